Source: an optimization exercise on an open RTL-to-GDS flow (aim: small area and a short achievable clock period). Production flows keep margins and buffers that such runs may drop.
In this exercise RTL edits were held to simulation tests only and were not proved equivalent to the original.
Runs are listed by start time; runs that overlapped did not see each other's results, and the first one shown may already differ from the original design.
Some runs may be left out. An edit can pass the tests and still lose a function that they never use.
No activity file was given, so power comes from the tool's default toggle rates.

File: config.mk
export PLATFORM = sky130hd
export DESIGN_NAME = smips_core
export DESIGN_NICKNAME = smips_core
export VERILOG_FILES = /design/flow/design.v
export SDC_FILE = /design/flow/constraint.sdc
export NUM_CORES = 4
export LEC_CHECK = 0
export CAP_MARGIN = 20
export CORE_MARGIN = 2
export CORE_UTILIZATION = 40
export SLEW_MARGIN = 20
File: constraint.sdc
create_clock -name core_clock -period 11.0 [get_ports {clk}]
set_input_delay 2.2000 -clock core_clock [delete_from_list [all_inputs] [get_ports {clk}]]
set_output_delay 2.2000 -clock core_clock [all_outputs]
set_load 0.01 [all_outputs]
File: design.v
module alu(
    input  [3:0]  ctl,
    input  [31:0] data_1,
    input  [31:0] data_2,
    output reg [31:0] res,
    output zero
);
    always @ * begin
        case(ctl)
            4'b0010: res = data_1 + data_2;
            4'b0110: res = data_1 - data_2;
            4'b0000: res = data_1 & data_2;
            4'b0001:  res = data_1 | data_2;
            4'b1100: res = ~(data_1 | data_2);
            default: res = 32'b0;
        endcase
    end
    assign zero = res == 32'd0;
endmodule
module alu_control(
    input [1:0] alu_op,
    input [5:0] funct,
    output reg [3:0] alu_ctrl
);
    always @ * begin
        case(alu_op)
            2'b00: alu_ctrl = 4'b0010;  
            2'b01: alu_ctrl = 4'b0110;  
            2'b10: begin  
                case(funct)
                    6'b100000: alu_ctrl = 4'b0010;
                    6'b100010: alu_ctrl = 4'b0110;
                    6'b100100: alu_ctrl = 4'b0000;
                    6'b100101: alu_ctrl = 4'b0001;
                    6'b101010: alu_ctrl = 4'b0111;
                    default: alu_ctrl = 4'b0;
                endcase
            end
            default: alu_ctrl = 4'b0;
        endcase
    end
endmodule
module control_unit(
    input [5:0] operation,
    output reg [1:0] alu_op,
    output reg reg_dst,
    output reg branch,
    output reg mem_read,
    output reg mem_write,
    output reg mem_to_reg,
    output reg alu_src,
    output reg reg_write_enable
);
    always @ *
        case(operation)
            6'b000000: reg_dst = 1'b1;
            default:   reg_dst = 1'b0;
        endcase
    always @ *
        case(operation)
            6'b000100:    branch = 1'b1;
            default: branch = 1'b0;
        endcase
    always @ *
        case(operation)
            6'b100011:     mem_read = 1'b1;
            default: mem_read = 1'b0;
        endcase
    always @ *
        case(operation)
            6'b101011:     mem_write = 1'b1;
            default: mem_write = 1'b0;
        endcase
    always @ *
        case(operation)
            6'b100011:     mem_to_reg = 1'b1;
            default: mem_to_reg = 1'b0;
        endcase
    always @ *
        case(operation)
            6'b100011:     alu_src = 1'b1;
            6'b101011:     alu_src = 1'b1;
            default: alu_src = 1'b0;
        endcase
    always @ *
        case(operation)
            6'b000000: reg_write_enable = 1'b1;
            6'b100011:       reg_write_enable = 1'b1;
            default:   reg_write_enable = 1'b0;
        endcase
    always @ *
        case(operation)
            6'b000000: alu_op = 2'b10;
            6'b000100:      alu_op = 2'b01;
            default:   alu_op = 2'b00;
        endcase
endmodule
module sign_extend(
    input [15:0] in,
    output [31:0] out
);
    assign out = { {16{in[15]}}, in[15:0] };
endmodule
module program_sequencer(
    input clk,
    input reset,
    input pc_src,
    input [31:0] branch_target,
    output [31:0] i_addr
);
    reg [31:0] pc;
    wire [31:0] pc_incr;
    assign pc_incr = pc + 4;
    always @(posedge clk) begin
        if(reset == 1'b1)
            pc <= 32'd0;
        else
            case(pc_src)
                1'b0: pc <= pc_incr;
                1'b1: pc <= pc_incr + (branch_target << 2);
                default: pc <= pc_incr;
            endcase
    end
    assign i_addr = pc;
endmodule
module register_file(
    input clk,
    input reset,
    input write_enable,
    input [4:0] reg_1, reg_2, write_reg,
    input [31:0] write_data,
    output reg [31:0] data_1, data_2
);
    reg [31:0] reg_file [31:0];
    integer i;  
    always @(posedge clk) begin
        if(reset == 1'b1) begin
            for(i=0; i<32; i=i+1)
                reg_file[i] <= 32'd0;
            data_1 <= 32'd0;
            data_2 <= 32'd0;
        end else begin
            data_1 <= reg_file[reg_1];
            data_2 <= reg_file[reg_2];
            if(write_enable) begin
                reg_file[write_reg] <= write_data;
            end
        end
    end
endmodule
module smips_core(
    input clk,
    input reset,
    output [31:0] imem_addr,
    input  [31:0] imem_rdata,
    output [31:0] dmem_addr,
    output [31:0] dmem_wdata,
    output        dmem_we,
    input  [31:0] dmem_rdata
);
    wire [3:0] alu_ctrl;
    wire [1:0] alu_op;
    wire alu_src;
    wire reg_dst;
    wire pc_src;
    wire reg_write_enable, ram_write_enable;
    wire write_back_select;
    wire branch;
    wire zero;
    wire ram_read_enable;  
    wire [31:0] i_addr, instruction;
    wire [31:0] data_1, alu_res;
    wire [31:0] ram_data_out;
    wire [31:0] reg_data_2;
    wire [31:0] branch_target;
    wire [5:0]  alu_funct;
    assign instruction  = imem_rdata;
    assign ram_data_out = dmem_rdata;
    assign imem_addr    = i_addr;
    assign dmem_addr    = alu_res;
    assign dmem_wdata   = reg_data_2;
    assign dmem_we      = ram_write_enable;
    assign alu_funct = instruction[5:0];
    assign pc_src = branch & zero;
    reg [31:0] reg_write_data;
    always @ * begin
        case(write_back_select)
            1'b0: reg_write_data = alu_res;
            1'b1: reg_write_data = ram_data_out;
            default: reg_write_data = alu_res;
        endcase
    end
    reg [4:0] reg_write_reg;
    always @ * begin
        case(reg_dst)
            1'b0: reg_write_reg = instruction[20:16];
            1'b1: reg_write_reg = instruction[15:11];
            default: reg_write_reg = instruction[15:11];
        endcase
    end
    reg [31:0] alu_data_2;
    always @ * begin
        case(alu_src)
            1'b0: alu_data_2 = reg_data_2;
            1'b1: alu_data_2 = branch_target;  
            default: alu_data_2 = reg_data_2;
        endcase
    end
    sign_extend jump_extend(
        .in(instruction[15:0]),
        .out(branch_target)
    );
    alu_control alu_controller(
        .alu_op(alu_op),
        .funct(alu_funct),
        .alu_ctrl(alu_ctrl)
    );
    alu alu(
        .ctl(alu_ctrl),
        .data_1(data_1),
        .data_2(alu_data_2),
        .res(alu_res),
        .zero(zero)
    );
    register_file reg_file(
        .clk(clk),
        .reset(reset),
        .reg_1(instruction[25:21]),
        .reg_2(instruction[20:16]),
        .write_reg(reg_write_reg),
        .write_data(reg_write_data),
        .write_enable(reg_write_enable),
        .data_1(data_1),
        .data_2(reg_data_2)
    );
    program_sequencer prog_seq(
        .clk(clk),
        .reset(reset),
        .pc_src(pc_src),
        .branch_target(branch_target),
        .i_addr(i_addr)
    );
    control_unit ctrl_unit(
        .operation(instruction[31:26]),
        .alu_op(alu_op),
        .reg_dst(reg_dst),
        .branch(branch),
        .mem_read(ram_read_enable),
        .mem_write(ram_write_enable),
        .mem_to_reg(write_back_select),
        .alu_src(alu_src),
        .reg_write_enable(reg_write_enable)
    );
endmodule
File: run.sh
#!/bin/bash
# synth_recipe.tcl (not shown) runs the flow's synth.tcl, then flattens the netlist and writes it again
# the make line also repeats each setting of config.mk as NAME=value (left out here)
make -C /OpenROAD-flow-scripts/flow DESIGN_CONFIG=/design/flow/config.mk WORK_HOME=/design/flow/orfs CLKGATE_MAP_FILE= SYNTH_SCRIPT=/design/flow/synth_recipe.tcl finish
==> impl_metrics.py, run 1 <==
metrics = {
    "placement": {
        "dpl.hpwl_um": 127300,
        "port_buffers": 160,
        "gp_congestion": 0.9537,
    },
    "cells_and_area": {
        "nets": 4567,
        "drive_gt1_share_pct": 24.86,
        "fillers": 13260,
        "syn2layout_area_growth_pct": 13.89,
        "antenna_cells": 0,
    },
    "clock_tree": {
        "cts_inserted_buffers": 116,
        "cts_max_level": 3,
        "cts.path.max_buffers": 3,
        "clkSinkCount": 1118,
        "cts_hold_buf": 0,
        "cts_tree": "done",
        "cts-resized-gates": 0,
        "post_cts_buffers": 0,
        "clockRootBuffer": "clkbuf_16",
        "path_clk_slew_ns": 0.06,
        "clk_latency_ns": 0.78,
    },
    "power_and_ir_drop": {
        "finalPower_w": 0.01140,
        "ir_worst_vdd_v": 0.0001505,
        "p_per_area_nw_per_um2": 165.8,
        "total_leakage_power_nw": 23.69,
    },
    "routing": {
        "wl_per_cell_um": 32.64,
        "ant_nets": 0,
        "topRoutingLayerUsed": "met5",
        "wl_met2_um": 97060,
        "vias": 41730,
        "routed_via_density": 6.368,
        "first_iter_violations": 6121,
        "wl_met1_um": 82470,
        "route.detailed.drc": 0,
        "drt_pass1_iterations": 8,
        "wl_met3_um": 24120,
        "wl_um": 213900,
    },
    "critical_path": {
        "start_kind": "input pin",
        "crit_type": "in -> out",
        "worstPathMaxFanout": 7,
        "arrival_ns": 8.26,
        "cp-end-kind": "primary output",
        "r2r_setup_slack_ns": 3.90,
        "cp.required_ns": 8.80,
    },
    "global_route": {
        "antenna_found_initial": 3,
        "grt_pass1_vias": 40100,
        "grt_overflow": 0,
        "grt_usage_pct": 27.58,
        "grt_pass1_wl_um": 299800,
        "grt_max_degree": 131,
    },
    "logic_synthesis": {
        "async_reset_ff_share_pct": 0,
        "synth_edf_count": 1024,
        "yosysMostFrequentCell": "nor2_1",
        "yosys.area.top_type": "edfxtp_1",
        "synth.yosys.warnings": 6,
        "syn-cell-area_sq_um": 60400,
        "ys_types": 77,
        "yosysTopAreaCellShare_pct": 50.91,
        "synth_common_cells": "nor2_1 (1220), edfxtp_1 (1024), mux4_2 (640)",
        "postSynthCellCount": 4397,
        "avgSynthCellArea_sq_um": 13.74,
        "ys.flop_type": "edfxtp_1",
        "ys_seq_area_share_pct": 54.03,
        "synthTopCellsByArea": "edfxtp_1 (51%), mux4_2 (24%), nor2_1 (7.6%)",
        "synth_seq_cells": 1118,
    },
    "die": {
        "die_x_um": 392.6,
        "die_h_um": 392.6,
        "coreArea_sq_um": 150000,
        "die_area_sq_um": 154100,
        "pin_count": 163,
        "start_util_pct": 40.28,
        "rows": 142,
    },
    "timing": {
        "drv_slew": 0,
        "min_period_over_period_pct": 95.08,
        "finClkSkew_ns": 0.05480,
        "tns_ns": 0,
        "rsz0062_at_grt": "false",
        "relSlewSlack_pct": 21.89,
        "fmax_mhz": 95.61,
        "setup_violations": 0,
        "hold_viol": 0,
        "tightestPinTransition_ns": 1.162,
        "finalCriticalPeriod_ns": 10.46,
    },
    "flow_run": {
        "drv_cap": 0,
    },
    "status": {
        "status": "finished clean",
    },
    "worst_hold_path": {
        "hold_class": "reg -> reg",
    },
}
==> layer usage <==
metal  vias up  global-route usage [%]
li1      16900                       -
met1     21710                   38.31
met2      2658                   42.13
met3       459                   5.702
met4         2                   11.91
met5         -                       0
==> area by class of cell <==
| class | instances | area, sq um | share of cell area (%) |
|---|---|---|---|
| Clock buffer | 153 | 3122 | 4.538 |
| Inverter | 36 | 140.1 | 0.2037 |
| Tap cell | 2016 | 2522 | 3.667 |
| Sequential cell | 1118 | 32630 | 47.44 |
| Timing Repair Buffer | 319 | 2999 | 4.360 |
| Multi-Input combinational cell | 2844 | 26670 | 38.78 |
| Clock inverter | 68 | 699.4 | 1.017 |
==> cells in the final DEF (no fill, tap or decap), types with 12 or more instances in the layout <==
cell	instances
a211oi_1	16
a21o_1	27
a21oi_1	99
and3_1	19
buf_4	149
clkbuf_1	29
clkbuf_16	117
clkdlybuf4s50_1	150
clkinv_1	18
clkinv_2	25
dfxtp_1	94
edfxtp_1	1024
ha_1	64
inv_1	34
mux2i_1	91
mux2i_4	25
mux4_2	640
nand2_1	82
nand2_2	33
nand2b_2	30
nand3_1	41
nor2_1	1218
nor2b_1	12
nor3_1	40
nor4_1	13
o21ai_0	65
xnor2_1	58
xor2_1	38
==> flip-flops by register name, summed over array words and instances (netlist names) <==
| signal | count |
|---|---|
| reg_file.reg_file | 1024 |
| reg_file.data_1 | 32 |
| reg_file.data_2 | 32 |
| prog_seq.pc | 30 |
==> worst max-delay path, cell delays in order <==
cell and delay [ns]:
clkdlybuf4s50_1 0.41, or3_1 0.44, or4_1 0.50, nor4_1 0.22
o21ai_0 0.19, or3_4 0.44, a21o_1 0.25, o41ai_2 0.45
nand2_1 0.09, o211ai_1 0.21, o21ai_0 0.18, ha_1 0.40
a21oi_2 0.30, and3_1 0.20, nand3_1 0.16, a31oi_1 0.31
o21ai_0 0.19, xnor2_1 0.18, o221ai_1 0.19, buf_4 0.18
clkdlybuf4s50_1 0.54
==> stage by stage <==
step / instances / hold slack (ns) / util [%] / area [sq um] / setup WS [ns]
after floorplan: 4398 / 0.6093 / - / 60400 / 0.7288
final: 6554 / 0.6565 / 45.87 / 68790 / 0.5412
after global placement: 6326 / 0.6342 / 43.18 / 64750 / 0.1899
after CTS: 6552 / 0.6657 / 45.81 / 68700 / 0.1549
after detailed placement: 6331 / 0.6448 / 43.27 / 64880 / 0.1745
after global routing: 6554 / 0.7101 / 45.87 / 68790 / 0.1307
==> logic make-up (layout without fill, tap and decap cells) <==
kind of cell	Yosys count	in the layout	synth area share, %
and+or+nand+nor	1564	1564	10.62
DFF	1118	1118	54.03
muxes	762	762	25.90
buffers and inverters	436	576	2.768
AOI/OAI and AO/OA	354	354	3.897
xor gates and xnor gates	96	96	1.392
adders and majority gates	66	66	1.392
other	1	2	0.006209
==> worst paths after layout <==
| path | start | endpoint | cells past startpoint |
|---|---|---|---|
| max | imem_rdata[2] | dmem_addr[31] | 21 |
| min | prog_seq.pc[31] | prog_seq.pc[31] | 3 |
| min reg2reg | prog_seq.pc[31] | prog_seq.pc[31] | 3 |
| max reg2reg | reg_file.data_2[3] | prog_seq.pc[31] | 24 |
==> power by group <==
group / switching, W / leakage, nW / internal, W
registers: 0.000109 / 11.3 / 0.00478
logic: 0.00162 / 10.5 / 0.000890
clock network: 0.00178 / 1.85 / 0.00222
==> run 2: changes to the inputs <==
==> design.v (replaced) <==
module smips_core(
    input clk,
    input reset,
    output [31:0] imem_addr,
    input  [31:0] imem_rdata,
    output [31:0] dmem_addr,
    output [31:0] dmem_wdata,
    output        dmem_we,
    input  [31:0] dmem_rdata
);
    wire [5:0]  op    = imem_rdata[31:26];
    wire [4:0]  rs    = imem_rdata[25:21];
    wire [4:0]  rt    = imem_rdata[20:16];
    wire [4:0]  rd    = imem_rdata[15:11];
    wire [5:0]  funct = imem_rdata[5:0];
    wire [31:0] imm   = {{16{imem_rdata[15]}}, imem_rdata[15:0]};
    reg  [31:0] A, B;
    reg  [29:0] pc;      
    wire is_r   = op == 6'b000000;
    wire is_lw  = op == 6'b100011;
    wire is_sw  = op == 6'b101011;
    wire is_beq = op == 6'b000100;
    wire f_add  = funct == 6'b100000;
    wire f_sub  = funct == 6'b100010;
    wire f_and  = funct == 6'b100100;
    wire f_or   = funct == 6'b100101;
    wire f_slt  = funct == 6'b101010;
    wire sel_addi = is_lw | is_sw;
    wire sel_sub  = is_beq | (is_r & f_sub);
    wire sel_or   = is_r & f_or;
    wire sel_and  = is_r & ~(f_add | f_sub | f_or | f_slt);
    wire sel_add  = (is_r & f_add) | ~(is_r | sel_addi | is_beq);
    wire [31:0] y_add  = A + B;
    wire [31:0] y_sub  = A - B;
    wire [31:0] y_addi = A + imm;
    wire [31:0] y = ({32{sel_add}}  & y_add)
                  | ({32{sel_sub}}  & y_sub)
                  | ({32{sel_and}}  & (A & B))
                  | ({32{sel_or}}   & (A | B))
                  | ({32{sel_addi}} & y_addi);
    assign imem_addr  = {pc, 2'b00};
    assign dmem_addr  = y;
    assign dmem_wdata = B;
    assign dmem_we    = is_sw;
    wire taken = is_beq & (A == B);
    wire [29:0] pc_next = pc + (taken ? imm[29:0] : 30'd0) + 30'd1;
    always @(posedge clk)
        if (reset) pc <= 30'd0;
        else       pc <= pc_next;
    wire        we = is_r | is_lw;
    wire [4:0]  wa = is_r ? rd : rt;
    wire [31:0] wd = reset ? 32'd0 : (is_lw ? dmem_rdata : y);
    reg  [31:0] rf [0:31];
    genvar g;
    generate
        for (g = 0; g < 32; g = g + 1) begin : regs
            wire wen = reset | (we & (wa == g));
            always @(posedge clk)
                if (wen) rf[g] <= wd;
        end
    endgenerate
    always @(posedge clk) begin
        if (reset) begin
            A <= 32'd0;
            B <= 32'd0;
        end else begin
            A <= rf[rs];
            B <= rf[rt];
        end
    end
endmodule
==> impl_metrics.py, run 2 <==
metrics = {
    "timing": {
        "hold_viol": 0,
        "setup_violations": 0,
        "fmax_mhz": 113.8,
        "tns_ns": 0,
        "finalCriticalPeriod_ns": 8.784,
        "worst_slack_ns": 2.216,
        "drv_slew": 0,
        "rsz0062_at_grt": "false",
        "tightestPinTransition_ns": 1.251,
        "relSlewSlack_pct": 16.40,
        "min_period_over_period_pct": 79.85,
        "finClkSkew_ns": 0.05851,
    },
    "placement": {
        "gp_congestion": 0.9737,
        "port_buffers": 160,
        "dp_slack_ns": 2.299,
        "dp.cells": 6109,
        "place_area_sq_um": 58240,
        "dpl.hpwl_um": 143200,
    },
    "critical_path": {
        "cp_slowest_cell": "clkdlybuf4s50_1",
        "arrival_ns": 6.58,
        "worstPathCellList": "clkdlybuf4s50_1 > or4_4 > a311oi_2 > a2111oi_0 > a21boi_0 > a22o_1 > a21oi_1 > o311ai_1 > a32oi_1 > o21ai_0 > clkdlybuf4s50_1",
        "cp.required_ns": 8.80,
        "start_kind": "input pin",
        "worstPathMaxFanout": 11,
        "crit_top_cell": "clkdlybuf4s50_1",
        "crit_type": "in -> out",
        "cp-end-kind": "primary output",
        "critPathMaxStageDelay_ns": 0.79,
    },
    "cells_and_area": {
        "drive_gt1_share_pct": 10.76,
        "postLayoutCoreUtil_pct": 46.35,
        "fillers": 11850,
        "syn2layout_area_growth_pct": 15.07,
        "stdcell_count": 6319,
        "nets": 4677,
        "largest_register_ffs": 1024,
        "layout_commonest_cell": "edfxtp_1",
        "mostFrequentLayoutCells": "edfxtp_1 (1024), a22oi_1 (374), a221oi_1 (310)",
        "reg_top3": "rf x1024, A x32, B x32",
        "multi_input_comb_area_sq_um": 20300,
        "regArea_sq_um": 32630,
        "regMostFlops": "rf",
        "finalInstanceArea_sq_um": 61780,
    },
    "die": {
        "rows": 134,
        "die_x_um": 370.4,
        "pin_count": 163,
        "die_h_um": 370.4,
        "start_util_pct": 40.28,
        "die_area_sq_um": 137200,
        "coreArea_sq_um": 133300,
    },
    "power_and_ir_drop": {
        "total_leakage_power_nw": 21.65,
        "p_per_area_nw_per_um2": 182.8,
        "ir_worst_vdd_v": 0.0001456,
        "seq_power_share_pct": 50.4,
        "p_clk_share_pct": 33.3,
        "internal-power_w": 0.007890,
        "p_sw_w": 0.003402,
        "switching_share_pct": 30.13,
        "power_frac_comb_pct": 16.3,
    },
    "routing": {
        "routed_via_density": 7.570,
        "ant_nets": 0,
        "wl_um": 265400,
        "wl_met3_um": 46410,
        "drt_pass1_iterations": 8,
        "topRoutingLayerUsed": "met5",
        "first_iter_violations": 10530,
        "wl_met1_um": 87800,
        "wl_per_cell_um": 41.99,
        "route.detailed.drc": 0,
        "vias": 47830,
        "wl_met2_um": 108200,
    },
    "logic_synthesis": {
        "synth_compound_area_share_pct": 22.00,
        "synthTopCellsByArea": "edfxtp_1 (57%), a22oi_1 (5.2%), a221oi_1 (5.1%)",
        "muxShareOfSynthArea_pct": 0.1491,
        "synth_xor_area_share_pct": 0.8808,
        "syn-cell-area_sq_um": 53690,
        "synth_simple_gate_area_share_pct": 9.493,
        "synth_top_family_by_area": "compound AO/OA/AOI/OAI gates",
        "postSynthCellCount": 4326,
        "yosys.area.top_type": "edfxtp_1",
        "synth_edf_count": 1024,
        "yosys.area_share.adder_pct": 3.761,
        "ys_seq_area_share_pct": 60.77,
        "synth.yosys.warnings": 2,
        "synth_common_cells": "edfxtp_1 (1024), a22oi_1 (374), a221oi_1 (310), nor2_1 (310), a22o_1 (298)",
        "yosysTopAreaCellShare_pct": 57.27,
        "ys_types": 95,
        "yosysMostFrequentCell": "edfxtp_1",
        "avgSynthCellArea_sq_um": 12.41,
        "synth_seq_cells": 1118,
        "ys.flop_type": "edfxtp_1",
        "async_reset_ff_share_pct": 0,
    },
    "status": {
        "status": "finished clean",
    },
    "global_route": {
        "grt_usage_pct": 37.39,
        "antenna_found_initial": 18,
        "grt_overflow": 0,
        "grt_pass1_wl_um": 355100,
        "grt_max_degree": 100,
        "grt_pass1_vias": 43900,
    },
    "flow_run": {
        "drv_cap": 0,
    },
    "clock_tree": {
        "cts-resized-gates": 0,
        "cts_hold_buf": 0,
        "clk_latency_ns": 0.78,
        "cts_tree": "done",
        "cts_max_level": 3,
        "clockRootBuffer": "clkbuf_16",
        "path_clk_slew_ns": 0.07,
        "cts_inserted_buffers": 109,
        "post_cts_buffers": 0,
        "cts.path.max_buffers": 3,
        "clkSinkCount": 1118,
    },
    "worst_hold_path": {
        "hold_class": "reg -> reg",
    },
}
[run 2: cell count changes in the layout (fill, tap and decap cells not counted), moves of 84 or more]
cell / before / now
nor2_1: 1218 / 243
mux4_2: 640 / 0
a22oi_1: 3 / 374
a221oi_1: 4 / 310
a22o_1: 0 / 298
nand4_1: 10 / 143
nor3_1: 40 / 145
ha_1: 64 / 155
a21oi_1: 99 / 183
[run 2: routing by layer]
metal	up-vias	global-route usage, %
li1	17880	-
met3	1522	16.39
met4	22	24.30
met1	23010	45.53
met2	5404	53.71
met5	-	0.1748
[run 2: kinds of logic after synthesis]
kind of cell,count (synthesis)
compound gates,1540
flops,1118
simple gates,1046
buf+inv,400
fa+ha+maj,159
xor+xnor,54
mux,8
other cells,1
[run 2: layout make-up]
class	count	area share, %
flip-flops and latches	1118	52.81
multi-input cells	2809	32.86
clock buffers	128	4.668
repair buffers	307	4.380
well taps	1768	3.580
clock inverters	74	1.019
inverters	107	0.6501
diodes	8	0.03240
[run 2: worst max-delay path, delay by kind of cell]
| kind | cells | cell delay [ns] |
|---|---|---|
| simple gates | 1 | 0.67 |
| compound gates | 8 | 2.34 |
| buf+inv | 2 | 1.38 |
[run 2: path summary, 6_finish.rpt]
check,startpoint,end,slack [ns],cells after the start
hold / removal,rf[0][4],B[4],0.55,2
setup / recovery,imem_rdata[29],dmem_addr[30],2.22,11
setup reg to reg,B[14],pc[24],4.95,17
hold reg to reg,rf[0][4],B[4],0.55,2
[run 2: stage by stage]
stage / power, W / hold WS [ns]
3_3_place_gp: 0.007480 / 0.5240
4_1_cts: 0.01115 / 0.5488
3_5_place_dp: 0.007485 / 0.5300
2_1_floorplan: 0.006549 / 0.5093
5_1_grt: 0.01152 / 0.5821
6_report: 0.01129 / 0.5469
[run 2: power groups by stage]
stage | combinational [W] | sequential (W) | clock, W
floorplan | 0.000915 | 0.00563 | 0
global placement | 0.00173 | 0.00575 | 0
detailed placement | 0.00174 | 0.00575 | 0
CTS | 0.00174 | 0.00566 | 0.00375
global route | 0.00189 | 0.00572 | 0.00391
finish | 0.00184 | 0.00569 | 0.00376
==> run 3: changes to the inputs <==
==> design.v (replaced) <==
module add_carry #(parameter N = 16) (
    input  [N-1:0] a,
    input  [N-1:0] b,
    output [N:0]   c
);
    wire [N:0] s = {1'b0, a} + {1'b0, b};
    assign c = s ^ {1'b0, a ^ b};
endmodule
module y_mux(input c, input z0, input z1, output y);
    assign y = c ? z1 : z0;
endmodule
module add_bk #(parameter N = 32) (
    input  [N-1:0] a,
    input  [N-1:0] b,
    input          ci,
    output [N-1:0] s
);
    localparam HALF = N / 2;
    reg [N:0] g, p;
    integer i, l;
    always @* begin
        g = {a & b, ci};
        p = {a ^ b, 1'b0};
        for (l = 1; l <= N; l = l * 2)
            for (i = 2*l-1; i <= N; i = i + 2*l) begin
                g[i] = g[i] | (p[i] & g[i-l]);
                p[i] = p[i] & p[i-l];
            end
        for (l = HALF; l >= 1; l = l / 2)
            for (i = 3*l-1; i <= N; i = i + 2*l) begin
                g[i] = g[i] | (p[i] & g[i-l]);
                p[i] = p[i] & p[i-l];
            end
    end
    assign s = a ^ b ^ g[N-1:0];
endmodule
module rf_aoi222(input s0, d0, s1, d1, s2, d2, output y);
    assign y = ~((s0 & d0) | (s1 & d1) | (s2 & d2));
endmodule
module rf_rdbit(input [31:0] sel, input [31:0] d, output q);
    wire [9:0] n;
    genvar g;
    generate
        for (g = 0; g < 10; g = g + 1) begin : t
            rf_aoi222 u(.s0(sel[3*g]), .d0(d[3*g]), .s1(sel[3*g+1]), .d1(d[3*g+1]),
                        .s2(sel[3*g+2]), .d2(d[3*g+2]), .y(n[g]));
        end
    endgenerate
    assign q = ~&n | (sel[30] & d[30]) | (sel[31] & d[31]);
endmodule
module smips_core(
    input clk,
    input reset,
    output [31:0] imem_addr,
    input  [31:0] imem_rdata,
    output [31:0] dmem_addr,
    output [31:0] dmem_wdata,
    output        dmem_we,
    input  [31:0] dmem_rdata
);
    wire [5:0]  op    = imem_rdata[31:26];
    wire [4:0]  rs    = imem_rdata[25:21];
    wire [4:0]  rt    = imem_rdata[20:16];
    wire [4:0]  rd    = imem_rdata[15:11];
    wire [5:0]  funct = imem_rdata[5:0];
    wire [15:0] imm   = imem_rdata[15:0];
    reg  [31:0] A, B;
    reg  [29:0] pc;      
    wire is_r   = op == 6'b000000;
    wire is_lw  = op == 6'b100011;
    wire is_sw  = op == 6'b101011;
    wire is_beq = op == 6'b000100;
    wire f_add  = funct == 6'b100000;
    wire f_sub  = funct == 6'b100010;
    wire f_or   = funct == 6'b100101;
    wire f_slt  = funct == 6'b101010;
    wire sel_addi = is_lw | is_sw;
    wire sel_sub  = is_beq | (is_r & f_sub);
    wire sel_or   = is_r & f_or;
    wire sel_and  = is_r & ~(f_add | f_sub | f_or | f_slt);
    wire sel_add  = (is_r & f_add) | ~(is_r | sel_addi | is_beq);
    wire [31:0] y_add, y_sub;
    add_bk #(32) u_add(.a(A), .b(B),  .ci(1'b0), .s(y_add));
    add_bk #(32) u_sub(.a(A), .b(~B), .ci(1'b1), .s(y_sub));
    wire [31:0] y_rr = ({32{sel_add}} & y_add)
                     | ({32{sel_sub}} & y_sub)
                     | ({32{sel_and}} & (A & B))
                     | ({32{sel_or}}  & (A | B));
    wire [16:0] c_lo;
    add_carry #(16) u_addi(.a(A[15:0]), .b(imm), .c(c_lo));
    wire [15:0] p_lo  = A[15:0] ^ imm;
    wire [15:0] a_hi  = A[31:16];
    wire [15:0] a_inc = a_hi + 16'd1;
    wire [15:0] a_dec = a_hi - 16'd1;
    wire [31:0] z0 = sel_addi ? {imm[15] ? a_dec : a_hi, p_lo}  : y_rr;
    wire [31:0] z1 = sel_addi ? {imm[15] ? a_hi : a_inc, ~p_lo} : y_rr;
    wire [31:0] cy = {{16{c_lo[16]}}, c_lo[15:0]};
    wire [31:0] y;
    assign y[0] = z0[0];
    genvar k;
    generate
        for (k = 1; k < 32; k = k + 1) begin : ym
            y_mux u(.c(cy[k]), .z0(z0[k]), .z1(z1[k]), .y(y[k]));
        end
    endgenerate
    assign imem_addr  = {pc, 2'b00};
    assign dmem_addr  = y;
    assign dmem_wdata = B;
    assign dmem_we    = is_sw;
    wire        taken  = is_beq & (y_sub == 32'd0);
    wire [29:0] pc_inc = pc + 30'd1;
    wire [29:0] pc_br  = pc_inc + {{14{imm[15]}}, imm};
    always @(posedge clk)
        if (reset)      pc <= 30'd0;
        else if (taken) pc <= pc_br;
        else            pc <= pc_inc;
    wire        we = is_r | is_lw;
    wire [4:0]  wa = is_r ? rd : rt;
    wire [31:0] wd = reset ? 32'd0 : (is_lw ? dmem_rdata : y);
    reg  [31:0] rf [0:31];
    genvar g, b;
    generate
        for (g = 0; g < 32; g = g + 1) begin : regs
            wire wen = reset | (we & (wa == g));
            always @(posedge clk)
                if (wen) rf[g] <= wd;
        end
    endgenerate
    wire [31:0] sel_a, sel_b, a_d, b_d;
    generate
        for (g = 0; g < 32; g = g + 1) begin : dec
            assign sel_a[g] = ~reset & (rs == g);
            assign sel_b[g] = ~reset & (rt == g);
        end
        for (b = 0; b < 32; b = b + 1) begin : rdp
            wire [31:0] col;
            for (g = 0; g < 32; g = g + 1) begin : c
                assign col[g] = rf[g][b];
            end
            rf_rdbit ua(.sel(sel_a), .d(col), .q(a_d[b]));
            rf_rdbit ub(.sel(sel_b), .d(col), .q(b_d[b]));
        end
    endgenerate
    always @(posedge clk) begin
        A <= a_d;
        B <= b_d;
    end
endmodule
--- a/config.mk
+++ b/config.mk
@@ -10,2 +10,4 @@
 export CORE_UTILIZATION = 40
 export SLEW_MARGIN = 20
+export SYNTH_HIERARCHICAL = 1
+export SYNTH_MINIMUM_KEEP_SIZE = 0
==> impl_metrics.py, run 3 <==
metrics = {
    "status": {
        "status": "finished clean",
    },
    "placement": {
        "dpl.hpwl_um": 120700,
        "gp_congestion": 0.9523,
        "port_buffers": 160,
        "place_area_sq_um": 56900,
    },
    "power_and_ir_drop": {
        "p_sw_w": 0.003529,
        "p_clk_share_pct": 31.4,
        "power_frac_comb_pct": 18.1,
        "seq_power_share_pct": 50.5,
        "total_leakage_power_nw": 21.08,
        "switching_share_pct": 29.20,
        "p_per_area_nw_per_um2": 199.5,
        "internal-power_w": 0.008555,
        "ir_worst_vdd_v": 0.0001545,
    },
    "logic_synthesis": {
        "postSynthCellCount": 3634,
        "syn-cell-area_sq_um": 51510,
        "avgSynthCellArea_sq_um": 14.17,
        "synth.yosys.warnings": 9,
    },
    "cells_and_area": {
        "syn2layout_area_growth_pct": 17.60,
        "nets": 4179,
        "reg_top3": "rf x1024, A x32, B x32",
        "mostFrequentLayoutCells": "edfxtp_1 (1024), a222oi_1 (643), nand2_1 (251)",
        "finalInstanceArea_sq_um": 60570,
        "drive_gt1_share_pct": 13.76,
        "postLayoutCoreUtil_pct": 47.44,
        "largest_register_ffs": 1024,
        "regMostFlops": "rf",
        "layout_commonest_cell": "edfxtp_1",
    },
    "critical_path": {
        "crit_top_cell": "clkdlybuf4s50_1",
        "cp.required_ns": 8.80,
        "cp_slowest_cell": "or3_1",
        "crit_type": "in -> out",
        "worstPathMaxFanout": 22,
        "cp-end-kind": "primary output",
        "arrival_ns": 6.06,
        "critPathMaxStageDelay_ns": 0.86,
        "start_kind": "input pin",
        "worstPathCellList": "clkdlybuf4s50_1 > or4_1 > or3_1 > nor2b_2 > buf_4 > a221o_1 > a211oi_1 > nor2_1 > mux2_4 > clkdlybuf4s50_1",
    },
    "global_route": {
        "grt_usage_pct": 28.48,
        "grt_overflow": 0,
        "grt_pass1_wl_um": 272000,
        "grt_max_degree": 49,
        "antenna_found_initial": 9,
        "grt_pass1_vias": 38620,
    },
    "timing": {
        "tns_ns": 0,
        "setup_violations": 0,
        "finalCriticalPeriod_ns": 8.258,
        "fin_hold_ws_ns": 0.5835,
        "fmax_mhz": 121.1,
        "min_period_over_period_pct": 75.07,
        "finClkSkew_ns": 0.05455,
        "hold_viol": 0,
        "relSlewSlack_pct": 13.38,
        "tightestPinTransition_ns": 1.299,
        "drv_slew": 0,
        "rsz0062_at_grt": "false",
    },
    "routing": {
        "drt_pass1_iterations": 14,
        "wl_per_cell_um": 34.02,
        "wl_um": 194800,
        "routed_via_density": 7.070,
        "first_iter_violations": 9317,
        "vias": 40480,
        "ant_nets": 0,
        "route.detailed.drc": 0,
    },
    "clock_tree": {
        "cts.path.max_buffers": 3,
        "cts_max_level": 3,
        "clk_latency_ns": 0.74,
        "cts_inserted_buffers": 111,
        "clockRootBuffer": "clkbuf_16",
        "cts_hold_buf": 0,
        "cts-resized-gates": 0,
        "post_cts_buffers": 0,
        "cts_tree": "done",
        "clkSinkCount": 1118,
        "path_clk_slew_ns": 0.08,
    },
    "flow_run": {
        "drv_cap": 0,
    },
    "die": {
        "die_area_sq_um": 131600,
        "die_x_um": 362.8,
        "rows": 131,
        "die_h_um": 362.8,
        "coreArea_sq_um": 127700,
        "start_util_pct": 40.34,
        "pin_count": 163,
    },
    "worst_hold_path": {
        "hold_class": "reg -> reg",
    },
}
run 3: through the flow:
stage / setup slack (ns) / std cells / power [W]
floorplan: 3.437 / 3636 / 0.007236
global placement: 2.943 / 5511 / 0.008224
detailed placement: 2.861 / 5514 / 0.008285
CTS: 2.845 / 5724 / 0.01203
global route: 2.637 / 5725 / 0.01247
finish: 2.742 / 5726 / 0.01208
run 3: per-layer routing:
layer	track usage [%]	wire (um)	up-vias	part of all wire, %
met2	43.80	85200	3355	44
met1	37.33	72190	19960	37
li1	-	-	16670	-
met4	11.68	7976	8	4.1
met3	8.829	29380	489	15
met5	0	61	-	0.031
run 3: worst max-delay path: cells and delay by family:
kind	cells	cell delay (ns)
AOI/OAI and AO/OA	2	0.83
buffers and inverters	3	1.34
muxes	1	0.31
and+or+nand+nor	4	1.34
run 3: power by group through the flow:
stage / Clock, W / Sequential (W) / Combinational (W)
CTS: 0.00383 / 0.00608 / 0.00213
detailed placement: 0 / 0.00616 / 0.00212
finish: 0.00380 / 0.00610 / 0.00218
floorplan: 0 / 0.00604 / 0.00120
global placement: 0 / 0.00612 / 0.00210
global route: 0.00399 / 0.00617 / 0.00231
run 3: area by class of cell:
cell class / instances / area, sq um
antenna: 1 / 2.502
clock buffer: 137 / 2907
clock inverter: 73 / 725.7
fill: 11100 / 67120
inverter: 128 / 480.5
multi-input combinational: 2310 / 19060
sequential: 1118 / 32630
tap: 1662 / 2079
timing repair buffer: 297 / 2680
run 3: path summary, 6_finish.rpt:
check                                    start  cells past startpoint             to  slack, ns
worst max register to register            A[0]                     18         pc[29]       5.27
worst max-delay path            imem_rdata[29]                     10  dmem_addr[14]       2.74
worst min register to register      rf[31][26]                      2          A[26]       0.58
worst min-delay path                rf[31][26]                      2          A[26]       0.58
==> run 4: changes to the inputs <==
--- a/config.mk
+++ b/config.mk
@@ -7,6 +7,10 @@
 export LEC_CHECK = 0
 export CAP_MARGIN = 20
+export CELL_PAD_IN_SITES_DETAIL_PLACEMENT = 1
 export CORE_MARGIN = 2
 export CORE_UTILIZATION = 40
+export CTS_BUF_LIST = sky130_fd_sc_hd__clkbuf_4 sky130_fd_sc_hd__clkbuf_8
+export PLACE_DENSITY = 0.5
+export SETUP_SLACK_MARGIN = 4.5
 export SLEW_MARGIN = 20
 export SYNTH_HIERARCHICAL = 1
==> impl_metrics.py, run 4 <==
metrics = {
    "die": {
        "coreArea_sq_um": 127700,
        "rows": 131,
        "start_util_pct": 40.34,
        "die_x_um": 362.8,
        "pin_count": 163,
        "die_area_sq_um": 131600,
        "die_h_um": 362.8,
    },
    "clock_tree": {
        "cts_max_level": 4,
        "clockRootBuffer": "clkbuf_8",
        "cts.path.max_buffers": 3,
        "clkSinkCount": 1118,
        "clk_latency_ns": 0.93,
        "cts_inserted_buffers": 185,
        "path_clk_slew_ns": 0.06,
        "cts_tree": "done",
    },
    "global_route": {
        "grt_usage_pct": 35.49,
        "grt_max_degree": 48,
        "grt_pass1_wl_um": 326500,
        "grt_pass1_vias": 42360,
        "grt_overflow": 0,
        "antenna_found_initial": 13,
    },
    "power_and_ir_drop": {
        "p_clk_share_pct": 29.4,
        "p_sw_w": 0.004027,
        "p_per_area_nw_per_um2": 200.2,
        "total_leakage_power_nw": 22.27,
        "seq_power_share_pct": 48.5,
        "power_frac_comb_pct": 22.1,
        "ir_worst_vdd_v": 0.0001424,
        "internal-power_w": 0.008629,
        "switching_share_pct": 31.82,
    },
    "cells_and_area": {
        "nets": 4357,
        "syn2layout_area_growth_pct": 22.76,
        "mostFrequentLayoutCells": "edfxtp_1 (1024), a222oi_1 (643), nand2_1 (237)",
        "layout_commonest_cell": "edfxtp_1",
        "regMostFlops": "rf",
        "largest_register_ffs": 1024,
        "reg_top3": "rf x1024, A x32, B x32",
        "stdcell_count": 5970,
        "fillers": 12630,
        "drive_gt1_share_pct": 24.36,
    },
    "timing": {
        "finalCriticalPeriod_ns": 6.831,
        "drv_slew": 0,
        "hold_viol": 0,
        "tightestPinTransition_ns": 1.007,
        "setup_violations": 0,
        "finClkSkew_ns": 0.05895,
        "tns_ns": 0,
        "fin_hold_ws_ns": 0.6013,
        "fmax_mhz": 146.4,
        "relSlewSlack_pct": 32.90,
        "rsz0062_at_grt": "true",
        "min_period_over_period_pct": 62.10,
    },
    "logic_synthesis": {
        "synth.yosys.warnings": 9,
        "syn-cell-area_sq_um": 51510,
        "postSynthCellCount": 3634,
        "avgSynthCellArea_sq_um": 14.17,
    },
    "routing": {
        "ant_nets": 0,
        "wl_per_cell_um": 40.13,
        "vias": 42430,
        "first_iter_violations": 8477,
        "drt_pass1_iterations": 10,
        "routed_via_density": 7.107,
        "route.detailed.drc": 0,
        "wl_um": 239600,
    },
    "placement": {
        "dpl.hpwl_um": 140000,
        "port_buffers": 160,
        "gp_congestion": 0.9846,
        "dp.cells": 5525,
    },
    "critical_path": {
        "start_kind": "input pin",
        "cp.required_ns": 8.80,
        "worstPathMaxFanout": 7,
        "cp-end-kind": "primary output",
        "arrival_ns": 4.63,
        "crit_type": "in -> out",
    },
    "worst_hold_path": {
        "hold_class": "reg -> reg",
    },
    "flow_run": {
        "drv_cap": 0,
    },
    "status": {
        "status": "finished clean",
    },
}
==> run 4: critical path: stages <==
cell	delay, ns
buf_6	0.09
or4_4	0.55
or2_4	0.27
a21oi_4	0.15
nor2_4	0.09
buf_16	0.17
a222oi_1	0.48
o21ai_1	0.17
mux2_4	0.33
buf_6	0.13
==> run 4: metrics by stage <==
step / power [W] / utilization, % / setup slack, ns / cell area (sq um)
after floorplan: 0.007234 / - / 4.274 / 51520
after global placement: 0.008467 / 44.65 / 3.046 / 57010
after detailed placement: 0.008536 / 44.67 / 3.022 / 57030
after CTS: 0.01249 / 49.10 / 4.283 / 62690
after global routing: 0.01304 / 49.51 / 4.161 / 63220
final: 0.01266 / 49.52 / 4.169 / 63230
==> run 4: final timing paths <==
path / slack [ns] / to / from / depth (start not counted)
worst max register to register: 5.59 / pc[29] / B[11] / 18
worst min register to register: 0.60 / B[5] / rf[31][5] / 2
worst min-delay path: 0.60 / B[5] / rf[31][5] / 2
worst max-delay path: 4.17 / dmem_addr[22] / imem_rdata[26] / 10
==> run 4: what timing repair did <==
action	CTS	global route
hold buffers	0	0
resized for setup	519	71
setup endpoints to repair	32	32
pin swaps	86	45
gates cloned	11	0
hold endpoints to repair	0	0
buffers inserted	56	27
==> run 4: area by class of cell <==
type                            count  area (sq um)  area share (%)
Antenna cell                        5         12.51         0.01979
Clock buffer                      255          3122           4.937
Clock inverter                     91         625.6          0.9894
Inverter                          128         498.0          0.7876
Multi-Input combinational cell   2311         20290           32.09
Sequential cell                  1118         32760           51.82
Tap cell                         1662          2079           3.289
Timing Repair Buffer              400          3841           6.075
==> run 4: power groups by stage <==
stage	Combinational [W]	Clock [W]	Sequential, W
floorplan	0.00120	0	0.00604
global placement	0.00232	0	0.00615
detailed placement	0.00235	0	0.00619
CTS	0.00259	0.00378	0.00612
global route	0.00289	0.00394	0.00621
finish	0.00279	0.00372	0.00614
==> run 4: routing by layer <==
metal  part of all wire (%)  vias to the layer above  routed length (um)  track usage, %
li1                       -                    17060                   -               -
met1                     36                    21640               87390           44.12
met2                     44                     3118              106400           54.45
met3                     12                      607               28100           9.094
met4                    7.4                        2               17640           24.02
met5                 0.0075                        -                  18               0
==> run 5: changes to the inputs <==
--- a/design.v
+++ b/design.v
@@ -9,4 +9,14 @@
 module y_mux(input c, input z0, input z1, output y);
     assign y = c ? z1 : z0;
+endmodule
+module z_bit(
+    input  s_add, s_sub, s_and, s_or, s_addi,
+    input  sum, diff, a, b, x0, x1,
+    output z0, z1
+);
+    wire n1 = ~((s_add & sum) | (s_sub & diff));
+    wire n2 = ~((s_and & a & b) | (s_or & (a | b)));
+    assign z0 = ~(n1 & n2 & ~(s_addi & x0));
+    assign z1 = ~(n1 & n2 & ~(s_addi & x1));
 endmodule
 module add_bk #(parameter N = 32) (
@@ -35,9 +45,32 @@
     assign s = a ^ b ^ g[N-1:0];
 endmodule
+module ctrl_dec(
+    input  [5:0] op,
+    input  [5:0] funct,
+    output s_add, s_sub, s_and, s_or, s_addi
+);
+    wire is_r   = op == 6'b000000;
+    wire is_lw  = op == 6'b100011;
+    wire is_sw  = op == 6'b101011;
+    wire is_beq = op == 6'b000100;
+    wire f_add  = funct == 6'b100000;
+    wire f_sub  = funct == 6'b100010;
+    wire f_or   = funct == 6'b100101;
+    wire f_slt  = funct == 6'b101010;
+    assign s_addi = is_lw | is_sw;
+    assign s_sub  = is_beq | (is_r & f_sub);
+    assign s_or   = is_r & f_or;
+    assign s_and  = is_r & ~(f_add | f_sub | f_or | f_slt);
+    assign s_add  = (is_r & f_add) | ~(is_r | s_addi | is_beq);
+endmodule
 module rf_aoi222(input s0, d0, s1, d1, s2, d2, output y);
     assign y = ~((s0 & d0) | (s1 & d1) | (s2 & d2));
 endmodule
+module rf_tail(input n8, n9, s0, d0, s1, d1, output y);
+    assign y = ~(n8 & n9 & ~((s0 & d0) | (s1 & d1)));
+endmodule
 module rf_rdbit(input [31:0] sel, input [31:0] d, output q);
     wire [9:0] n;
+    wire tl;
     genvar g;
     generate
@@ -47,5 +80,14 @@
         end
     endgenerate
-    assign q = ~&n | (sel[30] & d[30]) | (sel[31] & d[31]);
+    rf_tail u10(.n8(n[8]), .n9(n[9]), .s0(sel[30]), .d0(d[30]), .s1(sel[31]), .d1(d[31]), .y(tl));
+    assign q = ~&n[3:0] | ~&n[7:4] | tl;
+endmodule
+module rf_dec(input [4:0] a, input dis, output [31:0] y);
+    genvar g;
+    generate
+        for (g = 0; g < 32; g = g + 1) begin : d
+            assign y[g] = ~dis & (a == g);
+        end
+    endgenerate
 endmodule
 module smips_core(
@@ -71,20 +113,10 @@
     wire is_sw  = op == 6'b101011;
     wire is_beq = op == 6'b000100;
-    wire f_add  = funct == 6'b100000;
-    wire f_sub  = funct == 6'b100010;
-    wire f_or   = funct == 6'b100101;
-    wire f_slt  = funct == 6'b101010;
-    wire sel_addi = is_lw | is_sw;
-    wire sel_sub  = is_beq | (is_r & f_sub);
-    wire sel_or   = is_r & f_or;
-    wire sel_and  = is_r & ~(f_add | f_sub | f_or | f_slt);
-    wire sel_add  = (is_r & f_add) | ~(is_r | sel_addi | is_beq);
+    wire sel_add, sel_sub, sel_and, sel_or, sel_addi;
+    ctrl_dec u_dec(.op(op), .funct(funct), .s_add(sel_add), .s_sub(sel_sub),
+                   .s_and(sel_and), .s_or(sel_or), .s_addi(sel_addi));
     wire [31:0] y_add, y_sub;
     add_bk #(32) u_add(.a(A), .b(B),  .ci(1'b0), .s(y_add));
     add_bk #(32) u_sub(.a(A), .b(~B), .ci(1'b1), .s(y_sub));
-    wire [31:0] y_rr = ({32{sel_add}} & y_add)
-                     | ({32{sel_sub}} & y_sub)
-                     | ({32{sel_and}} & (A & B))
-                     | ({32{sel_or}}  & (A | B));
     wire [16:0] c_lo;
     add_carry #(16) u_addi(.a(A[15:0]), .b(imm), .c(c_lo));
@@ -93,13 +125,19 @@
     wire [15:0] a_inc = a_hi + 16'd1;
     wire [15:0] a_dec = a_hi - 16'd1;
-    wire [31:0] z0 = sel_addi ? {imm[15] ? a_dec : a_hi, p_lo}  : y_rr;
-    wire [31:0] z1 = sel_addi ? {imm[15] ? a_hi : a_inc, ~p_lo} : y_rr;
+    wire [31:0] x0 = {imm[15] ? a_dec : a_hi, p_lo};
+    wire [31:0] x1 = {imm[15] ? a_hi : a_inc, ~p_lo};
     wire [31:0] cy = {{16{c_lo[16]}}, c_lo[15:0]};
-    wire [31:0] y;
-    assign y[0] = z0[0];
+    wire [31:0] z0, z1, y;
     genvar k;
     generate
-        for (k = 1; k < 32; k = k + 1) begin : ym
-            y_mux u(.c(cy[k]), .z0(z0[k]), .z1(z1[k]), .y(y[k]));
+        for (k = 0; k < 32; k = k + 1) begin : ym
+            z_bit uz(.s_add(sel_add), .s_sub(sel_sub), .s_and(sel_and), .s_or(sel_or),
+                     .s_addi(sel_addi), .sum(y_add[k]), .diff(y_sub[k]), .a(A[k]), .b(B[k]),
+                     .x0(x0[k]), .x1(x1[k]), .z0(z0[k]), .z1(z1[k]));
+            if (k == 0) begin : b0
+                assign y[k] = z0[k];
+            end else begin : bk
+                y_mux u(.c(cy[k]), .z0(z0[k]), .z1(z1[k]), .y(y[k]));
+            end
         end
     endgenerate
@@ -108,11 +146,10 @@
     assign dmem_wdata = B;
     assign dmem_we    = is_sw;
-    wire        taken  = is_beq & (y_sub == 32'd0);
-    wire [29:0] pc_inc = pc + 30'd1;
-    wire [29:0] pc_br  = pc_inc + {{14{imm[15]}}, imm};
+    wire        taken   = is_beq & (A == B);
+    wire [29:0] pc_off  = taken ? {{14{imm[15]}}, imm} : 30'd0;
+    wire [30:0] pc_sum  = {pc, 1'b1} + {pc_off, 1'b1};
     always @(posedge clk)
-        if (reset)      pc <= 30'd0;
-        else if (taken) pc <= pc_br;
-        else            pc <= pc_inc;
+        if (reset) pc <= 30'd0;
+        else       pc <= pc_sum[30:1];
     wire        we = is_r | is_lw;
     wire [4:0]  wa = is_r ? rd : rt;
@@ -128,9 +165,7 @@
     endgenerate
     wire [31:0] sel_a, sel_b, a_d, b_d;
+    rf_dec u_deca(.a(rs), .dis(reset), .y(sel_a));
+    rf_dec u_decb(.a(rt), .dis(reset), .y(sel_b));
     generate
-        for (g = 0; g < 32; g = g + 1) begin : dec
-            assign sel_a[g] = ~reset & (rs == g);
-            assign sel_b[g] = ~reset & (rt == g);
-        end
         for (b = 0; b < 32; b = b + 1) begin : rdp
             wire [31:0] col;
==> flow/run.sh (new file) <==
#!/bin/bash
# Standard ORFS layout (standard.sh) with three changes:
#  - input/output ports buffered with buf_2 instead of the resizer's default pick
#  - clock tree: larger sink clusters, clkbuf_8/16 only, no dummy loads
# Each tool's output stays in orfs/logs; make's own output goes to standard.log.
set -euo pipefail
export BUFFER_PORTS_ARGS="-buffer_cell sky130_fd_sc_hd__buf_2"
export CTS_ARGS="-sink_clustering_enable -repair_clock_nets -dont_use_dummy_load -sink_clustering_size 20 -sink_clustering_max_diameter 80 -buf_list {sky130_fd_sc_hd__clkbuf_8 sky130_fd_sc_hd__clkbuf_16}"
bash standard.sh > standard.log 2>&1
==> standard.sh (new file) <==
#!/bin/bash
# synth_recipe.tcl (not shown) runs the flow's synth.tcl, then flattens the netlist and writes it again
# the make line also repeats each setting of config.mk as NAME=value (left out here)
make -C /OpenROAD-flow-scripts/flow DESIGN_CONFIG=/design/flow/config.mk WORK_HOME=/design/flow/orfs CLKGATE_MAP_FILE= SYNTH_SCRIPT=/design/flow/synth_recipe.tcl "${@:-finish}"
--- a/config.mk
+++ b/config.mk
@@ -10,5 +10,4 @@
 export CORE_MARGIN = 2
 export CORE_UTILIZATION = 40
-export CTS_BUF_LIST = sky130_fd_sc_hd__clkbuf_4 sky130_fd_sc_hd__clkbuf_8
 export PLACE_DENSITY = 0.5
 export SETUP_SLACK_MARGIN = 4.5
removed: run.sh
==> impl_metrics.py, run 5 <==
metrics = {
    "status": {
        "status": "finished clean",
    },
    "timing": {
        "rsz0062_at_grt": "true",
        "drv_slew": 0,
        "finClkSkew_ns": 0.09224,
        "finalCriticalPeriod_ns": 6.483,
        "relSlewSlack_pct": 27.31,
        "setup_violations": 0,
        "min_period_over_period_pct": 58.93,
        "fmax_mhz": 154.3,
        "hold_viol": 0,
        "tightestPinTransition_ns": 1.079,
        "tns_ns": 0,
    },
    "power_and_ir_drop": {
        "internal-power_w": 0.007639,
        "p_per_area_nw_per_um2": 188.9,
        "total_leakage_power_nw": 19.97,
        "ir_worst_vdd_v": 0.0001102,
        "seq_power_share_pct": 55.9,
        "p_sw_w": 0.003384,
        "p_clk_share_pct": 23.5,
        "power_frac_comb_pct": 20.6,
        "switching_share_pct": 30.70,
    },
    "worst_hold_path": {
        "min_path_cells": 2,
        "hold_end": "A[2]",
        "min-delay-start": "rf[10][2]",
        "hold_class": "reg -> reg",
    },
    "placement": {
        "dp.cells": 5432,
        "port_buffers": 160,
        "dpl.hpwl_um": 137100,
        "gp_congestion": 0.8927,
    },
    "global_route": {
        "grt_max_degree": 79,
        "grt.met2_usage_pct": 51.54,
        "grt_overflow": 0,
        "antenna_found_initial": 16,
        "grt_pass1_wl_um": 309400,
        "grtUsageMet1_pct": 44.42,
        "grt_usage_pct": 33.34,
        "grtUsageMet3_pct": 8.971,
        "grt_most_used_layer": "met2",
        "grt_pass1_vias": 40220,
    },
    "clock_tree": {
        "path_clk_slew_ns": 0.08,
        "clk_latency_ns": 0.68,
        "cts_inserted_buffers": 74,
        "cts_tree": "done",
        "clkSinkCount": 1118,
        "clockRootBuffer": "clkbuf_16",
        "cts_max_level": 3,
        "cts.path.max_buffers": 3,
    },
    "die": {
        "coreArea_sq_um": 127200,
        "die_h_um": 361.3,
        "pin_count": 163,
        "rows": 131,
        "die_area_sq_um": 130500,
        "die_x_um": 361.3,
        "start_util_pct": 40.14,
    },
    "critical_path": {
        "r2r_setup_slack_ns": 5.79,
        "cp.required_ns": 8.80,
        "cp-startpoint": "imem_rdata[9]",
        "worstPathMaxFanout": 8,
        "r2r_cells": 14,
        "arrival_ns": 4.28,
        "reg2reg_from": "A[3]",
        "start_kind": "input pin",
        "r2r_end": "pc[27]",
        "crit_type": "in -> out",
        "cp-end-kind": "primary output",
    },
    "routing": {
        "wl_per_cell_um": 40.40,
        "vias": 40780,
        "routed_via_density": 7.353,
        "ant_nets": 0,
        "first_iter_violations": 8296,
        "route.detailed.drc": 0,
        "wl_um": 224100,
        "drt_pass1_iterations": 14,
    },
    "cells_and_area": {
        "regMostFlops": "rf",
        "stdcell_count": 5546,
        "largest_register_ffs": 1024,
        "nets": 4086,
        "drive_gt1_share_pct": 18.54,
        "reg_top3": "rf x1024, A x32, B x32",
        "layout_commonest_cell": "edfxtp_1",
        "syn2layout_area_growth_pct": 14.26,
        "postLayoutCoreUtil_pct": 45.87,
        "mostFrequentLayoutCells": "edfxtp_1 (1024), a222oi_1 (672), nand2_1 (191)",
        "fillers": 12610,
    },
    "logic_synthesis": {
        "avgSynthCellArea_sq_um": 14.51,
        "synth.yosys.warnings": 9,
        "syn-cell-area_sq_um": 51060,
        "postSynthCellCount": 3518,
    },
    "flow_run": {
        "drv_cap": 0,
    },
}
[run 5: cell type report]
| type | instances | area [sq um] | share of cell area, % |
|---|---|---|---|
| Clock buffer | 74 | 1852 | 3.174 |
| Tap cell | 1662 | 2079 | 3.564 |
| Timing Repair Buffer | 330 | 2241 | 3.841 |
| Sequential cell | 1118 | 32750 | 56.14 |
| Inverter | 170 | 638.1 | 1.094 |
| Multi-Input combinational cell | 2187 | 18770 | 32.16 |
| Antenna cell | 5 | 12.51 | 0.02145 |
[run 5: power groups by stage]
stage	clock network [W]	logic [W]	registers, W
after CTS	0.00262	0.00215	0.00614
after global routing	0.00275	0.00241	0.00624
after detailed placement	0	0.00208	0.00622
final	0.00259	0.00227	0.00616
after floorplan	0	0.00118	0.00605
after global placement	0	0.00206	0.00618
[run 5: layer usage]
layer | part of all wire [%] | up-vias
li1 | - | 16210
met1 | 38 | 21100
met2 | 45 | 2898
met3 | 12 | 561
met4 | 4.6 | 16
met5 | 0.049 | -
[run 5: per-stage QoR]
step                      total power (W)  hold WS [ns]  area (sq um)  setup WS [ns]
after floorplan                  0.007231        0.4705         51100          3.741
after global placement           0.008240        0.4948         55500          4.052
after detailed placement         0.008308        0.5021         55500          3.961
after CTS                         0.01091        0.4873         57860          4.488
after global routing              0.01140        0.4952         58330          4.431
final                             0.01102        0.4845         58340          4.517
[run 5: how the worst max path moves through the flow]
| stage | slack (ns) | cells past startpoint | endpoint |
|---|---|---|---|
| 2_1_floorplan | 3.74 | 6 | dmem_addr[13] |
| 3_3_place_gp | 4.05 | 10 | dmem_addr[20] |
| 3_5_place_dp | 3.96 | 10 | dmem_addr[17] |
| 4_1_cts | 4.49 | 15 | dmem_addr[28] |
| 5_1_grt | 4.43 | 13 | dmem_addr[28] |
| 6_report | 4.52 | 10 | dmem_addr[18] |
[run 5: what timing repair did]
item / 4_1_cts / 5_1_grt
cloned: 3 / 0
buffers inserted: 13 / 19
resized for setup: 79 / 92
endpoints found under the setup margin: 32 / 32
pin swaps: 20 / 52
hold buffers: 0 / 0
[run 5: worst max-delay path, cell delays in order]
cell and delay [ns]:
buf_2 0.17, ha_1 0.34, a21oi_1 0.27, o21ai_2 0.14, a41oi_2 0.27, o21ai_4 0.09, buf_12 0.15, buf_12 0.15
mux2_4 0.33, buf_2 0.15
==> run 6: changes to the inputs <==
--- a/design.v
+++ b/design.v
@@ -7,16 +7,16 @@
     assign c = s ^ {1'b0, a ^ b};
 endmodule
-module y_mux(input c, input z0, input z1, output y);
-    assign y = c ? z1 : z0;
+module y_mux(input nc, input nz0, input nz1, output y);
+    assign y = ~(nc ? nz0 : nz1);
 endmodule
 module z_bit(
     input  s_add, s_sub, s_and, s_or, s_addi,
     input  sum, diff, a, b, x0, x1,
-    output z0, z1
+    output nz0, nz1
 );
     wire n1 = ~((s_add & sum) | (s_sub & diff));
     wire n2 = ~((s_and & a & b) | (s_or & (a | b)));
-    assign z0 = ~(n1 & n2 & ~(s_addi & x0));
-    assign z1 = ~(n1 & n2 & ~(s_addi & x1));
+    assign nz0 = n1 & n2 & ~(s_addi & x0);
+    assign nz1 = n1 & n2 & ~(s_addi & x1);
 endmodule
 module add_bk #(parameter N = 32) (
@@ -64,4 +64,87 @@
     assign s_add  = (is_r & f_add) | ~(is_r | s_addi | is_beq);
 endmodule
+module cg_nand2(input a, b, output y);
+    assign y = ~(a & b);
+endmodule
+module cg_nor2(input a, b, output y);
+    assign y = ~(a | b);
+endmodule
+module cg_inv(input a, output y);
+    assign y = ~a;
+endmodule
+module cg_a21oi(input a1, a2, b1, output y);
+    assign y = ~((a1 & a2) | b1);
+endmodule
+module cg_o21ai(input a1, a2, b1, output y);
+    assign y = ~((a1 | a2) & b1);
+endmodule
+module carry16(
+    input  [15:0] a,
+    input  [15:0] b,
+    output [15:0] nc,
+    output        nc16
+);
+    wire [15:0] g0, p0;       
+    wire [15:0] g1, p1;       
+    wire [15:0] g2, p2;       
+    wire [15:0] g3, p3;       
+    wire [15:0] g4;           
+    genvar i;
+    generate
+        for (i = 0; i < 16; i = i + 1) begin : l0
+            cg_nand2 ug(.a(a[i]), .b(b[i]), .y(g0[i]));
+            if (i >= 1) begin : p
+                cg_nor2 up(.a(a[i]), .b(b[i]), .y(p0[i]));
+            end else begin : np
+                assign p0[i] = 1'b1;
+            end
+        end
+        for (i = 0; i < 16; i = i + 1) begin : l1
+            if (i >= 1) begin : n
+                cg_o21ai ug(.a1(p0[i]), .a2(g0[i-1]), .b1(g0[i]), .y(g1[i]));
+            end else begin : t
+                cg_inv ug(.a(g0[i]), .y(g1[i]));
+            end
+            if (i >= 2) begin : p
+                cg_nor2 up(.a(p0[i]), .b(p0[i-1]), .y(p1[i]));
+            end else begin : np
+                assign p1[i] = 1'b0;
+            end
+        end
+        for (i = 0; i < 16; i = i + 1) begin : l2
+            if (i >= 2) begin : n
+                cg_a21oi ug(.a1(p1[i]), .a2(g1[i-2]), .b1(g1[i]), .y(g2[i]));
+            end else begin : t
+                cg_inv ug(.a(g1[i]), .y(g2[i]));
+            end
+            if (i >= 4) begin : p
+                cg_nand2 up(.a(p1[i]), .b(p1[i-2]), .y(p2[i]));
+            end else begin : np
+                assign p2[i] = 1'b1;
+            end
+        end
+        for (i = 0; i < 16; i = i + 1) begin : l3
+            if (i >= 4) begin : n
+                cg_o21ai ug(.a1(p2[i]), .a2(g2[i-4]), .b1(g2[i]), .y(g3[i]));
+            end else begin : t
+                cg_inv ug(.a(g2[i]), .y(g3[i]));
+            end
+            if (i >= 8) begin : p
+                cg_nor2 up(.a(p2[i]), .b(p2[i-4]), .y(p3[i]));
+            end else begin : np
+                assign p3[i] = 1'b0;
+            end
+        end
+        for (i = 0; i < 16; i = i + 1) begin : l4
+            if (i >= 8) begin : n
+                cg_a21oi ug(.a1(p3[i]), .a2(g3[i-8]), .b1(g3[i]), .y(g4[i]));
+            end else begin : t
+                cg_inv ug(.a(g3[i]), .y(g4[i]));
+            end
+        end
+    endgenerate
+    cg_a21oi ug16(.a1(p3[15]), .a2(g3[7]), .b1(g3[15]), .y(nc16));
+    assign nc = g4;
+endmodule
 module rf_aoi222(input s0, d0, s1, d1, s2, d2, output y);
     assign y = ~((s0 & d0) | (s1 & d1) | (s2 & d2));
@@ -113,12 +196,15 @@
     wire is_sw  = op == 6'b101011;
     wire is_beq = op == 6'b000100;
-    wire sel_add, sel_sub, sel_and, sel_or, sel_addi;
-    ctrl_dec u_dec(.op(op), .funct(funct), .s_add(sel_add), .s_sub(sel_sub),
-                   .s_and(sel_and), .s_or(sel_or), .s_addi(sel_addi));
+    wire [1:0] sel_add, sel_sub, sel_and, sel_or, sel_addi;
+    ctrl_dec u_dec0(.op(op), .funct(funct), .s_add(sel_add[0]), .s_sub(sel_sub[0]),
+                    .s_and(sel_and[0]), .s_or(sel_or[0]), .s_addi(sel_addi[0]));
+    ctrl_dec u_dec1(.op(op), .funct(funct), .s_add(sel_add[1]), .s_sub(sel_sub[1]),
+                    .s_and(sel_and[1]), .s_or(sel_or[1]), .s_addi(sel_addi[1]));
     wire [31:0] y_add, y_sub;
     add_bk #(32) u_add(.a(A), .b(B),  .ci(1'b0), .s(y_add));
     add_bk #(32) u_sub(.a(A), .b(~B), .ci(1'b1), .s(y_sub));
-    wire [16:0] c_lo;
-    add_carry #(16) u_addi(.a(A[15:0]), .b(imm), .c(c_lo));
+    wire [15:0] nc_lo;
+    wire        nc16b;
+    carry16 u_addi(.a(A[15:0]), .b(imm), .nc(nc_lo), .nc16(nc16b));
     wire [15:0] p_lo  = A[15:0] ^ imm;
     wire [15:0] a_hi  = A[31:16];
@@ -127,16 +213,16 @@
     wire [31:0] x0 = {imm[15] ? a_dec : a_hi, p_lo};
     wire [31:0] x1 = {imm[15] ? a_hi : a_inc, ~p_lo};
-    wire [31:0] cy = {{16{c_lo[16]}}, c_lo[15:0]};
-    wire [31:0] z0, z1, y;
+    wire [31:0] ncy = {{8{nc16b}}, {8{nc_lo[15]}}, nc_lo[14:0], 1'b1};
+    wire [31:0] nz0, nz1, y;
     genvar k;
     generate
         for (k = 0; k < 32; k = k + 1) begin : ym
-            z_bit uz(.s_add(sel_add), .s_sub(sel_sub), .s_and(sel_and), .s_or(sel_or),
-                     .s_addi(sel_addi), .sum(y_add[k]), .diff(y_sub[k]), .a(A[k]), .b(B[k]),
-                     .x0(x0[k]), .x1(x1[k]), .z0(z0[k]), .z1(z1[k]));
+            z_bit uz(.s_add(sel_add[k/16]), .s_sub(sel_sub[k/16]), .s_and(sel_and[k/16]),
+                     .s_or(sel_or[k/16]), .s_addi(sel_addi[k/16]), .sum(y_add[k]), .diff(y_sub[k]), .a(A[k]), .b(B[k]),
+                     .x0(x0[k]), .x1(x1[k]), .nz0(nz0[k]), .nz1(nz1[k]));
             if (k == 0) begin : b0
-                assign y[k] = z0[k];
+                assign y[k] = ~nz0[k];
             end else begin : bk
-                y_mux u(.c(cy[k]), .z0(z0[k]), .z1(z1[k]), .y(y[k]));
+                y_mux u(.nc(ncy[k]), .nz0(nz0[k]), .nz1(nz1[k]), .y(y[k]));
             end
         end
@@ -146,10 +232,11 @@
     assign dmem_wdata = B;
     assign dmem_we    = is_sw;
-    wire        taken   = is_beq & (A == B);
-    wire [29:0] pc_off  = taken ? {{14{imm[15]}}, imm} : 30'd0;
-    wire [30:0] pc_sum  = {pc, 1'b1} + {pc_off, 1'b1};
+    wire        taken  = is_beq & (A == B);
+    wire [29:0] pc_inc = pc + 30'd1;
+    wire [30:0] pc_br  = {pc, 1'b1} + {{14{imm[15]}}, imm, 1'b1};
     always @(posedge clk)
-        if (reset) pc <= 30'd0;
-        else       pc <= pc_sum[30:1];
+        if (reset)      pc <= 30'd0;
+        else if (taken) pc <= pc_br[30:1];
+        else            pc <= pc_inc;
     wire        we = is_r | is_lw;
     wire [4:0]  wa = is_r ? rd : rt;
--- a/config.mk
+++ b/config.mk
@@ -11,5 +11,5 @@
 export CORE_UTILIZATION = 40
 export PLACE_DENSITY = 0.5
-export SETUP_SLACK_MARGIN = 4.5
+export SETUP_SLACK_MARGIN = 4.7
 export SLEW_MARGIN = 20
 export SYNTH_HIERARCHICAL = 1
==> impl_metrics.py, run 6 <==
metrics = {
    "power_and_ir_drop": {
        "p_sw_w": 0.003412,
        "power_frac_comb_pct": 21.2,
        "internal-power_w": 0.007667,
        "seq_power_share_pct": 55.7,
        "p_clk_share_pct": 23.1,
        "p_per_area_nw_per_um2": 183.9,
        "switching_share_pct": 30.80,
        "total_leakage_power_nw": 20.66,
        "ir_worst_vdd_v": 0.00009836,
    },
    "logic_synthesis": {
        "synth.yosys.warnings": 9,
        "syn-cell-area_sq_um": 52120,
        "postSynthCellCount": 3738,
        "avgSynthCellArea_sq_um": 13.94,
    },
    "timing": {
        "tns_ns": 0,
        "min_period_over_period_pct": 57.53,
        "drv_slew": 0,
        "finClkSkew_ns": 0.07331,
        "relSlewSlack_pct": 22.66,
        "tightestPinTransition_ns": 1.157,
        "rsz0062_at_grt": "true",
        "setup_violations": 0,
        "hold_viol": 0,
        "finalCriticalPeriod_ns": 6.329,
        "fmax_mhz": 158.0,
    },
    "clock_tree": {
        "clk_latency_ns": 0.70,
        "path_clk_slew_ns": 0.08,
        "cts_inserted_buffers": 73,
        "cts_hold_buf": 0,
        "cts_max_level": 3,
        "cts_tree": "done",
        "cts.path.max_buffers": 3,
        "clkSinkCount": 1118,
        "clockRootBuffer": "clkbuf_16",
    },
    "critical_path": {
        "worstPathMaxFanout": 8,
        "start_kind": "input pin",
        "cp.required_ns": 8.80,
        "worstPathCellList": "buf_2 > nor2b_4 > nand4b_1 > a21oi_4 > buf_6 > a222oi_1 > buf_4 > o211a_1 > mux2i_1 > buf_2",
        "arrival_ns": 4.13,
        "crit_buf_inv": 4,
        "cp_top_family": "buffers and inverters",
        "crit_top_cell": "buf_2",
        "crit_type": "in -> out",
        "cp-end-kind": "primary output",
        "cp_slowest_cell": "a21oi_4",
        "critPathMaxStageDelay_ns": 0.31,
    },
    "cells_and_area": {
        "fillers": 13070,
        "mostFrequentLayoutCells": "edfxtp_1 (1024), a222oi_1 (672), nand2_1 (226)",
        "nets": 4322,
        "regMostFlops": "rf",
        "drive_gt1_share_pct": 18.94,
        "syn2layout_area_growth_pct": 15.60,
        "largest_register_ffs": 1024,
        "reg_top3": "rf x1024, A x32, B x32",
        "postLayoutCoreUtil_pct": 46.53,
        "finalInstanceArea_sq_um": 60250,
        "layout_commonest_cell": "edfxtp_1",
    },
    "die": {
        "rows": 132,
        "die_area_sq_um": 133200,
        "die_h_um": 365.0,
        "die_x_um": 365.0,
        "start_util_pct": 40.25,
        "pin_count": 163,
        "coreArea_sq_um": 129500,
    },
    "routing": {
        "vias": 41150,
        "wl_um": 210600,
        "wl_per_cell_um": 35.83,
        "route.detailed.drc": 0,
        "drt_pass1_iterations": 10,
        "ant_nets": 0,
        "routed_via_density": 6.999,
        "first_iter_violations": 7539,
    },
    "global_route": {
        "grt_pass1_vias": 40600,
        "grt_pass1_wl_um": 293500,
        "grt_usage_pct": 30.56,
        "antenna_found_initial": 8,
        "grt_overflow": 0,
        "grt_max_degree": 47,
    },
    "worst_hold_path": {
        "hold_class": "reg -> reg",
    },
    "placement": {
        "place_area_sq_um": 56890,
        "dpl.hpwl_um": 127800,
        "gp_congestion": 0.9043,
        "port_buffers": 160,
    },
    "flow_run": {
        "drv_cap": 0,
    },
    "status": {
        "status": "finished clean",
    },
}
run 6: repair_timing:
item                                    in CTS  in global routing
buffers inserted                            18                 41
hold endpoints to repair                     0                  0
resized for setup                          119                127
gates cloned                                 1                  6
endpoints found under the setup margin      32                 32
pin swaps                                   38                 45
run 6: path summary, 6_finish.rpt:
path | slack, ns | from | endpoint | cells past startpoint
setup / recovery | 4.67 | imem_rdata[4] | dmem_addr[30] | 10
hold / removal | 0.54 | rf[10][25] | B[25] | 2
setup reg to reg | 6.77 | B[6] | rf[7][18] | 15
hold reg to reg | 0.54 | rf[10][25] | B[25] | 2
run 6: metal layers:
metal	vias to the layer above	routed length, um	track usage [%]
met5	-	16	0
met4	2	8119	11.57
met3	413	20760	5.130
met2	2459	97060	49.03
met1	21240	84690	41.57
li1	17040	-	-
run 6: area by class of cell:
cell class | instances | area [sq um] | share of cell area, %
sequential | 1118 | 32760 | 54.37
multi-input combinational | 2385 | 20070 | 33.32
timing repair buffer | 367 | 2693 | 4.469
tap | 1742 | 2180 | 3.618
clock buffer | 73 | 1827 | 3.032
inverter | 186 | 698.2 | 1.159
antenna | 8 | 20.02 | 0.03323
run 6: through the flow:
stage / setup slack [ns] / power (W) / std cells / hold slack (ns)
finish: 4.671 / 0.01108 / 5879 / 0.5405
global route: 4.607 / 0.01149 / 5871 / 0.5614
CTS: 4.663 / 0.01093 / 5822 / 0.5384
detailed placement: 3.927 / 0.008340 / 5730 / 0.5193
global placement: 4.060 / 0.008256 / 5725 / 0.5009
floorplan: 4.762 / 0.007274 / 3740 / 0.4705
run 6: power by group through the flow:
| stage | Sequential [W] | Combinational, W | Clock (W) |
|---|---|---|---|
| after global placement | 0.00619 | 0.00206 | 0 |
| final | 0.00617 | 0.00235 | 0.00256 |
| after CTS | 0.00615 | 0.00218 | 0.00260 |
| after detailed placement | 0.00624 | 0.00210 | 0 |
| after floorplan | 0.00608 | 0.00119 | 0 |
| after global routing | 0.00625 | 0.00250 | 0.00275 |
run 6: worst reg2reg max path, cell delays in order, from the launching register on:
cell,delay (ns)
dfxtp_4,0.43
inv_1,0.07
ha_2,0.38
o21ai_2,0.10
a2111oi_4,0.39
o21ai_2,0.14
nand2_1,0.14
a21o_1,0.13
a21oi_1,0.07
fa_1,0.38
xnor2_1,0.20
a222oi_1,0.12
o211a_1,0.17
mux2i_2,0.19
nand2_1,0.12
a21oi_4,0.83
==> run 7: changes to the inputs <==
==> design.v: back to that of run 5 <==
==> flow/run.sh (replaced) <==
#!/bin/bash
# Standard ORFS layout (standard.sh) with three changes:
#  - input/output ports buffered with buf_2 instead of the resizer's default pick
#  - clock tree: sink clusters of up to 25 within 100 um, clkbuf_8/16 only, no dummy loads
# Each tool's output stays in orfs/logs; make's own output goes to standard.log.
set -euo pipefail
export BUFFER_PORTS_ARGS="-buffer_cell sky130_fd_sc_hd__buf_2"
export CTS_ARGS="-sink_clustering_enable -repair_clock_nets -dont_use_dummy_load -sink_clustering_size 25 -sink_clustering_max_diameter 100 -buf_list {sky130_fd_sc_hd__clkbuf_8 sky130_fd_sc_hd__clkbuf_16}"
bash standard.sh > standard.log 2>&1
--- a/config.mk
+++ b/config.mk
@@ -11,5 +11,5 @@
 export CORE_UTILIZATION = 40
 export PLACE_DENSITY = 0.5
-export SETUP_SLACK_MARGIN = 4.7
+export SETUP_SLACK_MARGIN = 4.5
 export SLEW_MARGIN = 20
 export SYNTH_HIERARCHICAL = 1
==> impl_metrics.py, run 7 <==
metrics = {
    "die": {
        "start_util_pct": 40.14,
        "coreArea_sq_um": 127200,
        "pin_count": 163,
        "die_h_um": 361.3,
        "die_area_sq_um": 130500,
        "rows": 131,
        "die_x_um": 361.3,
    },
    "timing": {
        "hold_viol": 0,
        "min_period_over_period_pct": 59.45,
        "rsz0062_at_grt": "true",
        "fmax_mhz": 152.9,
        "tns_ns": 0,
        "tightestPinTransition_ns": 1.113,
        "finalCriticalPeriod_ns": 6.540,
        "worst_slack_ns": 4.460,
        "setup_violations": 0,
        "finClkSkew_ns": 0.06552,
        "drv_slew": 0,
        "relSlewSlack_pct": 25.04,
    },
    "clock_tree": {
        "cts.path.max_buffers": 3,
        "clockRootBuffer": "clkbuf_16",
        "cts_max_level": 2,
        "path_clk_slew_ns": 0.09,
        "cts_hold_buf": 0,
        "cts_tree": "done",
        "cts_inserted_buffers": 53,
        "clk_latency_ns": 0.71,
        "clkSinkCount": 1118,
    },
    "power_and_ir_drop": {
        "ir_worst_vdd_v": 0.0001229,
        "finalPower_w": 0.01063,
        "total_leakage_power_nw": 19.75,
        "p_per_area_nw_per_um2": 183.6,
    },
    "worst_hold_path": {
        "hold_class": "reg -> reg",
    },
    "placement": {
        "port_buffers": 160,
        "place_area_sq_um": 55500,
        "gp_congestion": 0.8927,
        "dpl.hpwl_um": 137100,
        "dp_slack_ns": 3.961,
    },
    "global_route": {
        "grt_pass1_vias": 40070,
        "grt_pass1_wl_um": 308500,
        "antenna_found_initial": 18,
        "grt_usage_pct": 33.21,
        "grt_overflow": 0,
        "grt_max_degree": 79,
    },
    "logic_synthesis": {
        "synth.yosys.warnings": 9,
        "avgSynthCellArea_sq_um": 14.51,
        "postSynthCellCount": 3518,
        "syn-cell-area_sq_um": 51060,
    },
    "critical_path": {
        "crit_type": "in -> out",
        "cp_top_family": "compound AO/OA/AOI/OAI gates",
        "worstPathCellList": "buf_2 > ha_1 > nand4_1 > a21oi_1 > a2111oi_2 > o41ai_1 > mux2_4 > buf_6",
        "r2r_setup_slack_ns": 5.74,
        "cp.required_ns": 8.80,
        "worstPathMaxFanout": 5,
        "arrival_ns": 4.34,
        "cp-end-kind": "primary output",
        "cp_slowest_cell": "o41ai_1",
        "crit_buf_inv": 2,
        "start_kind": "input pin",
        "critPathMaxStageDelay_ns": 0.56,
    },
    "routing": {
        "drt_pass1_iterations": 11,
        "wl_per_cell_um": 40.44,
        "wl_um": 223800,
        "routed_via_density": 7.361,
        "vias": 40730,
        "first_iter_violations": 8101,
        "ant_nets": 0,
        "route.detailed.drc": 0,
    },
    "cells_and_area": {
        "largest_register_ffs": 1024,
        "mostFrequentLayoutCells": "edfxtp_1 (1024), a222oi_1 (672), nand2_1 (191)",
        "syn2layout_area_growth_pct": 13.43,
        "reg_top3": "rf x1024, A x32, B x32",
        "layout_commonest_cell": "edfxtp_1",
        "nets": 4074,
        "drive_gt1_share_pct": 18.39,
        "finalInstanceArea_sq_um": 57920,
        "regMostFlops": "rf",
    },
    "status": {
        "status": "finished clean",
    },
    "flow_run": {
        "drv_cap": 0,
    },
}
[run 7: stage by stage]
step | utilization [%] | instances | hold slack, ns
global route | 45.53 | 5529 | 0.5497
finish | 45.54 | 5534 | 0.5203
CTS | 45.11 | 5502 | 0.5126
global placement | 43.63 | 5432 | 0.4948
floorplan | - | 3520 | 0.4705
detailed placement | 43.63 | 5432 | 0.5021
[run 7: per-layer routing]
metal  global-route usage (%)  routed length, um
met1                    44.62              86540
met2                    51.39              99370
met3                    8.407              27420
met4                    13.65              10380
met5                        0                101
[run 7: power by group]
group          internal [W]  switching [W]  leakage (nW)
Combinational      0.000792        0.00150          7.80
Clock              0.000860        0.00132         0.653
Sequential          0.00566       0.000497          11.3
[run 7: path summary, 6_finish.rpt]
kind,from,endpoint,cells past startpoint
max,imem_rdata[2],dmem_addr[13],8
min,rf[8][10],B[10],2
max reg2reg,A[23],pc[27],14
min reg2reg,rf[8][10],B[10],2
[run 7: cell type report]
class                      count  area, sq um
clock buffer                  53         1326
antenna                        5        12.51
multi-input combinational   2187        18800
inverter                     170        638.1
fill                       12640        69270
timing repair buffer         339         2302
tap                         1662         2079
sequential                  1118        32760
[run 7: worst min-delay path: cells and delay by family, from the launching register on]
family             cells  cell delay (ns)
DFF                    1             0.35
AOI/OAI and AO/OA      1             0.09
and+or+nand+nor        1             0.09
[run 7: repair_timing]
action | CTS | global route
endpoints found under the setup margin | 32 | 32
pin swaps | 21 | 53
gates resized for setup | 94 | 84
setup buffers | 14 | 27
hold endpoints to repair | 0 | 0
gates cloned | 3 | 0
==> run 8: changes to the inputs <==
==> flow/run.sh (replaced) <==
#!/bin/bash
# Standard ORFS layout (standard.sh) with three changes:
#  - input/output ports buffered with buf_1 instead of the resizer's default pick
#  - clock tree: sink clusters of up to 25 within 100 um, clkbuf_8/16 only, no dummy loads
# Each tool's output stays in orfs/logs; make's own output goes to standard.log.
set -euo pipefail
export BUFFER_PORTS_ARGS="-buffer_cell sky130_fd_sc_hd__buf_1"
export CTS_ARGS="-sink_clustering_enable -repair_clock_nets -dont_use_dummy_load -sink_clustering_size 25 -sink_clustering_max_diameter 100 -buf_list {sky130_fd_sc_hd__clkbuf_8 sky130_fd_sc_hd__clkbuf_16}"
bash standard.sh > standard.log 2>&1
==> impl_metrics.py, run 8 <==
metrics = {
    "routing": {
        "wl_met2_um": 100300,
        "vias": 40770,
        "ant_nets": 0,
        "first_iter_violations": 8584,
        "topRoutingLayerUsed": "met5",
        "drt_pass1_iterations": 12,
        "wl_per_cell_um": 40.46,
        "wl_um": 225400,
        "routed_via_density": 7.319,
        "wl_met1_um": 86550,
        "route.detailed.drc": 0,
        "wl_met3_um": 29020,
    },
    "critical_path": {
        "reg2reg_from": "A[23]",
        "cp-end-kind": "primary output",
        "crit_type": "in -> out",
        "arrival_ns": 4.33,
        "start_kind": "input pin",
        "cp.required_ns": 8.80,
        "worstPathMaxFanout": 8,
        "cp-startpoint": "imem_rdata[8]",
    },
    "clock_tree": {
        "cts_tree": "done",
        "cts_inserted_buffers": 53,
        "path_clk_slew_ns": 0.10,
        "clkSinkCount": 1118,
        "cts_hold_buf": 0,
        "cts.path.max_buffers": 3,
        "clk_latency_ns": 0.71,
        "cts_max_level": 2,
        "clockRootBuffer": "clkbuf_16",
    },
    "die": {
        "die_area_sq_um": 130500,
        "coreArea_sq_um": 127200,
        "rows": 131,
        "die_h_um": 361.3,
        "pin_count": 163,
        "start_util_pct": 40.14,
        "die_x_um": 361.3,
    },
    "timing": {
        "finClkSkew_ns": 0.07224,
        "min_period_over_period_pct": 59.38,
        "drv_slew": 0,
        "rsz0062_at_grt": "true",
        "tightestPinTransition_ns": 1.101,
        "finalCriticalPeriod_ns": 6.531,
        "worst_slack_ns": 4.469,
        "setup_violations": 0,
        "fmax_mhz": 153.1,
        "tns_ns": 0,
        "fin_hold_ws_ns": 0.5148,
        "hold_viol": 0,
        "relSlewSlack_pct": 26.57,
    },
    "worst_hold_path": {
        "min-delay-start": "rf[7][5]",
        "hold_class": "reg -> reg",
    },
    "power_and_ir_drop": {
        "total_leakage_power_nw": 19.50,
        "ir_worst_vdd_v": 0.0001317,
        "p_per_area_nw_per_um2": 183.9,
        "finalPower_w": 0.01073,
    },
    "status": {
        "status": "finished clean",
    },
    "cells_and_area": {
        "largest_register_ffs": 1024,
        "syn2layout_area_growth_pct": 14.30,
        "layout_commonest_cell": "edfxtp_1",
        "finalInstanceArea_sq_um": 58360,
        "regMostFlops": "rf",
        "drive_gt1_share_pct": 16.56,
        "reg_top3": "rf x1024, A x32, B x32",
        "nets": 4109,
        "mostFrequentLayoutCells": "edfxtp_1 (1024), a222oi_1 (672), buf_4 (203)",
    },
    "global_route": {
        "grt_usage_pct": 33.03,
        "grt_pass1_wl_um": 306300,
        "antenna_found_initial": 26,
        "grt_overflow": 0,
        "grt_pass1_vias": 39620,
        "grt_max_degree": 70,
    },
    "placement": {
        "dpl.hpwl_um": 137700,
        "port_buffers": 160,
        "place_area_sq_um": 55300,
        "dp_slack_ns": 3.937,
        "gp_congestion": 0.8846,
    },
    "logic_synthesis": {
        "postSynthCellCount": 3518,
        "avgSynthCellArea_sq_um": 14.51,
        "syn-cell-area_sq_um": 51060,
        "synth.yosys.warnings": 9,
    },
    "flow_run": {
        "drv_cap": 0,
    },
}
run 8: area by class of cell:
cell class	instances	area [sq um]
diodes	6	15.01
inverters	170	640.6
flip-flops and latches	1118	32790
multi-input cells	2187	19050
well taps	1662	2079
repair buffers	374	2462
fillers	12650	68830
clock buffers	53	1326
run 8: where the power goes:
group | total, W | switching, W | leakage [nW] | internal, W
sequential | 0.00616 | 0.000493 | 11.3 | 0.00567
combinational | 0.00238 | 0.00156 | 7.54 | 0.000827
clock | 0.00219 | 0.00133 | 0.653 | 0.000861
run 8: path summary, 6_finish.rpt:
path         cells after the start  slack (ns)             to
max                              9        4.47  dmem_addr[21]
min                              2        0.51           A[5]
max reg2reg                     14        5.56         pc[27]
min reg2reg                      2        0.51           A[5]
run 8: stage by stage:
step	std cells	utilization, %
finish	5570	45.89
global route	5564	45.87
floorplan	3520	-
detailed placement	5431	43.48
global placement	5431	43.48
CTS	5500	44.93
run 8: layer usage:
metal	GRT usage, %	vias up
li1	-	16250
met1	44.83	21040
met2	51.42	2953
met3	8.299	501
met4	11.72	22
met5	0.2590	-
run 8: critical path: stages:
cell      delay [ns]
clkbuf_2        0.18
ha_4            0.33
o211ai_1        0.19
or3_4           0.45
o21ai_4         0.18
buf_12          0.14
buf_12          0.16
mux2_4          0.36
buf_6           0.13
run 8: what timing repair did:
action                                  in CTS  in global routing
endpoints found under the setup margin      32                 31
setup buffers                               14                 63
gates resized for setup                    109                166
gates cloned                                 2                  1
pin swaps                                   20                 69
==> run 9: changes to the inputs <==
--- a/design.v
+++ b/design.v
@@ -7,16 +7,16 @@
     assign c = s ^ {1'b0, a ^ b};
 endmodule
-module y_mux(input c, input z0, input z1, output y);
-    assign y = c ? z1 : z0;
+module y_mux(input nc, input nz0, input nz1, output y);
+    assign y = ~(nc ? nz0 : nz1);
 endmodule
 module z_bit(
     input  s_add, s_sub, s_and, s_or, s_addi,
     input  sum, diff, a, b, x0, x1,
-    output z0, z1
+    output nz0, nz1
 );
     wire n1 = ~((s_add & sum) | (s_sub & diff));
     wire n2 = ~((s_and & a & b) | (s_or & (a | b)));
-    assign z0 = ~(n1 & n2 & ~(s_addi & x0));
-    assign z1 = ~(n1 & n2 & ~(s_addi & x1));
+    assign nz0 = n1 & n2 & ~(s_addi & x0);
+    assign nz1 = n1 & n2 & ~(s_addi & x1);
 endmodule
 module add_bk #(parameter N = 32) (
@@ -64,4 +64,87 @@
     assign s_add  = (is_r & f_add) | ~(is_r | s_addi | is_beq);
 endmodule
+module cg_nand2(input a, b, output y);
+    assign y = ~(a & b);
+endmodule
+module cg_nor2(input a, b, output y);
+    assign y = ~(a | b);
+endmodule
+module cg_inv(input a, output y);
+    assign y = ~a;
+endmodule
+module cg_a21oi(input a1, a2, b1, output y);
+    assign y = ~((a1 & a2) | b1);
+endmodule
+module cg_o21ai(input a1, a2, b1, output y);
+    assign y = ~((a1 | a2) & b1);
+endmodule
+module carry16(
+    input  [15:0] a,
+    input  [15:0] b,
+    output [15:0] nc,
+    output        nc16
+);
+    wire [15:0] g0, p0;       
+    wire [15:0] g1, p1;       
+    wire [15:0] g2, p2;       
+    wire [15:0] g3, p3;       
+    wire [15:0] g4;           
+    genvar i;
+    generate
+        for (i = 0; i < 16; i = i + 1) begin : l0
+            cg_nand2 ug(.a(a[i]), .b(b[i]), .y(g0[i]));
+            if (i >= 1) begin : p
+                cg_nor2 up(.a(a[i]), .b(b[i]), .y(p0[i]));
+            end else begin : np
+                assign p0[i] = 1'b1;
+            end
+        end
+        for (i = 0; i < 16; i = i + 1) begin : l1
+            if (i >= 1) begin : n
+                cg_o21ai ug(.a1(p0[i]), .a2(g0[i-1]), .b1(g0[i]), .y(g1[i]));
+            end else begin : t
+                cg_inv ug(.a(g0[i]), .y(g1[i]));
+            end
+            if (i >= 2) begin : p
+                cg_nor2 up(.a(p0[i]), .b(p0[i-1]), .y(p1[i]));
+            end else begin : np
+                assign p1[i] = 1'b0;
+            end
+        end
+        for (i = 0; i < 16; i = i + 1) begin : l2
+            if (i >= 2) begin : n
+                cg_a21oi ug(.a1(p1[i]), .a2(g1[i-2]), .b1(g1[i]), .y(g2[i]));
+            end else begin : t
+                cg_inv ug(.a(g1[i]), .y(g2[i]));
+            end
+            if (i >= 4) begin : p
+                cg_nand2 up(.a(p1[i]), .b(p1[i-2]), .y(p2[i]));
+            end else begin : np
+                assign p2[i] = 1'b1;
+            end
+        end
+        for (i = 0; i < 16; i = i + 1) begin : l3
+            if (i >= 4) begin : n
+                cg_o21ai ug(.a1(p2[i]), .a2(g2[i-4]), .b1(g2[i]), .y(g3[i]));
+            end else begin : t
+                cg_inv ug(.a(g2[i]), .y(g3[i]));
+            end
+            if (i >= 8) begin : p
+                cg_nor2 up(.a(p2[i]), .b(p2[i-4]), .y(p3[i]));
+            end else begin : np
+                assign p3[i] = 1'b0;
+            end
+        end
+        for (i = 0; i < 16; i = i + 1) begin : l4
+            if (i >= 8) begin : n
+                cg_a21oi ug(.a1(p3[i]), .a2(g3[i-8]), .b1(g3[i]), .y(g4[i]));
+            end else begin : t
+                cg_inv ug(.a(g3[i]), .y(g4[i]));
+            end
+        end
+    endgenerate
+    cg_a21oi ug16(.a1(p3[15]), .a2(g3[7]), .b1(g3[15]), .y(nc16));
+    assign nc = g4;
+endmodule
 module rf_aoi222(input s0, d0, s1, d1, s2, d2, output y);
     assign y = ~((s0 & d0) | (s1 & d1) | (s2 & d2));
@@ -113,12 +196,15 @@
     wire is_sw  = op == 6'b101011;
     wire is_beq = op == 6'b000100;
-    wire sel_add, sel_sub, sel_and, sel_or, sel_addi;
-    ctrl_dec u_dec(.op(op), .funct(funct), .s_add(sel_add), .s_sub(sel_sub),
-                   .s_and(sel_and), .s_or(sel_or), .s_addi(sel_addi));
+    wire [1:0] sel_add, sel_sub, sel_and, sel_or, sel_addi;
+    ctrl_dec u_dec0(.op(op), .funct(funct), .s_add(sel_add[0]), .s_sub(sel_sub[0]),
+                    .s_and(sel_and[0]), .s_or(sel_or[0]), .s_addi(sel_addi[0]));
+    ctrl_dec u_dec1(.op(op), .funct(funct), .s_add(sel_add[1]), .s_sub(sel_sub[1]),
+                    .s_and(sel_and[1]), .s_or(sel_or[1]), .s_addi(sel_addi[1]));
     wire [31:0] y_add, y_sub;
     add_bk #(32) u_add(.a(A), .b(B),  .ci(1'b0), .s(y_add));
     add_bk #(32) u_sub(.a(A), .b(~B), .ci(1'b1), .s(y_sub));
-    wire [16:0] c_lo;
-    add_carry #(16) u_addi(.a(A[15:0]), .b(imm), .c(c_lo));
+    wire [15:0] nc_lo;
+    wire        nc16b;
+    carry16 u_addi(.a(A[15:0]), .b(imm), .nc(nc_lo), .nc16(nc16b));
     wire [15:0] p_lo  = A[15:0] ^ imm;
     wire [15:0] a_hi  = A[31:16];
@@ -127,16 +213,16 @@
     wire [31:0] x0 = {imm[15] ? a_dec : a_hi, p_lo};
     wire [31:0] x1 = {imm[15] ? a_hi : a_inc, ~p_lo};
-    wire [31:0] cy = {{16{c_lo[16]}}, c_lo[15:0]};
-    wire [31:0] z0, z1, y;
+    wire [31:0] ncy = {{8{nc16b}}, {8{nc_lo[15]}}, nc_lo[14:0], 1'b1};
+    wire [31:0] nz0, nz1, y;
     genvar k;
     generate
         for (k = 0; k < 32; k = k + 1) begin : ym
-            z_bit uz(.s_add(sel_add), .s_sub(sel_sub), .s_and(sel_and), .s_or(sel_or),
-                     .s_addi(sel_addi), .sum(y_add[k]), .diff(y_sub[k]), .a(A[k]), .b(B[k]),
-                     .x0(x0[k]), .x1(x1[k]), .z0(z0[k]), .z1(z1[k]));
+            z_bit uz(.s_add(sel_add[k/16]), .s_sub(sel_sub[k/16]), .s_and(sel_and[k/16]),
+                     .s_or(sel_or[k/16]), .s_addi(sel_addi[k/16]), .sum(y_add[k]), .diff(y_sub[k]), .a(A[k]), .b(B[k]),
+                     .x0(x0[k]), .x1(x1[k]), .nz0(nz0[k]), .nz1(nz1[k]));
             if (k == 0) begin : b0
-                assign y[k] = z0[k];
+                assign y[k] = ~nz0[k];
             end else begin : bk
-                y_mux u(.c(cy[k]), .z0(z0[k]), .z1(z1[k]), .y(y[k]));
+                y_mux u(.nc(ncy[k]), .nz0(nz0[k]), .nz1(nz1[k]), .y(y[k]));
             end
         end
@@ -146,10 +232,11 @@
     assign dmem_wdata = B;
     assign dmem_we    = is_sw;
-    wire        taken   = is_beq & (A == B);
-    wire [29:0] pc_off  = taken ? {{14{imm[15]}}, imm} : 30'd0;
-    wire [30:0] pc_sum  = {pc, 1'b1} + {pc_off, 1'b1};
+    wire        taken  = is_beq & (y_sub == 32'd0);   
+    wire [29:0] pc_inc = pc + 30'd1;
+    wire [30:0] pc_br  = {pc, 1'b1} + {{14{imm[15]}}, imm, 1'b1};
     always @(posedge clk)
-        if (reset) pc <= 30'd0;
-        else       pc <= pc_sum[30:1];
+        if (reset)      pc <= 30'd0;
+        else if (taken) pc <= pc_br[30:1];
+        else            pc <= pc_inc;
     wire        we = is_r | is_lw;
     wire [4:0]  wa = is_r ? rd : rt;
--- a/config.mk
+++ b/config.mk
@@ -11,5 +11,5 @@
 export CORE_UTILIZATION = 40
 export PLACE_DENSITY = 0.5
-export SETUP_SLACK_MARGIN = 4.5
+export SETUP_SLACK_MARGIN = 4.8
 export SLEW_MARGIN = 20
 export SYNTH_HIERARCHICAL = 1
==> impl_metrics.py, run 9 <==
metrics = {
    "status": {
        "status": "finished clean",
    },
    "power_and_ir_drop": {
        "switching_share_pct": 31.42,
        "ir_worst_vdd_v": 0.0001170,
        "seq_power_share_pct": 56.6,
        "p_per_area_nw_per_um2": 179.8,
        "finalPower_w": 0.01088,
        "p_sw_w": 0.003418,
        "p_clk_share_pct": 20.3,
        "internal-power_w": 0.007461,
        "power_frac_comb_pct": 23.2,
        "total_leakage_power_nw": 20.30,
    },
    "routing": {
        "first_iter_violations": 8052,
        "drt_pass1_iterations": 13,
        "wl_um": 218600,
        "topRoutingLayerUsed": "met5",
        "wl_per_cell_um": 37.28,
        "routed_via_density": 7.074,
        "vias": 41480,
        "wl_met1_um": 83530,
        "wl_met3_um": 23710,
        "ant_nets": 0,
        "route.detailed.drc": 0,
        "wl_met2_um": 101200,
    },
    "global_route": {
        "antenna_found_initial": 12,
        "grt_pass1_wl_um": 301700,
        "grt_usage_pct": 31.80,
        "grt_pass1_vias": 41650,
        "grt_max_degree": 49,
        "grt_overflow": 0,
    },
    "cells_and_area": {
        "mostFrequentLayoutCells": "edfxtp_1 (1024), a222oi_1 (672), buf_4 (223)",
        "nets": 4309,
        "layout_commonest_cell": "edfxtp_1",
        "stdcell_count": 5864,
        "largest_register_ffs": 1024,
        "drive_gt1_share_pct": 18.97,
        "regMostFlops": "rf",
        "syn2layout_area_growth_pct": 16.77,
        "reg_top3": "rf x1024, A x32, B x32",
    },
    "clock_tree": {
        "clk_latency_ns": 0.72,
        "clockRootBuffer": "clkbuf_16",
        "cts_inserted_buffers": 54,
        "cts_max_level": 2,
        "cts_tree": "done",
        "path_clk_slew_ns": 0.10,
        "cts_hold_buf": 0,
        "cts.path.max_buffers": 3,
        "clkSinkCount": 1118,
    },
    "die": {
        "rows": 132,
        "start_util_pct": 40.18,
        "coreArea_sq_um": 129000,
        "die_area_sq_um": 132500,
        "pin_count": 163,
        "die_h_um": 364.0,
        "die_x_um": 364.0,
    },
    "logic_synthesis": {
        "postSynthCellCount": 3691,
        "synth.yosys.warnings": 9,
        "avgSynthCellArea_sq_um": 14.04,
        "syn-cell-area_sq_um": 51830,
    },
    "flow_run": {
        "drv_cap": 0,
    },
    "placement": {
        "gp_congestion": 0.8806,
        "port_buffers": 160,
        "dp.cells": 5693,
        "dp_slack_ns": 3.745,
        "dpl.hpwl_um": 127400,
    },
    "timing": {
        "finClkSkew_ns": 0.08111,
        "min_period_over_period_pct": 58.14,
        "relSlewSlack_pct": 36.94,
        "drv_slew": 0,
        "tightestPinTransition_ns": 0.9460,
        "finalCriticalPeriod_ns": 6.396,
        "tns_ns": 0,
        "fin_hold_ws_ns": 0.5182,
        "worst_slack_ns": 4.604,
        "setup_violations": 0,
        "rsz0062_at_grt": "true",
        "hold_viol": 0,
        "fmax_mhz": 156.4,
    },
    "critical_path": {
        "start_kind": "input pin",
        "cp-end-kind": "primary output",
        "cp_slowest_cell": "nand4_1",
        "worstPathMaxFanout": 4,
        "cp.required_ns": 8.80,
        "crit_type": "in -> out",
        "critPathMaxStageDelay_ns": 0.23,
        "cp_top_family": "simple AND/OR/NAND/NOR gates",
        "crit_buf_inv": 4,
        "arrival_ns": 4.20,
        "worstPathCellList": "buf_12 > buf_12 > clkinvlp_4 > and3_4 > and3_4 > nand4_1 > nor2_2 > nand3_1 > xnor2_1 > nand2_1 > o211a_1 > mux2i_1 > buf_2",
    },
    "worst_hold_path": {
        "hold_class": "reg -> reg",
    },
}
## run 9: routing by layer
layer	GRT usage [%]	up-vias
li1	-	16940
met1	41.17	21340
met2	51.42	2652
met3	6.619	538
met4	14.35	18
met5	0	-
## run 9: cell type report
cell class	count	area, sq um
Sequential cell	1118	32780
Tap cell	1742	2180
Multi-Input combinational cell	2341	20300
Inverter	188	709.4
Fill cell	12840	68470
Antenna cell	6	15.01
Timing Repair Buffer	415	3181
Clock buffer	54	1351
## run 9: path summary, 6_finish.rpt
| kind | from | slack (ns) | cells past startpoint | end |
|---|---|---|---|---|
| worst min register to register | rf[10][14] | 0.52 | 2 | B[14] |
| worst max-delay path | imem_rdata[15] | 4.60 | 13 | dmem_addr[29] |
| worst min-delay path | rf[10][14] | 0.52 | 2 | B[14] |
| worst max register to register | B[11] | 5.80 | 18 | pc[24] |
## run 9: per-stage QoR
stage	util, %	cell area (sq um)
after global placement	43.58	56220
after CTS	46.00	59340
final	46.92	60520
after floorplan	-	51890
after global routing	46.91	60510
after detailed placement	43.58	56220
## run 9: power groups by stage
stage / logic [W] / registers, W / clock network (W)
after floorplan: 0.00117 / 0.00607 / 0
after global placement: 0.00204 / 0.00617 / 0
after detailed placement: 0.00206 / 0.00621 / 0
after CTS: 0.00230 / 0.00613 / 0.00224
after global routing: 0.00267 / 0.00623 / 0.00236
final: 0.00252 / 0.00615 / 0.00220
## run 9: what timing repair did
action	in CTS	in global routing
pin swaps	67	89
setup endpoints to repair	32	31
buffers inserted	56	47
gates resized for setup	287	182
gates cloned	7	1
## run 9: worst register-to-register path: stages (launching register included)
cell and delay, ns:
dfxtp_4 0.44, inv_1 0.10, ha_1 0.34, nand4_4 0.14, a2111oi_4 0.21, buf_4 0.18
o211ai_1 0.09, buf_4 0.18, nand2_2 0.11, o21ai_2 0.09, nand2b_1 0.12, fa_2 0.50
nor4_1 0.56, nand4_1 0.39, or3_1 0.80, nor2_1 0.41, nand3_1 0.12, a31o_2 0.23
o311ai_1 0.08
==> run 10: changes to the inputs <==
--- a/design.v
+++ b/design.v
@@ -146,4 +146,12 @@
     cg_a21oi ug16(.a1(p3[15]), .a2(g3[7]), .b1(g3[15]), .y(nc16));
     assign nc = g4;
+endmodule
+module br_taken(
+    input  [5:0]  op,
+    input  [31:0] a,
+    input  [31:0] b,
+    output        taken
+);
+    assign taken = (op == 6'b000100) & (a == b);
 endmodule
 module rf_aoi222(input s0, d0, s1, d1, s2, d2, output y);
@@ -232,11 +240,11 @@
     assign dmem_wdata = B;
     assign dmem_we    = is_sw;
-    wire        taken  = is_beq & (y_sub == 32'd0);   
-    wire [29:0] pc_inc = pc + 30'd1;
-    wire [30:0] pc_br  = {pc, 1'b1} + {{14{imm[15]}}, imm, 1'b1};
+    wire        taken;
+    br_taken u_br(.op(op), .a(A), .b(B), .taken(taken));
+    wire [29:0] pc_off  = taken ? {{14{imm[15]}}, imm} : 30'd0;
+    wire [30:0] pc_sum  = {pc, 1'b1} + {pc_off, 1'b1};
     always @(posedge clk)
-        if (reset)      pc <= 30'd0;
-        else if (taken) pc <= pc_br[30:1];
-        else            pc <= pc_inc;
+        if (reset) pc <= 30'd0;
+        else       pc <= pc_sum[30:1];
     wire        we = is_r | is_lw;
     wire [4:0]  wa = is_r ? rd : rt;
--- a/config.mk
+++ b/config.mk
@@ -11,5 +11,5 @@
 export CORE_UTILIZATION = 40
 export PLACE_DENSITY = 0.5
-export SETUP_SLACK_MARGIN = 4.8
+export SETUP_SLACK_MARGIN = 4.7
 export SLEW_MARGIN = 20
 export SYNTH_HIERARCHICAL = 1
==> impl_metrics.py, run 10 <==
metrics = {
    "routing": {
        "ant_nets": 0,
        "drt_pass1_iterations": 10,
        "first_iter_violations": 7560,
        "vias": 40290,
        "wl_um": 213000,
        "routed_via_density": 7.092,
        "wl_per_cell_um": 37.49,
        "route.detailed.drc": 0,
    },
    "cells_and_area": {
        "reg_top3": "rf x1024, A x32, B x32",
        "nets": 4196,
        "largest_register_ffs": 1024,
        "finalInstanceArea_sq_um": 58530,
        "syn2layout_area_growth_pct": 13.39,
        "drive_gt1_share_pct": 15.49,
        "mostFrequentLayoutCells": "edfxtp_1 (1024), a222oi_1 (672), nand2_1 (221)",
        "multi_input_comb_area_sq_um": 19310,
        "regMostFlops": "rf",
        "regArea_sq_um": 32780,
        "layout_commonest_cell": "edfxtp_1",
        "fillers": 12840,
    },
    "logic_synthesis": {
        "avgSynthCellArea_sq_um": 14.13,
        "syn-cell-area_sq_um": 51620,
        "synth.yosys.warnings": 9,
        "postSynthCellCount": 3654,
    },
    "power_and_ir_drop": {
        "p_per_area_nw_per_um2": 183.2,
        "ir_worst_vdd_v": 0.0001377,
        "total_leakage_power_nw": 19.75,
    },
    "die": {
        "pin_count": 163,
        "rows": 131,
        "coreArea_sq_um": 127800,
        "die_area_sq_um": 131900,
        "die_x_um": 363.2,
        "start_util_pct": 40.38,
        "die_h_um": 363.2,
    },
    "timing": {
        "min_period_over_period_pct": 57.66,
        "finalCriticalPeriod_ns": 6.343,
        "finClkSkew_ns": 0.05739,
        "fmax_mhz": 157.7,
        "tns_ns": 0,
        "hold_viol": 0,
        "drv_slew": 0,
        "setup_violations": 0,
        "tightestPinTransition_ns": 1.200,
        "rsz0062_at_grt": "true",
        "relSlewSlack_pct": 20.03,
    },
    "critical_path": {
        "cp_top_family": "compound AO/OA/AOI/OAI gates",
        "r2r_setup_slack_ns": 6.29,
        "worstPathMaxFanout": 8,
        "arrival_ns": 4.14,
        "critPathMaxStageDelay_ns": 0.26,
        "cp_slowest_cell": "mux2i_2",
        "worstPathCellList": "buf_2 > and2_4 > a22o_1 > a211oi_4 > buf_6 > buf_8 > a21oi_1 > o211a_1 > mux2i_2 > buf_2",
        "crit_buf_inv": 4,
        "cp-end-kind": "primary output",
        "start_kind": "input pin",
        "r2r_cells": 16,
        "cp.required_ns": 8.80,
        "crit_top_cell": "buf_2",
        "cp.depth": 10,
        "crit_type": "in -> out",
    },
    "global_route": {
        "antenna_found_initial": 8,
        "grt_pass1_wl_um": 294300,
        "grt_overflow": 0,
        "grt_pass1_vias": 39340,
        "grt_usage_pct": 31.09,
        "grt_max_degree": 49,
    },
    "placement": {
        "place_area_sq_um": 55730,
        "port_buffers": 160,
        "dpl.hpwl_um": 129300,
        "gp_congestion": 0.9153,
    },
    "flow_run": {
        "drv_cap": 0,
    },
    "worst_hold_path": {
        "min_path_cells": 2,
        "hold_class": "reg -> reg",
    },
    "clock_tree": {
        "cts_inserted_buffers": 53,
        "cts_tree": "done",
        "clockRootBuffer": "clkbuf_16",
        "clkSinkCount": 1118,
        "cts_max_level": 2,
        "clk_latency_ns": 0.69,
        "cts_hold_buf": 0,
        "cts.path.max_buffers": 3,
        "path_clk_slew_ns": 0.10,
    },
    "status": {
        "status": "finished clean",
    },
}
## run 10: per-stage QoR
| step | util [%] | setup slack, ns | instances | hold slack [ns] | total power [W] |
|---|---|---|---|---|---|
| after floorplan | - | 4.762 | 3656 | 0.4705 | 0.007221 |
| after global placement | 43.58 | 3.695 | 5556 | 0.4869 | 0.008268 |
| after detailed placement | 43.59 | 3.983 | 5557 | 0.5046 | 0.008351 |
| after CTS | 45.27 | 4.650 | 5649 | 0.5216 | 0.01057 |
| after global routing | 45.78 | 4.502 | 5679 | 0.5528 | 0.01110 |
| final | 45.78 | 4.657 | 5681 | 0.5262 | 0.01072 |
## run 10: layer usage
metal / vias up / wire [um] / track usage, %
met2: 2426 / 94700 / 48.35
met5: - / 115 / 0.5447
li1: 16610 / - / -
met1: 20820 / 84030 / 41.77
met3: 424 / 22070 / 5.809
met4: 4 / 12050 / 15.34
## run 10: worst register-to-register path, stage by stage (launching register included)
cell and delay (ns):
dfxtp_1 0.81, xor2_1 0.18, nor4_1 0.35, nand4b_1 0.19
nor3_2 0.21, buf_4 0.30, nand2_1 0.22, ha_1 0.26
inv_1 0.08, fa_1 0.24, a211oi_1 0.14, o21a_1 0.24
nor3_1 0.42, o211ai_1 0.23, nand2_1 0.18, mux2i_1 0.22
mux2_2 0.35
## run 10: final cells by class
cell class | count | share of cell area, %
diodes | 3 | 0.01283
clock buffers | 53 | 2.266
inverters | 176 | 1.129
multi-input cells | 2307 | 32.99
flip-flops and latches | 1118 | 56.01
well taps | 1662 | 3.553
repair buffers | 362 | 4.038
## run 10: worst paths after layout
kind                   end           from
max          dmem_addr[30]  imem_rdata[2]
min                  A[15]     rf[10][15]
max reg2reg         pc[22]          A[29]
min reg2reg          A[15]     rf[10][15]
## run 10: power by group
group	switching [W]	leakage [nW]	internal, W
Clock	0.00130	0.653	0.000860
Sequential	0.000531	11.3	0.00568
Combinational	0.00158	7.80	0.000769
## run 10: timing repair
| item | in CTS | in global routing |
|---|---|---|
| endpoints found under the setup margin | 32 | 32 |
| setup buffers | 36 | 29 |
| cloned | 3 | 0 |
| resized for setup | 159 | 115 |
| pin swaps | 48 | 58 |
==> run 11: changes to the inputs <==
--- a/design.v
+++ b/design.v
@@ -10,4 +10,11 @@
     assign y = ~(nc ? nz0 : nz1);
 endmodule
+module zb_n(input s0, d0, s1, d1, output y);
+    assign y = ~((s0 & d0) | (s1 & d1));
+endmodule
+module zb_t(input n1, n2, s_addi, x0, x1, output nz0, nz1);
+    assign nz0 = n1 & n2 & ~(s_addi & x0);
+    assign nz1 = n1 & n2 & ~(s_addi & x1);
+endmodule
 module z_bit(
     input  s_add, s_sub, s_and, s_or, s_addi,
@@ -15,8 +22,8 @@
     output nz0, nz1
 );
-    wire n1 = ~((s_add & sum) | (s_sub & diff));
-    wire n2 = ~((s_and & a & b) | (s_or & (a | b)));
-    assign nz0 = n1 & n2 & ~(s_addi & x0);
-    assign nz1 = n1 & n2 & ~(s_addi & x1);
+    wire n1, n2;
+    zb_n u1(.s0(s_add), .d0(sum), .s1(s_sub), .d1(diff), .y(n1));
+    zb_n u2(.s0(s_and), .d0(a & b), .s1(s_or), .d1(a | b), .y(n2));
+    zb_t ut(.n1(n1), .n2(n2), .s_addi(s_addi), .x0(x0), .x1(x1), .nz0(nz0), .nz1(nz1));
 endmodule
 module add_bk #(parameter N = 32) (
--- a/config.mk
+++ b/config.mk
@@ -11,5 +11,5 @@
 export CORE_UTILIZATION = 40
 export PLACE_DENSITY = 0.5
-export SETUP_SLACK_MARGIN = 4.7
+export SETUP_SLACK_MARGIN = 4.8
 export SLEW_MARGIN = 20
 export SYNTH_HIERARCHICAL = 1
==> impl_metrics.py, run 11 <==
metrics = {
    "critical_path": {
        "start_kind": "input pin",
        "worstPathCellList": "buf_1 > buf_6 > nor2_1 > a22o_1 > a211oi_4 > buf_6 > buf_16 > a22oi_2 > nand2_2 > a21oi_2 > mux2i_2 > buf_2",
        "reg2reg_from": "A[0]",
        "cp_slowest_cell": "a211oi_4",
        "arrival_ns": 4.14,
        "cp.required_ns": 8.80,
        "cp_top_family": "buffers and inverters",
        "crit_buf_inv": 5,
        "r2r_setup_slack_ns": 6.26,
        "crit_top_cell": "buf_6",
        "r2r_end": "rf[31][14]",
        "cp-end-kind": "primary output",
        "crit_type": "in -> out",
        "r2r_cells": 24,
        "worstPathMaxFanout": 8,
        "critPathMaxStageDelay_ns": 0.33,
    },
    "timing": {
        "setup_violations": 0,
        "fin_hold_ws_ns": 0.5240,
        "tightestPinTransition_ns": 1.187,
        "worst_slack_ns": 4.664,
        "rsz0062_at_grt": "true",
        "min_period_over_period_pct": 57.60,
        "drv_slew": 0,
        "fmax_mhz": 157.8,
        "tns_ns": 0,
        "hold_viol": 0,
        "relSlewSlack_pct": 20.05,
        "finClkSkew_ns": 0.07126,
        "finalCriticalPeriod_ns": 6.336,
    },
    "worst_hold_path": {
        "min_path_cells": 2,
        "hold_end": "B[29]",
        "min-delay-start": "rf[10][29]",
        "hold_class": "reg -> reg",
    },
    "die": {
        "die_area_sq_um": 132500,
        "pin_count": 163,
        "start_util_pct": 40.18,
        "rows": 132,
        "coreArea_sq_um": 129000,
        "die_h_um": 364.0,
        "die_x_um": 364.0,
    },
    "cells_and_area": {
        "stdcell_count": 5795,
        "layout_commonest_cell": "edfxtp_1",
        "fillers": 12890,
        "nets": 4223,
        "syn2layout_area_growth_pct": 14.32,
        "reg_top3": "rf x1024, A x32, B x32",
        "mostFrequentLayoutCells": "edfxtp_1 (1024), a222oi_1 (640), buf_4 (198)",
        "largest_register_ffs": 1024,
        "drive_gt1_share_pct": 19.09,
        "regMostFlops": "rf",
    },
    "routing": {
        "routed_via_density": 7.044,
        "first_iter_violations": 7860,
        "wl_um": 216300,
        "route.detailed.drc": 0,
        "vias": 40820,
        "drt_pass1_iterations": 12,
        "wl_per_cell_um": 37.33,
        "ant_nets": 0,
    },
    "status": {
        "status": "finished clean",
    },
    "clock_tree": {
        "cts_inserted_buffers": 54,
        "cts_max_level": 2,
        "clkSinkCount": 1118,
        "clk_latency_ns": 0.71,
        "cts.path.max_buffers": 3,
        "path_clk_slew_ns": 0.10,
        "clockRootBuffer": "clkbuf_16",
        "cts_tree": "done",
    },
    "placement": {
        "dpl.hpwl_um": 129700,
        "dp.cells": 5649,
        "port_buffers": 160,
        "gp_congestion": 0.9160,
        "dp_slack_ns": 3.659,
    },
    "global_route": {
        "grt_pass1_wl_um": 298100,
        "grt_usage_pct": 31.57,
        "grt_overflow": 0,
        "antenna_found_initial": 18,
        "grt_pass1_vias": 40050,
        "grt_max_degree": 78,
    },
    "power_and_ir_drop": {
        "ir_worst_vdd_v": 0.0001757,
        "p_per_area_nw_per_um2": 182.1,
        "finalPower_w": 0.01079,
        "total_leakage_power_nw": 20.10,
    },
    "logic_synthesis": {
        "postSynthCellCount": 3655,
        "avgSynthCellArea_sq_um": 14.18,
        "synth.yosys.warnings": 9,
        "syn-cell-area_sq_um": 51830,
    },
    "flow_run": {
        "drv_cap": 0,
    },
}
-- run 11: worst max-delay path by stage --
stage,start,end,depth (start not counted)
5_1_grt,imem_rdata[1],dmem_addr[29],12
2_1_floorplan,imem_rdata[5],dmem_addr[16],7
3_3_place_gp,imem_rdata[5],dmem_addr[17],9
6_report,imem_rdata[1],dmem_addr[16],12
4_1_cts,imem_rdata[26],dmem_addr[22],11
3_5_place_dp,imem_rdata[5],dmem_addr[17],9
-- run 11: area by class of cell --
type                    count  area [sq um]  area share (%)
clock buffers              54          1351           2.281
inverters                 144         540.5          0.9123
flip-flops and latches   1118         32720           55.23
multi-input cells        2341         19740           33.32
diodes                     10         25.02         0.04224
repair buffers            386          2689           4.538
well taps                1742          2180           3.679
-- run 11: layer usage --
metal / share of wire (%) / wire, um / up-vias / track usage [%]
met5: 0.031 / 66 / - / 0
met1: 39 / 84600 / 21000 / 43.31
met4: 4.2 / 9118 / 10 / 12.65
met3: 11 / 24290 / 423 / 5.574
li1: - / - / 16630 / -
met2: 45 / 98240 / 2757 / 49.71
-- run 11: worst register-to-register path, delay by kind of cell (launching register included) --
kind	cells	cell delay, ns
adders and majority gates	2	0.81
xor gates and xnor gates	1	0.23
and+or+nand+nor	4	0.55
muxes	1	0.23
AOI/OAI and AO/OA	7	1.06
DFF	1	0.40
buffers and inverters	9	1.18
-- run 11: through the flow --
stage | utilization (%) | cell area (sq um)
2_1_floorplan | - | 51910
3_3_place_gp | 43.50 | 56110
3_5_place_dp | 43.56 | 56190
4_1_cts | 45.43 | 58600
5_1_grt | 45.92 | 59230
6_report | 45.93 | 59250
-- run 11: power breakdown --
part / internal [W] / switching [W] / total, W
sequential: 0.00568 / 0.000491 / 0.00617
clock: 0.000875 / 0.00132 / 0.00219
combinational: 0.000801 / 0.00162 / 0.00242
total: 0.00735 / 0.00343 / 0.0108
-- run 11: what timing repair did --
item                       CTS  global route
cloned                       2             2
setup buffers               55            22
hold buffers                 0             0
pin swaps                   39            33
setup endpoints to repair   32            31
resized for setup          142           119

-- port drivers added, routing unchanged --
Ports are ideal in the flow. The routed layouts listed here were re-timed in OpenROAD.
Step 1, drivers: a clkbuf_16 drives clk and a buf_2 each remaining input, both assumed.
Step 2 moves the port delays by t, midway between the first and last clock arrival at a register: inputs arrive t later, outputs are due t later. That takes back most of the time a late clock gives input paths.
a / b / c = ideal / step 1 / step 2; a / b = the first two.
| run | t (ns) | slack for setup (ns) | worst setup path after step 2 | worst register clock-pin slew, ns |
|---|---|---|---|---|
| run 1 | 0.830 | 0.541 / 0.512 / 0.512 | input to output | 0.07 / 0.07 |
| run 2 | 0.831 | 2.216 / 2.180 / 2.180 | input to output | 0.08 / 0.08 |
| run 3 | 0.790 | 2.742 / 2.714 / 2.714 | input to output | 0.08 / 0.08 |
| run 4 | 0.977 | 4.169 / 4.135 / 4.135 | input to output | 0.07 / 0.07 |
| run 5 | 0.730 | 4.517 / 4.494 / 4.216 | input to register | 0.09 / 0.09 |
| run 6 | 0.742 | 4.671 / 4.647 / 4.610 | input to register | 0.09 / 0.09 |
| run 7 | 0.770 | 4.460 / 4.395 / 4.176 | input to register | 0.10 / 0.10 |
| run 8 | 0.764 | 4.469 / 4.440 / 4.088 | input to register | 0.11 / 0.11 |
| run 9 | 0.760 | 4.604 / 4.552 / 4.552 | input to output | 0.11 / 0.11 |
| run 10 | 0.736 | 4.657 / 4.601 / 4.418 | input to register | 0.10 / 0.10 |
| run 11 | 0.748 | 4.664 / 4.611 / 4.583 | input to register | 0.11 / 0.11 |
After both steps every run listed still meets setup and hold. The setup slack of run 8, which loses most, moves by -0.029 ns with the drivers and by -0.381 ns with both steps.
